Context: an optimization exercise on an open-source flow, tuned for small area. The choices shown serve that exercise and are no tape-out recipe. RTL that was checked went through simulation tests only; none was proved equivalent to the original. Runs are listed by start time; runs that overlapped did not see each other's results, and the first one shown may already differ from the original design. Some runs may be left out. An edit can pass the tests and still lose a function that they never use. No functional check of the RTL was part of runs 2 and 7. No activity file was given, so power comes from the tool's default toggle rates.

--- config.mk ---
export PLATFORM = sky130hd
export DESIGN_NAME = RISCVunicycle
export DESIGN_NICKNAME = RISCVunicycle
export VERILOG_FILES = /design/flow/design.v
export SDC_FILE = /design/flow/constraint.sdc
export NUM_CORES = 4
export LEC_CHECK = 0
export CAP_MARGIN = 20
export CORE_MARGIN = 2
export CORE_UTILIZATION = 40
export SETUP_SLACK_MARGIN = 0.3
export SLEW_MARGIN = 20
--- constraint.sdc ---
create_clock -name core_clock -period 10.0 [get_ports {clk}]
set_input_delay 2.0000 -clock core_clock [delete_from_list [all_inputs] [get_ports {clk}]]
set_output_delay 2.0000 -clock core_clock [all_outputs]
set_load 0.01 [all_outputs]
--- design.v ---
module adder (
    input  wire signed [31:0] ina,
    input  wire signed [31:0] inb,
    output wire signed [31:0] out
);
    assign out = ina + inb;
endmodule
module mux21 (
    input  wire sel,
    input  wire [31:0] ina,
    input  wire [31:0] inb,
    output wire [31:0] out
);
    assign out = (sel) ? inb : ina;
endmodule
module mux4 (
    input  wire [31:0] d0,
    input  wire [31:0] d1,
    input  wire [31:0] d2,
    input  wire [31:0] d3,
    input  wire [1:0]  sel,
    output wire [31:0] out
);
    assign out = (sel[1]) ? ((sel[0]) ? d3 : d2) : ((sel[0]) ? d1 : d0);
endmodule
module pc_register (
    input  wire clk,
    input  wire rst,
    input  wire [31:0] pcnext,
    output reg  [31:0] pc
);
    always @(posedge clk, posedge rst) begin  
        if (rst) begin
            pc <= 32'b0;
        end 
        else begin
            pc <= pcnext;
        end
    end
endmodule
module register_file(
    input  wire        clk,
    input  wire        we3,
    input  wire [4:0]  a1,
    input  wire [4:0]  a2,
    input  wire [4:0]  a3,
    input  wire [31:0] wd3,
    output wire [31:0] rd1,
    output wire [31:0] rd2
    );
    reg [31:0] rf[31:0];
    always @(posedge clk) begin
        if (we3) rf[a3] <= wd3;
    end
    assign rd1 = (a1 != 0) ? rf[a1] : 0;
    assign rd2 = (a2 != 0) ? rf[a2] : 0;
endmodule
module imm_ext (
    input  wire [31:0] instr,
    input  wire [2:0]  ImmSrc,
    output reg  [31:0] ImmExt
);
    always @(*) begin
        case (ImmSrc)
            3'b000: ImmExt = {{20{instr[31]}}, instr[31:20]};  
            3'b001: ImmExt = {{20{instr[31]}}, instr[31:25], instr[11:7]};  
            3'b010: ImmExt = {{20{instr[31]}}, instr[7], instr[30:25], instr[11:8], 1'b0};  
            3'b011: ImmExt = {{12{instr[31]}}, instr[19:12], instr[20], instr[30:21], 1'b0};  
            3'b100: ImmExt = instr[31:12] << 12;  
            default: ImmExt = 32'bx;
        endcase
    end
endmodule
module alu (
    input  wire [3:0]  ALUControl,
    input  wire signed [31:0] SrcA,
    input  wire signed [31:0] SrcB,
    output reg  signed [31:0] ALUResult,
    output reg         zero,
    output reg         comparison
);
    always @(*) begin
        comparison = 0;  
        ALUResult = 32'bx;  
        case (ALUControl)
            4'b0000: ALUResult = SrcA + SrcB;  
            4'b0001: ALUResult = SrcA - SrcB;  
            4'b0010: ALUResult = SrcA & SrcB;  
            4'b0011: ALUResult = SrcA | SrcB;  
            4'b0100: ALUResult = SrcA ^ SrcB;  
            4'b0101: ALUResult = (SrcA) < (SrcB) ? 1 : 0;  
            4'b0110: ALUResult = ($unsigned(SrcA) < $unsigned(SrcB)) ? 1 : 0;  
            4'b0111: ALUResult = SrcA << SrcB[4:0];  
            4'b1000: ALUResult = SrcA >> SrcB[4:0];  
            4'b1001: ALUResult = SrcA >>> SrcB[4:0];  
            4'b1010: comparison = (SrcA) != (SrcB) ? 1 : 0;  
            4'b1011: comparison = (SrcA < SrcB) ? 1 : 0;  
            4'b1100: comparison = (SrcA >= SrcB) ? 1 : 0;  
            default: begin
                ALUResult = 32'bx;
                comparison = 0;
            end
        endcase
    end
    always @(*) begin
        case (ALUControl)
            4'b0001: zero = (SrcA == SrcB) ? 1 : 0;  
            default: zero = 0;  
        endcase
    end
endmodule
module aludeco (
    input  wire [6:0] opcode,
    input  wire [2:0] funct3,
    input  wire [6:0] funct7,
    input  wire [1:0] ALUOp,
    output reg  [3:0] ALUControl
);
    wire instr_sel;
    assign instr_sel = funct7[5] && opcode[5] ? 1'b1 : 1'b0;
    always @(*) begin
        case (ALUOp)
            2'b00: ALUControl = 4'b0000;  
            2'b01: case (funct3)
                3'b000:  ALUControl = 4'b0001;  
                3'b001:  ALUControl = 4'b1010;  
                3'b100:  ALUControl = 4'b1011;  
                3'b101:  ALUControl = 4'b1100;  
                default: ALUControl = 4'bx;
            endcase
            2'b10: case (funct3)
                3'b000: begin
                    if (instr_sel) ALUControl = 4'b0001;  
                    else ALUControl = 4'b0000;  
                end
                3'b001: ALUControl = 4'b0111;  
                3'b010: ALUControl = 4'b0101;  
                3'b011: ALUControl = 4'b0110;  
                3'b100: ALUControl = 4'b0100;  
                3'b101: begin
                    if (funct7[5]) ALUControl = 4'b1001;  
                    else ALUControl = 4'b1000;  
                end
                3'b110: ALUControl = 4'b0011;  
                3'b111: ALUControl = 4'b0010;  
                default: ALUControl = 4'bx;
            endcase
            2'b11: ALUControl = 4'b0000;   
            default: ALUControl = 4'bx;
        endcase
    end
endmodule
module maindeco (
    input  wire [6:0] opcode,
    output reg        Branch,
    output reg        Jump,
    output reg  [1:0] ResultSrc,
    output reg        MemWrite,
    output reg        MemRead,
    output reg        ALUSrc,
    output reg  [2:0] ImmSrc,
    output reg        RegWrite,
    output reg  [1:0] ALUOp,
    output reg        JumpSrc
);
    parameter R_type = 7'b0110011;
    parameter I_type = 7'b0010011;
    parameter B_type = 7'b1100011;
    parameter lw     = 7'b0000011;
    parameter sw     = 7'b0100011;
    parameter lui    = 7'b0110111;
    parameter jal    = 7'b1101111;
    parameter jalr   = 7'b1100111;
    always @(*) begin
        case (opcode)
            R_type: begin
                Branch    = 1'b0;
                Jump      = 1'b0;
                JumpSrc   = 1'bx;
                ResultSrc = 2'b00;
                MemWrite  = 1'b0;
                MemRead   = 1'b0;
                ALUSrc    = 1'b0;
                ImmSrc    = 3'bx;
                RegWrite  = 1'b1;
                ALUOp     = 2'b10;
            end 
            I_type: begin
                Branch    = 1'b0;
                Jump      = 1'b0;
                JumpSrc   = 1'bx;
                ResultSrc = 2'b00;
                MemWrite  = 1'b0;
                MemRead   = 1'b0;
                ALUSrc    = 1'b1;
                ImmSrc    = 3'b0;
                RegWrite  = 1'b1;
                ALUOp     = 2'b10;
            end
            B_type: begin
                Branch    = 1'b1;
                Jump      = 1'b0;
                JumpSrc   = 1'b0;
                ResultSrc = 2'bx;
                MemWrite  = 1'b0;
                MemRead   = 1'b0;
                ALUSrc    = 1'b0;
                ImmSrc    = 3'b010;
                RegWrite  = 1'b0;
                ALUOp     = 2'b01;
            end
            lw: begin
                Branch    = 1'b0;
                Jump      = 1'b0;
                JumpSrc   = 1'bx;
                ResultSrc = 2'b01;
                MemWrite  = 1'b0;
                MemRead   = 1'b1;
                ALUSrc    = 1'b1;
                ImmSrc    = 3'b000;
                RegWrite  = 1'b1;
                ALUOp     = 2'b00;
            end
            sw: begin
                Branch    = 1'b0;
                Jump      = 1'b0;
                JumpSrc   = 1'bx;
                ResultSrc = 2'bx;
                MemWrite  = 1'b1;
                MemRead   = 1'b0;
                ALUSrc    = 1'b1;
                ImmSrc    = 3'b001;
                RegWrite  = 1'b0;
                ALUOp     = 2'b00;
            end
            lui: begin
                Branch    = 1'b0;
                Jump      = 1'b0;
                JumpSrc   = 1'bx;
                ResultSrc = 2'b11;
                MemWrite  = 1'b0;
                MemRead   = 1'b0;
                ALUSrc    = 1'bx;
                ImmSrc    = 3'b100;
                RegWrite  = 1'b1;
                ALUOp     = 2'bx;
            end
            jal: begin
                Branch    = 1'b0;
                Jump      = 1'b1;
                JumpSrc   = 1'b0;
                ResultSrc = 2'b10;
                MemWrite  = 1'b0;
                MemRead   = 1'b0;
                ALUSrc    = 1'bx;
                ImmSrc    = 3'b011;
                RegWrite  = 1'b1;
                ALUOp     = 2'bx;
            end
            jalr: begin
                Branch    = 1'b0;
                Jump      = 1'b1;
                JumpSrc   = 1'b1;
                ResultSrc = 2'b10;
                MemWrite  = 1'b0;
                MemRead   = 1'b0;
                ALUSrc    = 1'b1;
                ImmSrc    = 3'b000;
                RegWrite  = 1'b1;
                ALUOp     = 2'b11;
            end
            default: begin
                Branch    = 1'bx;
                Jump      = 1'bx;
                JumpSrc   = 1'bx;
                ResultSrc = 2'bx;
                MemWrite  = 1'bx;
                MemRead   = 1'bx;
                ALUSrc    = 1'bx;
                ImmSrc    = 3'bx;
                RegWrite  = 1'bx;
                ALUOp     = 2'bx;
            end
        endcase
    end
endmodule
module control_unit (
    input wire [6:0] opcode,
    input wire [2:0] funct3,
    input wire [6:0] funct7,
    input wire       zero,
    input wire       comparison,
    output wire       PCSrc,
    output wire       Jump,
    output wire [1:0] ResultSrc,
    output wire       MemWrite,
    output wire       MemRead,
    output wire       ALUSrc,
    output wire [2:0] ImmSrc,
    output wire       RegWrite,
    output wire [3:0] ALUControl,
    output wire       JumpSrc
);
    wire [1:0] ALUOp;
    wire Branch;
    maindeco main_decoder(
        .opcode(opcode),
        .Branch(Branch),
        .Jump(Jump),
        .ResultSrc(ResultSrc),
        .MemWrite(MemWrite),
        .MemRead(MemRead),
        .ALUSrc(ALUSrc),
        .ImmSrc(ImmSrc),
        .RegWrite(RegWrite),
        .ALUOp(ALUOp),
        .JumpSrc(JumpSrc)
    );
    aludeco alu_decoder(
        .opcode(opcode),
        .funct3(funct3),
        .funct7(funct7),
        .ALUOp(ALUOp),
        .ALUControl(ALUControl)
        );
    assign PCSrc = (zero | comparison) & Branch | Jump;
endmodule
module datapath (
    input wire        clk,
    input wire        rst,
    input wire [31:0] instr,
    input wire        PCSrc,
    input wire [1:0]  ResultSrc,
    input wire        ALUSrc,
    input wire [2:0]  ImmSrc,
    input wire        RegWrite,
    input wire [3:0]  ALUControl,
    input wire [31:0] ReadData,
    input wire        JumpSrc,
    output wire [31:0] PC,
    output wire        zero,
    output wire        comparison,
    output wire signed [31:0] ALUResult,
    output wire [31:0] WriteData
);
    wire [31:0] PCNext;
    wire [31:0] PCPlus4;
    wire [31:0] PCTarget;
    wire [31:0] PCBranch;
    wire [31:0] PCJump;
    wire [31:0] SrcA;
    wire [31:0] SrcB;
    wire [31:0] ImmExt;
    wire [31:0] Result;
    wire [31:0] SrcAPlusImm;
    pc_register pc_reg(
        .clk(clk),
        .rst(rst),
        .pcnext(PCNext),
        .pc(PC)
    );
    adder pc_4(
        .ina(PC),
        .inb(32'd4),
        .out(PCPlus4)
    );
    adder pc_branch(
        .ina(PC),
        .inb(ImmExt),
        .out(PCBranch)
    );
    adder jalr_add(
        .ina(SrcA),
        .inb(ImmExt),
        .out(SrcAPlusImm)
    );
    mux21 target_mux(
        .sel(JumpSrc),
        .ina(PCBranch),      
        .inb(SrcAPlusImm),
        .out(PCTarget)
    );
    mux21 pc_mux(
        .sel(PCSrc),
        .ina(PCPlus4),
        .inb(PCTarget),
        .out(PCNext)
    );
    register_file regfile(
        .clk(clk),
        .we3(RegWrite),
        .a1(instr[19:15]),
        .a2(instr[24:20]),
        .a3(instr[11:7]),
        .wd3(Result),
        .rd1(SrcA),
        .rd2(WriteData)
    );
    imm_ext imm_extend(
        .instr(instr),
        .ImmSrc(ImmSrc),
        .ImmExt(ImmExt)
    );
    mux21 alu_mux(
        .sel(ALUSrc),
        .ina(WriteData),
        .inb(ImmExt),
        .out(SrcB)
    );
    alu alu(
        .ALUControl(ALUControl),
        .SrcA(SrcA),
        .SrcB(SrcB),
        .ALUResult(ALUResult),
        .zero(zero),
        .comparison(comparison)
    );
    mux4 result_mux(
        .d0(ALUResult),
        .d1(ReadData),
        .d2(PCPlus4),
        .d3(ImmExt),
        .sel(ResultSrc),
        .out(Result)
    );
endmodule
module RISCVunicycle (
    input  wire        clk,
    input  wire        rst,
    input  wire [31:0] instr,
    input  wire [31:0] ReadData,
    output wire [31:0] PC,
    output wire        MemWrite,
    output wire        MemRead,
    output wire signed [31:0] ALUResult,
    output wire [31:0] WriteData
);
    wire ALUSrc;
    wire RegWrite;
    wire Jump;
    wire PCSrc;
    wire zero;
    wire comparison;
    wire JumpSrc;
    wire [1:0] ResultSrc;
    wire [2:0] ImmSrc;
    wire [3:0] ALUControl;
    wire [6:0] opcode;
    wire [2:0] funct3;
    wire [6:0] funct7;
    assign opcode = instr[6:0];
    assign funct3 = instr[14:12];
    assign funct7 = instr[31:25];
    control_unit ctrl_unit(
        .opcode(opcode),
        .funct3(funct3),
        .funct7(funct7),
        .zero(zero),
        .comparison(comparison),
        .PCSrc(PCSrc),
        .Jump(Jump),
        .ResultSrc(ResultSrc),
        .MemWrite(MemWrite),
        .MemRead(MemRead),
        .ALUSrc(ALUSrc),
        .ImmSrc(ImmSrc),
        .RegWrite(RegWrite),
        .ALUControl(ALUControl),
        .JumpSrc(JumpSrc)
    );
    datapath datapath(
        .clk(clk),
        .rst(rst),
        .instr(instr),
        .PCSrc(PCSrc),
        .ResultSrc(ResultSrc),
        .ALUSrc(ALUSrc),
        .ImmSrc(ImmSrc),
        .RegWrite(RegWrite),
        .ALUControl(ALUControl),
        .ReadData(ReadData),
        .PC(PC),
        .zero(zero),
        .comparison(comparison),
        .ALUResult(ALUResult),
        .WriteData(WriteData),
        .JumpSrc(JumpSrc)
    );
endmodule
--- run.sh ---
#!/bin/bash
# synth_recipe.tcl (not shown) runs the flow's synth.tcl, then flattens the netlist and writes it again
# the make line also repeats each setting of config.mk as NAME=value (left out here)
make -C /OpenROAD-flow-scripts/flow DESIGN_CONFIG=/design/flow/config.mk WORK_HOME=/design/flow/orfs CLKGATE_MAP_FILE= SYNTH_SCRIPT=/design/flow/synth_recipe.tcl finish
==> results of run 1 <==
## worst max path at each step
stage	from	end	slack, ns	cells after the start
detailed placement	instr[20]	ALUResult[23]	-0.36	27
CTS	instr[20]	ALUResult[30]	0.27	24
global route	instr[20]	ALUResult[0]	0.21	22
global placement	instr[20]	ALUResult[23]	-0.42	27
finish	instr[17]	ALUResult[17]	0.38	16
floorplan	instr[20]	ALUResult[27]	0.30	24
## through the flow
stage | hold WS, ns | std cells | TNS [ns]
after floorplan | 0.592 | 4520 | 0
after global placement | 0.672 | 6976 | -1.56
after detailed placement | 0.681 | 6978 | -1.22
after CTS | 0.697 | 7180 | 0
after global routing | 0.721 | 7190 | 0
final | 0.705 | 7191 | 0
## metal layers
layer / part of all wire, % / track usage, %
met5: 0.028 / 0
met1: 38 / 43.7
met3: 11 / 6.40
met4: 6.1 / 16.9
met2: 45 / 51.5
## worst max-delay path, stage by stage
cell and delay [ns]:
buf_6 0.23, buf_12 0.25, or3b_1 0.53, buf_4 0.24
o22a_1 0.21, nand4_1 0.30, nand3_2 0.44, or3_1 0.54
nand3_1 0.10, o21ai_1 0.07, o21ai_0 0.69, o21ai_0 0.40
a32o_1 0.48, a21oi_1 0.34, buf_4 0.19, clkdlybuf4s50_1 0.53
## cells in the mapped netlist (20+ instances only)
| master | number | area (sq um) |
|---|---|---|
| a211oi_1 | 32 | 240 |
| a21o_1 | 64 | 480 |
| a21oi_1 | 253 | 1270 |
| a22o_1 | 28 | 245 |
| a22oi_1 | 46 | 345 |
| a31oi_1 | 27 | 169 |
| and2_1 | 23 | 144 |
| and3_1 | 20 | 125 |
| buf_1 | 40 | 150 |
| buf_12 | 22 | 440 |
| buf_2 | 77 | 385 |
| clkbuf_1 | 175 | 657 |
| dfrtp_1 | 32 | 801 |
| edfxtp_1 | 1024 | 30700 |
| ha_1 | 129 | 1610 |
| inv_1 | 132 | 495 |
| mux2_2 | 39 | 439 |
| mux2i_1 | 244 | 2440 |
| mux4_1 | 27 | 709 |
| mux4_2 | 460 | 10400 |
| nand2_1 | 252 | 946 |
| nand3_1 | 102 | 510 |
| nand4_1 | 26 | 163 |
| nor2_1 | 266 | 998 |
| nor2b_1 | 33 | 206 |
| nor3_1 | 51 | 255 |
| o211ai_1 | 51 | 383 |
| o21a_1 | 25 | 188 |
| o21ai_0 | 205 | 1030 |
| o21ai_1 | 39 | 195 |
| o221ai_1 | 44 | 385 |
| o22ai_1 | 59 | 369 |
| xnor2_1 | 41 | 359 |
| xor2_1 | 31 | 272 |
## where the power goes
part           internal (uW)  switching [uW]  total, uW
clock                   2310            1790       4100
sequential              5310             136       5450
combinational           1720            2830       4560
## cell usage in the layout, fill, tap and decap left out, types with 18 or more instances in the layout
cell / instances
nand3_1: 101
nor2_1: 224
clkdlybuf4s50_1: 145
a31oi_1: 20
mux2i_1: 238
mux2_2: 39
dfrtp_1: 32
o211ai_1: 51
xor2_1: 31
clkinv_2: 26
buf_12: 43
inv_1: 131
or3_1: 18
o22ai_1: 57
nand4_1: 26
and2_1: 22
clkbuf_16: 114
mux4_2: 460
buf_4: 555
o221ai_1: 42
ha_1: 124
nor2_4: 32
a21o_1: 63
mux4_1: 27
edfxtp_1: 1024
xnor2_1: 41
nor2b_1: 30
and3_1: 20
nand2_1: 250
nor3_1: 42
a22oi_1: 46
a21oi_1: 239
clkinv_1: 22
a22o_1: 27
a211oi_1: 29
o21ai_0: 198
o21ai_1: 44
o21a_1: 20
## layout make-up
type	count	area share, %
diodes	1	0.00337
clock buffers	122	3.80
clock inverters	77	1.01
inverters	139	0.703
multi-input cells	2977	39.0
flip-flops and latches	1056	42.5
well taps	2044	3.44
repair buffers	775	9.51
## what timing repair did
item                                    CTS  global route
endpoints found under the setup margin   23            24
hold buffers                              0             0
gates resized for setup                  42            81
pin swaps                                 1            11
cloned                                    2             3
buffers inserted                          1             7
## logic make-up (layout without fill, tap and decap cells)
group / after synthesis / in the layout / synth area share, %
buffers and inverters: 487 / 1113 / 4.02
adder cells (fa/ha/maj): 133 / 133 / 2.71
multiplexers: 776 / 776 / 22.6
AO/OA/AOI/OAI: 1104 / 1104 / 12.1
XOR/XNOR: 72 / 72 / 1.01
AND/OR/NAND/NOR: 892 / 892 / 6.84
flip-flops: 1056 / 1056 / 50.7
other: 0 / 1 / 0
==> qor.txt, run 1 <==
Synth Register Bits: 1056
Critical Path AT: 7.62 ns
PortBufs: 163
Cells on worst reg2reg path: 23
Root buffer cell: clkbuf_16
Kind of end point of the critical path: output pin
Post-route cell area: 74300 sq um
Top FF cell, synth: edfxtp_1
Initial DRT Pass Iterations: 6
CTS tree: built
Status: timing/DRC/antenna clean
DR iter-0 viols: 6896
Min Tclk post-route: 9.62 ns
Final hold violations: 0
Share of layout cells above drive strength 1: 29.4%
Gp weighted congestion: 1.05
Layout Utilization: 48.1%
GRT Total Usage: 32.9%
CTS Buf Count: 108
Worst Skew: 0.0647 ns
Average routed wire per standard cell: 37.1 um
DR vias: 47358
Final setup margin: 0.383 ns
Syn. warnings: 6
Die width: 398 um
Place WS: -0.365 ns
Post-synthesis sequential area ratio: 50.7%
# IOs: 164
Maximum VDD drop: 0.000147 V
Measured slew at the worst slew-check pin: 1.31 ns
Grt ovf: 0
Total chip power: 14100 uW
Final Cycle Share: 96.2%
Max reg flops: 1024
Via/cell ratio: 6.59
Area of the multi-input gates: 29000 sq um
DP HPWL: 183000 um
Flip-flop and latch area: 31600 sq um
Worst Hold Launch: datapath.pc_reg.pc[6]
Slew HR: 12.5%
Hold path depth: 2
Max Slew Vio Count: 0
Core area: 154000 sq um
Max Clk Rate: 104 MHz
Mapped Area: 62200 sq um
Critical R2R Capture: datapath.regfile.rf[10][28]
Reg2reg setup slack: 3.75 ns
Post-Synthesis Cells: 4520
Nets: 5255
Die area: 159000 sq um
Lkg Pwr: 0.0263 uW
Post-synth EDFFs: 1024
Yosys cell types: 118
First-pass GRT wire length: 364000 um
Critical path startpoint category: input port
Unrepaired setup endpoints after global routing: yes
Final WL: 267000 um
Initial Utilization: 40.3%
H-tree depth: 3
Min-Delay Endpoint: datapath.pc_reg.pc[6]
FFs w/ async S/R, synth: 3.03%
Clock Tree Buf Depth: 3
Setup Viol. Count Final: 0
Remaining DRCs: 0
Required @ worst endpoint: 8.00 ns
Crit path kind: in2out
Largest net degree at the start of global routing: 62
MaxCap Viol Count: 0
Syn avg cell area: 13.8 sq um
Hold Crit Class: reg2reg
Synth-to-layout area growth: 19.3%
Clock latency (worst-skew pair): 0.76 ns
Cell Area, Placed: 70000 sq um
Vert. Die Dim: 398 um
Vias in the first global route: 45665
Initial antenna violation count: 8
Critical path peak fanout: 19
Fillers: 13443
PwrDens: 190 nW/um^2
Clock Sinks: 1056
CTS clk-pin slew, worst paths: 0.07 ns
Routed Antenna Nets: 0
RR Startpoint: datapath.regfile.rf[28][0]
Row count: 144
==> run 2: changes to the inputs <==
==> design.v (replaced) <==
module pc_register (
    input  wire        clk,
    input  wire        rst,
    input  wire [31:0] pcnext,
    output reg  [31:0] pc
);
    always @(posedge clk, posedge rst)
        if (rst) pc <= 32'b0;
        else     pc <= pcnext;
endmodule
module register_file (
    input  wire        clk,
    input  wire        we,
    input  wire [4:0]  a1,
    input  wire [4:0]  a2,
    input  wire [4:0]  a3,
    input  wire [31:0] wd,
    output wire [31:0] rd1,
    output wire [31:0] rd2
);
    reg  [31:0] r [1:31];
    wire [31:1] s1, s2;
    genvar i, b;
    generate for (i = 1; i < 32; i = i + 1) begin : regs
        always @(posedge clk)
            if (we && a3 == i) r[i] <= wd;
        assign s1[i] = a1 == i;
        assign s2[i] = a2 == i;
    end endgenerate
    generate for (b = 0; b < 32; b = b + 1) begin : bits
        wire [31:1] col;
        for (i = 1; i < 32; i = i + 1) begin : c
            assign col[i] = r[i][b];
        end
        rmux m1 (.s(s1), .d(col), .y(rd1[b]));
        rmux m2 (.s(s2), .d(col), .y(rd2[b]));
    end endgenerate
endmodule
module rmux (
    input  wire [31:1] s,
    input  wire [31:1] d,
    output wire y
);
    assign y = |(s & d);
endmodule
module imm_ext (
    input  wire [31:0] instr,
    output wire [31:0] imm,
    output wire [31:0] pcimm
);
    wire [4:0] op = instr[6:2];
    wire is_s = ~op[4] & op[3] & ~op[2];
    wire is_u = op[2] & op[0];
    wire s31 = instr[31];
    assign imm[0]     = is_u ? 1'b0 : (is_s ? instr[7] : instr[20]);
    assign imm[4:1]   = is_u ? 4'b0 : (is_s ? instr[11:8] : instr[24:21]);
    assign imm[10:5]  = is_u ? 6'b0 : instr[30:25];
    assign imm[11]    = is_u ? 1'b0 : s31;
    assign imm[31:12] = is_u ? instr[31:12] : {20{s31}};
    wire is_j = op[1];
    assign pcimm[0]     = 1'b0;
    assign pcimm[4:1]   = is_j ? instr[24:21] : instr[11:8];
    assign pcimm[10:5]  = instr[30:25];
    assign pcimm[11]    = is_j ? instr[20] : instr[7];
    assign pcimm[19:12] = is_j ? instr[19:12] : {8{s31}};
    assign pcimm[31:20] = {12{s31}};
endmodule
module alu (
    input  wire [2:0]  f3,
    input  wire        alt,
    input  wire        is_alu,
    input  wire        is_lui,
    input  wire        is_jmp,
    input  wire        sub,
    input  wire [31:0] a,
    input  wire [31:0] b,
    input  wire [31:0] uimm,
    input  wire [31:0] pc4,
    output wire [31:0] y,
    output wire        eq,
    output wire        lt,
    output wire [31:0] sum
);
    wire [31:0] bx = b ^ {32{sub}};
    wire [32:0] s = {1'b0, a} + {1'b0, bx} + {32'b0, sub};
    assign sum = s[31:0];
    wire ltu = ~s[32];
    assign lt = (a[31] ^ b[31]) ? a[31] : s[31];
    wire [31:0] x = a ^ b;
    assign eq = ~|x;
    wire left = ~f3[2];
    wire [31:0] ar;
    genvar i;
    generate for (i = 0; i < 32; i = i + 1) begin : rev
        assign ar[i] = left ? a[31 - i] : a[i];
    end endgenerate
    wire fill = alt & a[31] & ~left;
    wire [31:0] sr = $signed({fill, ar}) >>> b[4:0];
    wire [31:0] srr;
    generate for (i = 0; i < 32; i = i + 1) begin : rev2
        assign srr[i] = sr[31 - i];
    end endgenerate
    wire o_add = is_alu & (f3 == 3'b000);
    wire o_sll = is_alu & (f3 == 3'b001);
    wire o_slt = is_alu & (f3 == 3'b010);
    wire o_slu = is_alu & (f3 == 3'b011);
    wire o_xor = is_alu & (f3 == 3'b100);
    wire o_sr  = is_alu & (f3 == 3'b101);
    wire o_or  = is_alu & (f3 == 3'b110);
    wire o_and = is_alu & (f3 == 3'b111);
    wire o_sum = o_add | ~(is_alu | is_lui | is_jmp);
    assign y = ({32{o_sum}} & sum) | ({32{o_sll}} & srr) | ({32{o_sr}} & sr) |
               ({32{o_xor}} & x) | ({32{o_or}} & (a | b)) | ({32{o_and}} & (a & b)) |
               {31'b0, (o_slt & lt) | (o_slu & ltu)} |
               ({32{is_lui}} & uimm) | ({32{is_jmp}} & pc4);
endmodule
module maindeco (
    input  wire [31:0] instr,
    output wire is_jal, is_jalr, is_br, is_lui, is_lw, is_alu, use_imm, reg_write,
    output wire MemWrite, MemRead, sub
);
    wire [4:0] op = instr[6:2];
    assign is_jal    = op[1];
    assign is_jalr   = op[0] & ~op[2] & ~op[1];
    assign is_br     = op[4] & ~op[0];
    assign is_lui    = op[2] & op[0];
    assign is_lw     = ~op[3] & ~op[2];
    assign MemRead   = is_lw;
    assign MemWrite  = ~op[4] & op[3] & ~op[2];
    assign is_alu    = op[2] & ~op[0];                        
    wire   is_r      = op[3] & op[2] & ~op[0];
    assign use_imm   = ~(is_r | is_br);
    assign reg_write = ~(op[3] & ~op[2] & ~op[0]);            
    wire [2:0] f3 = instr[14:12];
    assign sub = is_br | (is_alu & ~f3[2] & f3[1]) | (is_r & instr[30] & (f3 == 3'b000));
endmodule
module RISCVunicycle (
    input  wire        clk,
    input  wire        rst,
    input  wire [31:0] instr,
    input  wire [31:0] ReadData,
    output wire [31:0] PC,
    output wire        MemWrite,
    output wire        MemRead,
    output wire [31:0] ALUResult,
    output wire [31:0] WriteData
);
    wire        is_jal, is_jalr, is_br, is_lui, is_lw, is_alu, use_imm, reg_write, sub;
    wire [31:0] imm, pcimm;
    wire [31:0] SrcA, rs2;
    wire [31:0] SrcB;
    wire [31:0] alu_y;
    wire        eq, lt;
    wire [31:0] PCPlus4;
    wire [31:0] Result;
    maindeco dec (
        .instr(instr), .is_jal(is_jal), .is_jalr(is_jalr), .is_br(is_br),
        .is_lui(is_lui), .is_lw(is_lw), .is_alu(is_alu), .use_imm(use_imm),
        .reg_write(reg_write), .MemWrite(MemWrite), .MemRead(MemRead), .sub(sub)
    );
    imm_ext immx (.instr(instr), .imm(imm), .pcimm(pcimm));
    register_file rf (
        .clk(clk), .we(reg_write), .a1(instr[19:15]), .a2(instr[24:20]),
        .a3(instr[11:7]), .wd(Result), .rd1(SrcA), .rd2(rs2)
    );
    assign WriteData = rs2;
    assign SrcB = use_imm ? imm : rs2;
    alu alu (
        .f3(instr[14:12]), .alt(instr[30]), .is_alu(is_alu), .is_lui(is_lui),
        .is_jmp(is_jal | is_jalr), .sub(sub), .a(SrcA), .b(SrcB), .uimm(imm),
        .pc4(PCPlus4), .y(alu_y), .eq(eq), .lt(lt), .sum(ALUResult)
    );
    assign Result = is_lw ? ReadData : alu_y;
    wire taken = is_br & (instr[14] ? (lt ^ instr[12]) : (eq ^ instr[12]));
    wire [31:0] PCTarget = PC + pcimm;
    assign PCPlus4 = PC + 32'd4;
    wire [31:0] PCNext = is_jalr ? ALUResult : ((taken | is_jal) ? PCTarget : PCPlus4);
    pc_register pcr (.clk(clk), .rst(rst), .pcnext(PCNext), .pc(PC));
endmodule
--- a/config.mk
+++ b/config.mk
@@ -7,6 +7,8 @@
 export LEC_CHECK = 0
 export CAP_MARGIN = 20
 export CORE_MARGIN = 2
-export CORE_UTILIZATION = 40
-export SETUP_SLACK_MARGIN = 0.3
+export CORE_UTILIZATION = 70
+export SETUP_SLACK_MARGIN = 0
 export SLEW_MARGIN = 20
+export SYNTH_HIERARCHICAL = 1
+export SYNTH_MINIMUM_KEEP_SIZE = 0
==> run 2 against run 1 <==
Net effect:
- synthesized area shrank 15%
- the flow now stops in 5_1_grt
- synthesized cell count decreased by 11%
==> qor.txt, run 2 <==
Die width: 278 um (was 398 um)
Most common cell in the netlist: edfxtp_1 (unchanged)
Clock Sinks: 1024 (was 1056)
Synth area leaders: edfxtp_1 (57%), a22oi_1 (11%), ha_1 (3.0%) (was edfxtp_1 (49%), mux4_2 (17%), mux2i_1 (3.9%))
Root buffer cell: clkbuf_16 (unchanged)
Gp weighted congestion: 1.15 (was 1.05)
Status: stopped before the end (was timing/DRC/antenna clean)
Vert. Die Dim: 278 um (was 398 um)
Setup Buffers After CTS: 0 (was 1)
Error Message: [ERROR GRT-0232] Routing congestion too high. Check the congestion heatmap in the GUI.
Row count: 100 (was 144)
# IOs: 164 (unchanged)
PortBufs: 161 (was 163)
Largest net degree at the start of global routing: 42
Post-Synthesis Cells: 4026 (was 4520)
CTS Buf Count: 95 (was 108)
H-tree depth: 3 (unchanged)
Initial Utilization: 70.8% (was 40.3%)
Place WS: -0.0289 ns (was -0.365 ns)
Top-area cell type share of the netlist area: 56.5% (was 49.4%)
Top FF cell, synth: edfxtp_1 (unchanged)
FFs w/ async S/R, synth: 3.13% (was 3.03%)
Post-synthesis sequential area ratio: 58.0% (was 50.7%)
Failed at: 5_1_grt
Mapped Area: 52700 sq um (was 62200 sq um)
GRT Total Usage: 77.1%
Placed cells: 5448 (was 6978)
Syn avg cell area: 13.1 sq um (was 13.8 sq um)
Post-synth EDFFs: 992 (was 1024)
DP HPWL: 159000 um (was 183000 um)
Syn. warnings: 9 (was 6)
Clock Tree Buf Depth: 3 (unchanged)
Synth top cells by count: edfxtp_1 (992), a22oi_1 (778), nor2_1 (186) (was edfxtp_1 (1024), mux4_2 (460), nor2_1 (266))
Synth Register Bits: 1024 (was 1056)
Yosys cell types: 102 (was 118)
Post-synth top area cell: edfxtp_1 (unchanged)
Grt ovf: 46
-- run 2: cell count changes after synthesis, sizes merged, moves of 123 or more --
cell / before / now
a21oi: 256 / 106
a22oi: 46 / 778
mux2i: 248 / 61
mux4: 487 / 26
nand4: 26 / 149
o21ai: 249 / 93
-- run 2: timing repair --
item                       CTS
setup endpoints to repair    5
gates resized for setup     11
hold buffers                 0
-- run 2: power groups by stage --
stage	combinational, uW	clock [uW]	sequential, uW
after floorplan	2230	0	5550
after detailed placement	4540	0	5610
after CTS	4590	3520	5530
after global placement	4460	0	5600
-- run 2: worst min-delay path by stage --
stage / startpoint / endpoint
after global placement: pcr.pc[31] / pcr.pc[31]
after floorplan: pcr.pc[0] / pcr.pc[0]
after CTS: pcr.pc[31] / pcr.pc[31]
after detailed placement: pcr.pc[31] / pcr.pc[31]
-- run 2: per-layer routing --
layer	overflow	track usage [%]
met4	23	76.5
met5	1	30.2
met1	0	77.2
met3	0	63.8
met2	22	92.2
-- run 2: kinds of logic after synthesis --
group / count (synthesis) / synth area share, %
AOI/OAI and AO/OA: 1463 / 21.7
DFF: 1024 / 58.0
and+or+nand+nor: 879 / 8.79
buffers and inverters: 222 / 1.88
muxes: 192 / 4.56
adders and majority gates: 130 / 3.11
xor gates and xnor gates: 115 / 1.94
other: 1 / 0.00712
-- run 2: per-module statistics from Yosys, one instance, submodules excluded, a selection --
module / flip-flops and latches / cells inside / times used / cell area [sq um]
imm_ext: 0 / 94 / 1 / 657
register_file: 992 / 1130 / 1 / 30400
rmux: 0 / 20 / 64 / 154
alu: 0 / 969 / 1 / 7160
pc_register: 32 / 33 / 1 / 805
RISCVunicycle: 0 / 506 / 1 / 3700
-- run 2: stage by stage --
stage,cell area [sq um],TNS (ns)
floorplan,52700,0
global placement,58800,-0.00599
detailed placement,58900,-0.0289
CTS,61900,0
==> run 3: changes to the inputs <==
==> design.v (replaced) <==
module pcadd (
    input  wire [31:0] pc,
    input  wire [31:1] pi,
    output wire [31:0] t
);
    wire [31:2] c;
    wire [31:2] p, g;
    assign t[0] = pc[0];
    c_ha h1 (.a(pc[1]), .b(pi[1]), .co(c[2]), .s(t[1]));
    genvar b;
    generate for (b = 2; b < 32; b = b + 1) begin : g_
        if (b % 2 == 0) begin : ev
            c_ha    u (.a(pc[b]), .b(pi[b]), .co(g[b]), .s(p[b]));
            c_a21oi cc (.a1(p[b]), .a2(c[b]), .b1(g[b]), .y(c[b+1]));
        end else begin : od
            c_xnor2 u (.a(pc[b]), .b(pi[b]), .y(p[b]));
            if (b < 31) begin : cy
                c_nand2 v (.a(pc[b]), .b(pi[b]), .y(g[b]));
                c_o21ai cc (.a1(p[b]), .a2(c[b]), .b1(g[b]), .y(c[b+1]));
            end
        end
        c_xor2 sm (.a(p[b]), .b(c[b]), .y(t[b]));
    end endgenerate
endmodule
module pcinc (
    input  wire [31:0] pc,
    output wire [31:0] pc4
);
    wire [31:3] c;
    assign pc4[1:0] = pc[1:0];
    c_inv i2 (.a(pc[2]), .y(pc4[2]));
    assign c[3] = pc[2];
    genvar b;
    generate for (b = 3; b < 31; b = b + 1) begin : g
        c_ha h (.a(pc[b]), .b(c[b]), .co(c[b+1]), .s(pc4[b]));
    end endgenerate
    c_xor2 x31 (.a(pc[31]), .b(c[31]), .y(pc4[31]));
endmodule
module c_inv    (input a, output y);                 assign y = ~a;                          endmodule
module c_nand2  (input a, b, output y);              assign y = ~(a & b);                    endmodule
module c_nand3  (input a, b, c, output y);           assign y = ~(a & b & c);                endmodule
module c_nand4  (input a, b, c, d, output y);        assign y = ~(a & b & c & d);            endmodule
module c_nor2   (input a, b, output y);              assign y = ~(a | b);                    endmodule
module c_nor4   (input a, b, c, d, output y);        assign y = ~(a | b | c | d);            endmodule
module c_xor2   (input a, b, output y);              assign y = a ^ b;                       endmodule
module c_xnor2  (input a, b, output y);              assign y = ~(a ^ b);                    endmodule
module c_a21oi  (input a1, a2, b1, output y);        assign y = ~((a1 & a2) | b1);           endmodule
module c_o21ai  (input a1, a2, b1, output y);        assign y = ~((a1 | a2) & b1);           endmodule
module c_a22oi  (input a1, a2, b1, b2, output y);    assign y = ~((a1 & a2) | (b1 & b2));    endmodule
module c_a22o   (input a1, a2, b1, b2, output y);    assign y = (a1 & a2) | (b1 & b2);       endmodule
module c_o22ai  (input a1, a2, b1, b2, output y);    assign y = ~((a1 | a2) & (b1 | b2));    endmodule
module c_a222oi (input a1, a2, b1, b2, c1, c2, output y);
    assign y = ~((a1 & a2) | (b1 & b2) | (c1 & c2));
endmodule
module c_a2111o (input a1, a2, b1, c1, d1, output y); assign y = (a1 & a2) | b1 | c1 | d1;   endmodule
module c_mux2i  (input a0, a1, s, output y);         assign y = ~(s ? a1 : a0);              endmodule
module c_ha     (input a, b, output co, s);          assign co = a & b; assign s = a ^ b;    endmodule
module c_fa     (input a, b, ci, output co, s);      assign {co, s} = a + b + ci;            endmodule
module c_and2   (input a, b, output y);              assign y = a & b;                       endmodule
module c_or3    (input a, b, c, output y);           assign y = a | b | c;                   endmodule
module c_o22a   (input a1, a2, b1, b2, output y);    assign y = (a1 | a2) & (b1 | b2);       endmodule
module c_and3   (input a, b, c, output y);           assign y = a & b & c;                   endmodule
module c_and4   (input a, b, c, d, output y);        assign y = a & b & c & d;               endmodule
module pc_register (
    input  wire        clk,
    input  wire        rst,
    input  wire        s_jalr, s_tk, s_nt,
    input  wire [31:0] jalr_t,    
    input  wire [31:0] pc_t,      
    input  wire [31:0] pc4,
    output reg  [31:0] pc
);
    wire [31:0] npc, pcnext;
    genvar b;
    generate for (b = 0; b < 32; b = b + 1) begin : g
        c_a222oi m (.a1(s_jalr), .a2(jalr_t[b]), .b1(s_tk), .b2(pc_t[b]), .c1(s_nt), .c2(pc4[b]), .y(npc[b]));
        c_inv    i (.a(npc[b]), .y(pcnext[b]));
    end endgenerate
    always @(posedge clk, posedge rst)
        if (rst) pc <= 32'b0;
        else     pc <= pcnext;
endmodule
module register_file (
    input  wire        clk,
    input  wire        we,
    input  wire        re1,       
    input  wire [4:0]  a1,
    input  wire [4:0]  a2,
    input  wire [4:0]  a3,
    input  wire [31:0] wd,
    output wire [31:0] rd1,
    output wire [31:0] rd2
);
    wire [31:1] wsel, s1, s2;
    decode5 dw (.en(we),   .a(a3), .sel(wsel));
    decode5 d1 (.en(re1),  .a(a1), .sel(s1));
    decode5 d2 (.en(1'b1), .a(a2), .sel(s2));
    reg  [31:0] r [1:31];
    genvar i, b;
    generate for (i = 1; i < 32; i = i + 1) begin : regs
        always @(posedge clk)
            if (wsel[i]) r[i] <= wd;
    end endgenerate
    generate for (b = 0; b < 32; b = b + 1) begin : bits
        wire [31:1] col;
        for (i = 1; i < 32; i = i + 1) begin : c
            assign col[i] = r[i][b];
        end
        rmux31 m1 (.s(s1), .d(col), .y(rd1[b]));
        rmux31 m2 (.s(s2), .d(col), .y(rd2[b]));
    end endgenerate
endmodule
module decode5 (
    input  wire        en,
    input  wire [4:0]  a,
    output wire [31:1] sel
);
    wire [4:0] na;
    wire [3:0] nlo;
    wire [7:0] nhi;
    genvar k;
    generate for (k = 0; k < 5; k = k + 1) begin : iv
        c_inv u (.a(a[k]), .y(na[k]));
    end
    for (k = 0; k < 4; k = k + 1) begin : lo
        c_nand2 u (.a(k[0] ? a[0] : na[0]), .b(k[1] ? a[1] : na[1]), .y(nlo[k]));
    end
    for (k = 0; k < 8; k = k + 1) begin : hi
        c_nand4 u (.a(en), .b(k[0] ? a[2] : na[2]), .c(k[1] ? a[3] : na[3]),
                   .d(k[2] ? a[4] : na[4]), .y(nhi[k]));
    end
    for (k = 1; k < 32; k = k + 1) begin : o
        c_nor2 u (.a(nlo[k % 4]), .b(nhi[k / 4]), .y(sel[k]));
    end endgenerate
endmodule
module rmux31 (
    input  wire [31:1] s,
    input  wire [31:1] d,
    output wire        y
);
    wire [10:0] t;
    wire p1, p2, p3;
    genvar k;
    generate for (k = 0; k < 10; k = k + 1) begin : g
        c_a222oi u (.a1(s[3*k+1]), .a2(d[3*k+1]), .b1(s[3*k+2]), .b2(d[3*k+2]),
                    .c1(s[3*k+3]), .c2(d[3*k+3]), .y(t[k]));
    end endgenerate
    c_nand2 u10 (.a(s[31]), .b(d[31]), .y(t[10]));
    c_and4  n1 (.a(t[0]), .b(t[1]), .c(t[2]), .d(t[3]), .y(p1));
    c_and4  n2 (.a(t[4]), .b(t[5]), .c(t[6]), .d(t[7]), .y(p2));
    c_and3  n3 (.a(t[8]), .b(t[9]), .c(t[10]), .y(p3));
    c_nand3 o  (.a(p1), .b(p2), .c(p3), .y(y));
endmodule
module opb (
    input  wire [31:0] instr,
    input  wire [31:0] rs2,
    input  wire        sR, sI, sS, sIS, sU, nsub,
    output wire [31:0] bp
);
    wire [31:0] imm, nb;
    genvar b;
    generate for (b = 0; b < 32; b = b + 1) begin : g
        if (b < 5) begin : lo
            c_a22o  u (.a1(sI), .a2(instr[20+b]), .b1(sS), .b2(instr[7+b]), .y(imm[b]));
        end else if (b < 11) begin : md
            c_and2  u (.a(sIS), .b(instr[20+b]), .y(imm[b]));
        end else if (b == 11) begin : b11
            c_and2  u (.a(sIS), .b(instr[31]), .y(imm[b]));
        end else if (b < 31) begin : hi
            c_a22o  u (.a1(sIS), .a2(instr[31]), .b1(sU), .b2(instr[b]), .y(imm[b]));
        end else begin : b31
            assign imm[b] = instr[31];
        end
        c_mux2i m (.a0(imm[b]), .a1(rs2[b]), .s(sR), .y(nb[b]));
        c_xor2  x (.a(nb[b]), .b(nsub), .y(bp[b]));
    end endgenerate
endmodule
module pcimm (
    input  wire [31:0] instr,
    input  wire        j, nj,
    output wire [31:1] pi
);
    genvar b;
    generate for (b = 1; b < 32; b = b + 1) begin : g
        if (b < 5) begin : lo
            c_a22o u (.a1(j), .a2(instr[20+b]), .b1(nj), .b2(instr[7+b]), .y(pi[b]));
        end else if (b < 11) begin : md
            assign pi[b] = instr[20+b];
        end else if (b == 11) begin : b11
            c_a22o u (.a1(j), .a2(instr[20]), .b1(nj), .b2(instr[7]), .y(pi[b]));
        end else if (b < 20) begin : hi
            c_a22o u (.a1(j), .a2(instr[b]), .b1(nj), .b2(instr[31]), .y(pi[b]));
        end else begin : sg
            assign pi[b] = instr[31];
        end
    end endgenerate
endmodule
module alu (
    input  wire [31:0] a,
    input  wire [31:0] bp,       
    input  wire        sub,      
    input  wire        left, fillen,
    input  wire        o_sum, o_x, o_g, no_x, no_g, o_sr, o_sl, o_pc4, o_slt, o_sltu,
    input  wire        lt, ltu,
    input  wire [31:0] pc4,
    output wire [31:0] y,
    output wire [31:0] sum,
    output wire        nc32,     
    output wire        np31,     
    output wire        eq_n,     
    output wire        eq_m
);
    wire [31:0] p, g;
    genvar i;
    generate for (i = 0; i < 32; i = i + 1) begin : pg
        if (i % 2 == 0) begin : ev
            c_ha    u (.a(a[i]), .b(bp[i]), .co(g[i]), .s(p[i]));
        end else begin : od
            c_xnor2 u (.a(a[i]), .b(bp[i]), .y(p[i]));
            c_nand2 v (.a(a[i]), .b(bp[i]), .y(g[i]));
        end
    end endgenerate
    wire [8:0] c;
    assign c[0] = sub;
    generate for (i = 0; i < 8; i = i + 1) begin : b0
        if (i % 2 == 0) begin : ev
            c_a21oi cc (.a1(p[i]), .a2(c[i]), .b1(g[i]), .y(c[i+1]));
        end else begin : od
            c_o21ai cc (.a1(p[i]), .a2(c[i]), .b1(g[i]), .y(c[i+1]));
        end
        c_xor2 sm (.a(p[i]), .b(c[i]), .y(sum[i]));
    end endgenerate
    wire ncin2, ncin3;
    csblock #(.S(8),  .E(15), .INV(0)) k1 (.a(a), .bp(bp), .p(p), .g(g), .cin(c[8]),  .sum(sum[15:8]),  .cout(ncin2));
    csblock #(.S(16), .E(23), .INV(1)) k2 (.a(a), .bp(bp), .p(p), .g(g), .cin(ncin2), .sum(sum[23:16]), .cout(ncin3));
    csblock #(.S(24), .E(31), .INV(1)) k3 (.a(a), .bp(bp), .p(p), .g(g), .cin(ncin3), .sum(sum[31:24]), .cout(nc32));
    assign np31 = p[31];
    wire [3:0] en, om;
    wire enor;
    generate for (i = 0; i < 4; i = i + 1) begin : eqg
        c_nand4 ne (.a(p[8*i]),   .b(p[8*i+2]), .c(p[8*i+4]), .d(p[8*i+6]), .y(en[i]));
        c_nor4  no (.a(p[8*i+1]), .b(p[8*i+3]), .c(p[8*i+5]), .d(p[8*i+7]), .y(om[i]));
    end endgenerate
    c_nor4  eqa (.a(en[0]), .b(en[1]), .c(en[2]), .d(en[3]), .y(eq_n));
    c_nand4 eqb (.a(om[0]), .b(om[1]), .c(om[2]), .d(om[3]), .y(eq_m));
    wire [31:0] sr;
    shifter sh (.a(a), .left(left), .fillen(fillen), .sh(bp[4:0]), .y(sr));
    generate for (i = 0; i < 32; i = i + 1) begin : res
        wire y1, y2, y3;
        c_nand2  m1 (.a(o_sum), .b(sum[i]), .y(y1));
        c_a222oi m2 (.a1(o_sr), .a2(sr[i]), .b1(o_sl), .b2(sr[31-i]), .c1(o_pc4), .c2(pc4[i]), .y(y2));
        if (i % 2 == 0) begin : ev
            c_a22oi m3 (.a1(o_x), .a2(p[i]), .b1(o_g), .b2(g[i]), .y(y3));
        end else begin : od
            c_o22a  m3 (.a1(no_x), .a2(p[i]), .b1(no_g), .b2(g[i]), .y(y3));
        end
        if (i == 0) begin : b0
            wire y4;
            c_a22oi m4 (.a1(o_slt), .a2(lt), .b1(o_sltu), .b2(ltu), .y(y4));
            c_nand4 o  (.a(y1), .b(y2), .c(y3), .d(y4), .y(y[i]));
        end else begin : bn
            c_nand3 o  (.a(y1), .b(y2), .c(y3), .y(y[i]));
        end
    end endgenerate
endmodule
module shifter (
    input  wire [31:0] a,
    input  wire        left, fillen,
    input  wire [4:0]  sh,
    output wire [31:0] y
);
    wire fill, nfill;
    c_and2  fa (.a(fillen), .b(a[31]), .y(fill));
    c_nand2 fb (.a(fillen), .b(a[31]), .y(nfill));
    wire [31:0] s [0:5];    
    genvar i, k;
    generate for (i = 0; i < 32; i = i + 1) begin : rv
        c_mux2i u (.a0(a[i]), .a1(a[31-i]), .s(left), .y(s[0][i]));
    end
    for (k = 0; k < 5; k = k + 1) begin : st
        for (i = 0; i < 32; i = i + 1) begin : b
            if (i + (1 << k) < 32) begin : m
                c_mux2i u (.a0(s[k][i]), .a1(s[k][i + (1 << k)]), .s(sh[k]), .y(s[k+1][i]));
            end else begin : f
                c_mux2i u (.a0(s[k][i]), .a1(k % 2 == 0 ? nfill : fill), .s(sh[k]), .y(s[k+1][i]));
            end
        end
    end endgenerate
    assign y = s[5];
endmodule
module csblock #(parameter S = 12, parameter E = 21, parameter INV = 0) (
    input  wire [31:0]  a, bp, p, g,
    input  wire         cin,
    output wire [E:S]   sum,
    output wire         cout
);
    wire [E+1:S+1] k0, k1;    
    wire [E+1:S+1] cs;        
    c_nand2 f0 (.a(a[S]), .b(bp[S]), .y(k0[S+1]));
    c_nor2  f1 (.a(a[S]), .b(bp[S]), .y(k1[S+1]));
    genvar i;
    generate for (i = S + 1; i <= E; i = i + 1) begin : ch
        if (i % 2 == 0) begin : ev
            c_a21oi z (.a1(p[i]), .a2(k0[i]), .b1(g[i]), .y(k0[i+1]));
            c_a21oi o (.a1(p[i]), .a2(k1[i]), .b1(g[i]), .y(k1[i+1]));
        end else begin : od
            c_o21ai z (.a1(p[i]), .a2(k0[i]), .b1(g[i]), .y(k0[i+1]));
            c_o21ai o (.a1(p[i]), .a2(k1[i]), .b1(g[i]), .y(k1[i+1]));
        end
    end
    for (i = S + 1; i <= E + 1; i = i + 1) begin : sl
        if (INV) begin : n
            c_mux2i m (.a0(k1[i]), .a1(k0[i]), .s(cin), .y(cs[i]));
        end else begin : t
            c_mux2i m (.a0(k0[i]), .a1(k1[i]), .s(cin), .y(cs[i]));
        end
    end
    for (i = S + 1; i <= E; i = i + 1) begin : sm
        c_xnor2 x (.a(p[i]), .b(cs[i]), .y(sum[i]));
    end endgenerate
    generate if (INV) begin : s0n
        c_xnor2 x (.a(p[S]), .b(cin), .y(sum[S]));
    end else begin : s0t
        c_xor2  x (.a(p[S]), .b(cin), .y(sum[S]));
    end endgenerate
    assign cout = cs[E+1];
endmodule
module maindeco (
    input  wire [31:0] instr,
    output wire MemWrite, MemRead, nlw, reg_write, re1,
    output wire is_br, is_jal, is_jalr,
    output wire sR, sI, sS, sIS, sU, sub, nsub,
    output wire left, fillen,
    output wire o_sum, o_x, o_g, no_x, no_g, o_sr, o_sl, o_pc4, o_slt, o_sltu,
    output wire j, nj
);
    wire [4:0] op = instr[6:2];
    wire [2:0] f3 = instr[14:12];
    wire lw   = ~op[3] & ~op[2];
    wire sw   = ~op[4] & op[3] & ~op[2];
    wire jal  = op[1];
    wire jalr = op[0] & ~op[2] & ~op[1];
    wire br   = op[4] & ~op[0];
    wire lui  = op[2] & op[0];
    wire alu  = op[2] & ~op[0];
    wire r    = op[3] & op[2] & ~op[0];
    wire use_imm = ~(r | br);
    assign MemRead   = lw;
    assign nlw       = ~lw;
    assign MemWrite  = sw;
    assign reg_write = ~(op[3] & ~op[2] & ~op[0]);
    assign re1       = ~lui;
    assign is_br     = br;
    assign is_jal    = jal;
    assign is_jalr   = jalr;
    assign sR  = ~use_imm;
    assign sU  = lui;
    assign sS  = sw;
    assign sIS = use_imm & ~lui;
    assign sI  = use_imm & ~lui & ~sw;
    assign sub = br | (alu & ~f3[2] & f3[1]) | (r & instr[30] & (f3 == 3'b000));
    assign nsub = ~sub;
    assign left   = ~f3[2];
    assign fillen = instr[30] & f3[2];
    assign o_sum  = alu ? (f3 == 3'b000) : (lw | sw | lui);
    assign o_x    = alu & f3[2] & ~f3[0];
    assign o_g    = alu & f3[2] & f3[1];
    assign no_x   = ~o_x;
    assign no_g   = ~o_g;
    assign o_sr   = alu & (f3 == 3'b101);
    assign o_sl   = alu & (f3 == 3'b001);
    assign o_pc4  = jal | jalr;
    assign o_slt  = alu & (f3 == 3'b010);
    assign o_sltu = alu & (f3 == 3'b011);
    assign j  = jal;
    assign nj = ~jal;
endmodule
module control_unit (
    input  wire [2:0] f3,
    input  wire       is_br, is_jal, is_jalr,
    input  wire       nc32, np31, eq_n, eq_m,
    output wire       lt, ltu,
    output wire       s_jalr, s_tk, s_nt
);
    assign lt  = np31 ^ nc32;
    assign ltu = nc32;
    wire eq = eq_n & ~eq_m;
    wire taken = is_br & (f3[2] ? (lt ^ f3[0]) : (eq ^ f3[0]));
    assign s_jalr = is_jalr;
    assign s_tk   = is_jal | taken;
    assign s_nt   = ~(is_jalr | is_jal | taken);
endmodule
module RISCVunicycle (
    input  wire        clk,
    input  wire        rst,
    input  wire [31:0] instr,
    input  wire [31:0] ReadData,
    output wire [31:0] PC,
    output wire        MemWrite,
    output wire        MemRead,
    output wire [31:0] ALUResult,
    output wire [31:0] WriteData
);
    wire nlw, reg_write, re1, is_br, is_jal, is_jalr;
    wire sR, sI, sS, sIS, sU, sub, nsub, left, fillen;
    wire o_sum, o_x, o_g, no_x, no_g, o_sr, o_sl, o_pc4, o_slt, o_sltu, j, nj;
    wire lt, ltu, s_jalr, s_tk, s_nt, nc32, np31, eq_n, eq_m;
    wire [31:0] rs1, rs2, bp, sum, pc4, pc_t, Result;
    wire [31:1] pi;
    maindeco dec (
        .instr(instr), .MemWrite(MemWrite), .MemRead(MemRead), .nlw(nlw),
        .reg_write(reg_write), .re1(re1), .is_br(is_br), .is_jal(is_jal), .is_jalr(is_jalr),
        .sR(sR), .sI(sI), .sS(sS), .sIS(sIS), .sU(sU), .sub(sub), .nsub(nsub),
        .left(left), .fillen(fillen),
        .o_sum(o_sum), .o_x(o_x), .o_g(o_g), .no_x(no_x), .no_g(no_g), .o_sr(o_sr), .o_sl(o_sl),
        .o_pc4(o_pc4), .o_slt(o_slt), .o_sltu(o_sltu), .j(j), .nj(nj)
    );
    register_file rf (
        .clk(clk), .we(reg_write), .re1(re1), .a1(instr[19:15]), .a2(instr[24:20]),
        .a3(instr[11:7]), .wd(Result), .rd1(rs1), .rd2(rs2)
    );
    assign WriteData = rs2;
    opb ob (
        .instr(instr), .rs2(rs2), .sR(sR), .sI(sI), .sS(sS), .sIS(sIS), .sU(sU),
        .nsub(nsub), .bp(bp)
    );
    alu alu (
        .a(rs1), .bp(bp), .sub(sub), .left(left), .fillen(fillen),
        .o_sum(o_sum), .o_x(o_x), .o_g(o_g), .no_x(no_x), .no_g(no_g), .o_sr(o_sr), .o_sl(o_sl),
        .o_pc4(o_pc4), .o_slt(o_slt), .o_sltu(o_sltu), .lt(lt), .ltu(ltu), .pc4(pc4),
        .y(ALUResult), .sum(sum), .nc32(nc32), .np31(np31), .eq_n(eq_n), .eq_m(eq_m)
    );
    genvar b;
    generate for (b = 0; b < 32; b = b + 1) begin : wb
        c_a22o m (.a1(MemRead), .a2(ReadData[b]), .b1(nlw), .b2(ALUResult[b]), .y(Result[b]));
    end endgenerate
    control_unit cu (
        .f3(instr[14:12]), .is_br(is_br), .is_jal(is_jal), .is_jalr(is_jalr),
        .nc32(nc32), .np31(np31), .eq_n(eq_n), .eq_m(eq_m), .lt(lt), .ltu(ltu),
        .s_jalr(s_jalr), .s_tk(s_tk), .s_nt(s_nt)
    );
    pcimm pm (.instr(instr), .j(j), .nj(nj), .pi(pi));
    pcadd pa (.pc(PC), .pi(pi), .t(pc_t));
    pcinc pn (.pc(PC), .pc4(pc4));
    pc_register pcr (
        .clk(clk), .rst(rst), .s_jalr(s_jalr), .s_tk(s_tk), .s_nt(s_nt),
        .jalr_t(sum), .pc_t(pc_t), .pc4(pc4), .pc(PC)
    );
endmodule
--- a/config.mk
+++ b/config.mk
@@ -5,10 +5,10 @@
 export SDC_FILE = /design/flow/constraint.sdc
 export NUM_CORES = 4
 export LEC_CHECK = 0
-export CAP_MARGIN = 20
+export CAP_MARGIN = 0
 export CORE_MARGIN = 2
-export CORE_UTILIZATION = 70
+export CORE_UTILIZATION = 55
 export SETUP_SLACK_MARGIN = 0
-export SLEW_MARGIN = 20
+export SLEW_MARGIN = 0
 export SYNTH_HIERARCHICAL = 1
 export SYNTH_MINIMUM_KEEP_SIZE = 0
==> run 3 against run 2 <==
Net effect:
- now fails the layout checks on setup timing
- synthesized cell count shrank 25%
- synthesized area decreased by 10%
==> qor.txt, run 3 <==
Status: complete, but fails checks (was stopped before the end)
Layout check faults: setup timing
Kind of end point of the critical path: output pin
Critical R2R Capture: rf.r[9][31]
Synth top cells by count: edfxtp_1 (992), a222oi_1 (704), mux2i_1 (249) (was edfxtp_1 (992), a22oi_1 (778), nor2_1 (186))
Top reg by flops: rf.r
Initial DRT Pass Iterations: 13
Critical Path AT: 8.04 ns
Measured slew at the worst slew-check pin: 1.35 ns
Largest net degree at the start of global routing: 34
Reg2reg setup slack: 2.37 ns
Maximum VDD drop: 0.000232 V
Final WL: 199000 um
Via/cell ratio: 7.88
Crit-path max cell delay: 0.63 ns
Crit path kind: in2out
Final hold violations: 0
Post-synth top area cell: edfxtp_1 (unchanged)
Top FF cell, synth: edfxtp_1 (unchanged)
Vert. Die Dim: 297 um (was 278 um)
Unrepaired setup endpoints after global routing: yes
H-tree depth: 3 (unchanged)
Max reg flops: 992
Mapped Area: 47400 sq um (was 52700 sq um)
Grt ovf: 0
Vias in the first global route: 37575
MaxCap Viol Count: 0
Nets: 3908
Syn. warnings: 10 (was 9)
CP Launch Point: instr[17]
Average routed wire per standard cell: 39.7 um
Flip-flop and latch area: 30600 sq um
Slew HR: 10.2%
Clock Sinks: 1024 (unchanged)
# IOs: 164 (unchanged)
CTS tree: built
DP HPWL: 134000 um (was 159000 um)
Hold Crit Class: reg2reg
Place WS: -0.361 ns (was -0.0289 ns)
Lkg Pwr: 0.0196 uW
Hold-fix buffers, CTS: 0 (unchanged)
Initial antenna violation count: 25
Area of the multi-input gates: 17500 sq um
Die area: 88500 sq um
DR iter-0 viols: 10746
Synth Register Bits: 1024 (unchanged)
Cells on worst reg2reg path: 34
GRT Total Usage: 43.7%
Top-area cell type share of the netlist area: 62.9% (was 56.5%)
Die width: 297 um (was 278 um)
Max Clk Rate: 99.6 MHz
Core area: 85300 sq um
Initial Utilization: 55.5% (was 70.8%)
CTS Buf Count: 102 (was 95)
Largest registers: rf.r x992, pcr.pc x32
Fillers: 5799
Gp weighted congestion: 0.987 (was 1.15)
Worst Skew: 0.0412 ns
Yosys cell types: 43 (was 102)
Final Cycle Share: 100%
FFs w/ async S/R, synth: 3.13% (unchanged)
Setup Viol. Count Final: 1
Critical path peak fanout: 23
Max Slew Vio Count: 0
Clock latency (worst-skew pair): 0.72 ns
Critical path startpoint category: input port
Layout Utilization: 69.1%
Critical path's slowest cell: clkdlybuf4s50_1
Final setup margin: -0.0378 ns
First-pass GRT wire length: 276000 um
Most common cell after layout, fill and taps aside: edfxtp_1
Setup crit end: ALUResult[0]
Required @ worst endpoint: 8.00 ns
Most common cell in the netlist: edfxtp_1 (unchanged)
Min Tclk post-route: 10.04 ns
Synth-to-layout area growth: 24.4%
RR Startpoint: pcr.pc[3]
Post-Synthesis Cells: 3038 (was 4026)
DR vias: 39548
PwrDens: 223 nW/um^2
Most frequent cells in the layout: edfxtp_1 (992), a222oi_1 (704), buf_4 (449), mux2i_1 (238), clkdlybuf4s50_1 (149)
Post-synth EDFFs: 992 (unchanged)
Root buffer cell: clkbuf_16 (unchanged)
Syn avg cell area: 15.6 sq um (was 13.1 sq um)
Share of layout cells above drive strength 1: 23.0%
Post-synthesis sequential area ratio: 64.6% (was 58.0%)
Row count: 107 (was 100)
Routed Antenna Nets: 0
CTS clk-pin slew, worst paths: 0.07 ns
PortBufs: 161 (unchanged)
Synth area leaders: edfxtp_1 (63%), a222oi_1 (15%), mux2i_1 (5.3%) (was edfxtp_1 (57%), a22oi_1 (11%), ha_1 (3.0%))
Most used cell, CP: buf_4
Clock Tree Buf Depth: 3 (unchanged)
Remaining DRCs: 0
run 3: cell count changes after synthesis, sizes merged, moves of 68 or more:
cell / previous run / this run
and4: 5 / 129
a21oi: 106 / 38
clkbuf: 71 / 0
mux2i: 61 / 249
mux2: 105 / 0
nor2: 187 / 102
a22oi: 778 / 17
nand4: 149 / 30
nand3: 166 / 97
a221oi: 78 / 1
a222oi: 95 / 704
ha: 128 / 60
run 3: final cells by class:
class / count / area share [%]
sequential: 1024 / 51.9
tap: 1144 / 2.43
multi-input combinational: 1938 / 29.7
inverter: 55 / 0.389
clock inverter: 64 / 0.903
antenna: 8 / 0.0340
timing repair buffer: 661 / 10.1
clock buffer: 124 / 4.51
run 3: logic make-up after synthesis:
| family | count (synthesis) | share of synthesized area (%) |
|---|---|---|
| and+or+nand+nor | 601 | 7.16 |
| adders and majority gates | 60 | 1.58 |
| muxes | 249 | 5.26 |
| other | 1 | 0.00792 |
| xor gates and xnor gates | 128 | 2.38 |
| DFF | 1024 | 64.6 |
| buffers and inverters | 83 | 0.882 |
| AOI/OAI and AO/OA | 892 | 18.1 |
run 3: worst max-delay path: cells and delay by family:
family | cells | cell delay (ns)
simple gates | 6 | 1.09
buf+inv | 9 | 2.34
mux | 3 | 0.96
xor+xnor | 1 | 0.13
compound gates | 9 | 1.50
run 3: modules after synthesis (local to each module, per instance), a selection:
module / cells / flip-flops and latches / times used
c_a22oi: 1 / 0 / 17
pc_register: 33 / 32 / 1
c_nand3: 1 / 0 / 95
pcimm: 18 / 0 / 1
control_unit: 12 / 0 / 1
c_and3: 1 / 0 / 64
c_mux2i: 1 / 0 / 248
c_a222oi: 1 / 0 / 704
c_nand4: 1 / 0 / 30
c_ha: 1 / 0 / 60
pcinc: 2 / 0 / 1
c_and4: 1 / 0 / 128
c_xnor2: 1 / 0 / 54
c_o21ai: 1 / 0 / 42
run 3: how the worst min path moves through the flow:
stage	end	cells after the start	startpoint
2_1_floorplan	pcr.pc[0]	3	pcr.pc[0]
3_3_place_gp	pcr.pc[1]	2	pcr.pc[1]
3_5_place_dp	pcr.pc[1]	2	pcr.pc[1]
4_1_cts	pcr.pc[1]	2	pcr.pc[1]
5_1_grt	pcr.pc[1]	2	pcr.pc[1]
6_report	pcr.pc[1]	2	pcr.pc[1]
run 3: per-stage QoR:
stage	area (sq um)	setup TNS [ns]	std cells	total power [uW]	hold slack, ns
floorplan	47800	-13.60	3045	7410	0.632
global placement	55400	-2.51	4814	9240	0.609
detailed placement	55400	-2.74	4814	9330	0.603
CTS	58700	0	5005	13000	0.619
global route	58900	-0.117	5010	13500	0.662
finish	58900	-0.0378	5018	13100	0.634
run 3: metal layers:
metal / part of all wire [%] / vias to the layer above / global-route usage [%] / routed length, um
li1: - / 15622 / - / -
met3: 16 / 693 / 15.3 / 31900
met5: 0.093 / - / 0 / 185
met1: 34 / 19417 / 56.5 / 67400
met2: 44 / 3790 / 65.3 / 87000
met4: 6.2 / 26 / 22.4 / 12400
run 3: where the power goes:
group          internal (uW)  switching [uW]
Clock                   2030            1670
Combinational           1420            2450
Sequential              5430             138
run 3: what timing repair did:
item / in CTS / in global routing
buffers inserted: 3 / 5
endpoints found under the setup margin: 13 / 17
gates resized for setup: 33 / 46
pin swaps: 10 / 15
==> run 4: changes to the inputs <==
==> flow/run.sh (new file) <==
#!/bin/bash
# Own layout flow: the standard ORFS flow (standard.sh, unchanged synthesis)
# with two changes:
#  - plain buffers (buf_2) on the ports instead of the default port buffer,
#  - clock tree built from clkbuf_8 (clusters of up to 16 sinks, 80 um) without
#    dummy loads.
# The full make output goes to flow_make.log in the work folder; ORFS keeps its
# per-step logs under orfs/logs/.
set -euo pipefail
export BUFFER_PORTS_ARGS="-buffer_cell sky130_fd_sc_hd__buf_2"
export CTS_ARGS="-sink_clustering_enable -repair_clock_nets -dont_use_dummy_load -buf_list sky130_fd_sc_hd__clkbuf_8 -sink_clustering_size 16 -sink_clustering_max_diameter 80"
bash standard.sh > flow_make.log 2>&1
==> standard.sh (new file) <==
#!/bin/bash
# synth_recipe.tcl (not shown) runs the flow's synth.tcl, then flattens the netlist and writes it again
# the make line also repeats each setting of config.mk as NAME=value (left out here)
make -C /OpenROAD-flow-scripts/flow DESIGN_CONFIG=/design/flow/config.mk WORK_HOME=/design/flow/orfs CLKGATE_MAP_FILE= SYNTH_SCRIPT=/design/flow/synth_recipe.tcl "${@:-finish}"
--- a/config.mk
+++ b/config.mk
@@ -8,7 +8,7 @@
 export CAP_MARGIN = 0
 export CORE_MARGIN = 2
 export CORE_UTILIZATION = 55
-export SETUP_SLACK_MARGIN = 0
+export SETUP_SLACK_MARGIN = 0.1
 export SLEW_MARGIN = 0
 export SYNTH_HIERARCHICAL = 1
 export SYNTH_MINIMUM_KEEP_SIZE = 0
removed: run.sh
==> run 4 against run 3 <==
Net effect:
- register-to-register slack improved by 0.22 ns
- total power decreased by 16%
- the run now finishes clean
- synthesized area unchanged
- worst hold slack got worse by 0.043 ns
- sequential power about the same
- combinational power decreased by 8.5%
- clock power decreased by 47%
==> qor.txt, run 4 <==
Status: timing/DRC/antenna clean (was complete, but fails checks)
Max Clk Rate: 102 MHz (was 99.6 MHz)
DP HPWL: 135000 um (was 134000 um)
Die width: 297 um (unchanged)
Largest family of logic cells by synthesized area: compound AO/OA/AOI/OAI gates (unchanged)
Largest registers: rf.r x992, pcr.pc x32 (unchanged)
Most common cell after layout, fill and taps aside: edfxtp_1 (unchanged)
Final Cycle Share: 98.3% (was 100%)
Top FF cell, synth: edfxtp_1 (unchanged)
GRT Total Usage: 43.7% (about the same)
Vert. Die Dim: 297 um (unchanged)
Clock Tree Buf Depth: 3 (unchanged)
CTS tree: built (unchanged)
RR Startpoint: pcr.pc[3] (unchanged)
Grt ovf: 0 (unchanged)
Syn. warnings: 10 (unchanged)
Unrepaired setup endpoints after global routing: no (was yes)
Row count: 107 (unchanged)
Critical path's slowest cell: nand2_2 (was clkdlybuf4s50_1)
Mapped Area: 47400 sq um (unchanged)
Simple logic cell fraction of the synthesized area: 7.16% (unchanged)
Placed cells: 4605 (was 4814)
Max reg flops: 992 (unchanged)
Final hold violations: 0 (unchanged)
Syn avg cell area: 15.6 sq um (unchanged)
Final WL: 200000 um (was 199000 um)
Post-synth top area cell: edfxtp_1 (unchanged)
Vias in the first global route: 36095 (was 37575)
Synth-to-layout area growth: 14.2% (was 24.4%)
Most frequent cells in the layout: edfxtp_1 (992), a222oi_1 (704), buf_4 (293), mux2i_1 (242), buf_2 (160) (was edfxtp_1 (992), a222oi_1 (704), buf_4 (449), mux2i_1 (238), clkdlybuf4s50_1 (149))
FFs w/ async S/R, synth: 3.13% (unchanged)
Initial DRT Pass Iterations: 14 (was 13)
Stages on the worst setup path: 22 (was 28)
CTS clk-pin slew, worst paths: 0.09 ns (was 0.07 ns)
DR vias: 38201 (was 39548)
Top-area cell type share of the netlist area: 62.9% (unchanged)
# IOs: 164 (unchanged)
CTS Buf Count: 76 (was 102)
CP top delay family: simple AND/OR/NAND/NOR gates (was buffers and inverters)
Initial Utilization: 55.5% (unchanged)
Hold Crit Class: reg2reg (unchanged)
First-pass GRT wire length: 273000 um (was 276000 um)
Maximum VDD drop: 0.000170 V (was 0.000232 V)
Initial antenna violation count: 29 (was 25)
Critical path peak fanout: 9 (was 23)
Remaining DRCs: 0 (unchanged)
Measured slew at the worst slew-check pin: 1.34 ns (was 1.35 ns)
Xor and xnor area share after synthesis: 2.38% (unchanged)
Lkg Pwr: 0.0174 uW (was 0.0196 uW)
Largest net degree at the start of global routing: 33 (was 34)
Setup TNS: 0 ns (was -0.0378 ns)
Required @ worst endpoint: 8.00 ns (about the same)
Post-Synthesis Cells: 3038 (unchanged)
Cells on worst reg2reg path: 32 (was 34)
Top reg by flops: rf.r (unchanged)
Buffers and inverters on the worst path: 4 (was 9)
Clock Sinks: 1024 (unchanged)
PwrDens: 205 nW/um^2 (was 223 nW/um^2)
Max Slew Vio Count: 0 (unchanged)
Core area: 85300 sq um (unchanged)
MaxCap Viol Count: 0 (unchanged)
Adder-cell area share of the yosys netlist: 1.58% (unchanged)
PortBufs: 161 (unchanged)
Clock latency (worst-skew pair): 0.76 ns (was 0.72 ns)
Synth Register Bits: 1024 (unchanged)
DR iter-0 viols: 10004 (was 10746)
Hold-fix buffers, CTS: 0 (unchanged)
Most common cell in the netlist: edfxtp_1 (unchanged)
Compound-gate portion of the synthesized area: 18.1% (unchanged)
Routed Antenna Nets: 0 (unchanged)
Worst Skew: 0.146 ns (was 0.0412 ns)
CP Launch Point: instr[20] (was instr[17])
Yosys cell types: 43 (unchanged)
Via/cell ratio: 8.09 (was 7.88)
Slew HR: 10.6% (was 10.2%)
Die area: 88500 sq um (unchanged)
Crit-path max cell delay: 0.45 ns (was 0.63 ns)
Min Tclk post-route: 9.83 ns (was 10.04 ns)
Critical Path AT: 7.83 ns (was 8.04 ns)
Share of layout cells above drive strength 1: 21.6% (was 23.0%)
Mux cell area share after synthesis: 5.26% (unchanged)
Kind of end point of the critical path: output pin (unchanged)
Root buffer cell: clkbuf_8 (was clkbuf_16)
Layout Cells excl Fill: 4721 (was 5018)
Average routed wire per standard cell: 42.4 um (was 39.7 um)
Hold path depth: 2 (unchanged)
Critical path startpoint category: input port (unchanged)
Synth top cells by count: edfxtp_1 (992), a222oi_1 (704), mux2i_1 (249) (unchanged)
Post-synth EDFFs: 992 (unchanged)
CP cell instances: buf_2 -> nand2_2 -> nor2_4 -> buf_4 -> a222oi_1 -> and4_1 -> nand3_1 -> mux2i_2 -> xor2_4 -> ha_1 -> a21oi_2 -> o21ai_2 -> a21oi_2 -> o21ai_4 -> mux2i_4 -> mux2i_4 -> mux2i_2 -> xor2_2 -> a22oi_2 -> nand4_1 -> buf_4 -> buf_2
Crit path kind: in2out (unchanged)
Post-synthesis sequential area ratio: 64.6% (unchanged)
Gp weighted congestion: 1.00 (was 0.987)
Setup Viol. Count Final: 0 (was 1)
H-tree depth: 3 (unchanged)
Synth area leaders: edfxtp_1 (63%), a222oi_1 (15%), mux2i_1 (5.3%) (unchanged)
Worst Hold Launch: pcr.pc[0] (was pcr.pc[1])
Nets: 3692 (was 3908)
## run 4: layout make-up
class	count	area, sq um
fillers	6371	31200
repair buffers	467	3270
well taps	1144	1430
flip-flops and latches	1024	30600
clock buffers	76	1050
inverters	55	229
multi-input cells	1942	17500
diodes	13	32.5
## run 4: cell families (layout without fill, tap and decap cells)
logic type / count (synthesis) / count (layout)
AOI/OAI and AO/OA: 892 / 892
adders and majority gates: 60 / 60
buffers and inverters: 83 / 598
other: 1 / 21
DFF: 1024 / 1024
and+or+nand+nor: 601 / 605
xor gates and xnor gates: 128 / 128
muxes: 249 / 249
## run 4: worst paths after layout
path / to / slack (ns)
hold / removal: pcr.pc[0] / 0.59
min in group asynchronous: pcr.pc[22] / 1.39
setup / recovery: ALUResult[0] / 0.17
hold reg to reg: pcr.pc[0] / 0.59
max in group asynchronous: pcr.pc[9] / 8.21
setup reg to reg: rf.r[30][30] / 2.59
## run 4: timing repair
item / CTS / global route
endpoints found under the setup margin: 13 / 12
buffers inserted: 11 / 12
cloned: 4 / 0
gates resized for setup: 1 / 17
pin swaps: 8 / 5
## run 4: worst min-delay path, cell delays in order, from the launching register on
cell and delay [ns]:
dfrtp_1 0.41, a222oi_1 0.09, inv_1 0.06
## run 4: per-module statistics from Yosys (local to each module, per instance), a selection
| module | cells inside | flip-flops and latches |
|---|---|---|
| c_and2 | 1 | 0 |
| c_and3 | 1 | 0 |
| c_nand2 | 1 | 0 |
| c_and4 | 1 | 0 |
| pcadd | 1 | 0 |
| c_a21oi | 1 | 0 |
| c_o21ai | 1 | 0 |
| register_file | 993 | 992 |
| c_o22a | 1 | 0 |
| c_xnor2 | 1 | 0 |
| c_nor2 | 1 | 0 |
| pcimm | 18 | 0 |
| c_a22oi | 1 | 0 |
## run 4: stage by stage
step	cell area, sq um	hold WS [ns]	worst slack [ns]	util [%]	total power (uW)
finish	54100	0.591	0.174	63.4	11100
floorplan	47900	0.632	-1.14	-	7420
detailed placement	52700	0.584	-0.216	61.8	9030
CTS	53800	0.602	0.103	63.1	10900
global placement	52700	0.569	-0.104	61.8	8950
global route	54100	0.648	0.105	63.4	11300
## run 4: power breakdown
part / internal (uW) / total (uW) / switching [uW]
clock network: 682 / 1970 / 1290
registers: 5420 / 5550 / 132
logic: 1090 / 3540 / 2450
## run 4: routing by layer
layer  GRT usage [%]  wire, um  part of all wire [%]  vias up
li1                -         -                     -    15092
met5               0       290                  0.15        -
met3            14.4     31400                    16      640
met4            23.9     13100                   6.6       36
met1            55.6     67000                    34    18872
met2            66.4     88200                    44     3561
==> run 5: changes to the inputs <==
--- a/design.v
+++ b/design.v
@@ -83,7 +83,6 @@
 module register_file (
     input  wire        clk,
     input  wire        we,
-    input  wire        re1,       
     input  wire [4:0]  a1,
     input  wire [4:0]  a2,
     input  wire [4:0]  a3,
@@ -91,34 +90,40 @@
     output wire [31:0] rd1,
     output wire [31:0] rd2
 );
-    wire [31:1] wsel, s1, s2;
-    decode5 dw (.en(we),   .a(a3), .sel(wsel));
-    decode5 d1 (.en(re1),  .a(a1), .sel(s1));
-    decode5 d2 (.en(1'b1), .a(a2), .sel(s2));
-    reg  [31:0] r [1:31];
-    genvar i, b;
+    localparam NC = 4;
+    localparam GW = 32 / NC;
+    wire [NC*32-1:0] wsel, s1, s2;
+    decode5 #(.NC(NC)) dw (.en(we),   .a(a3), .sel(wsel));
+    decode5 #(.NC(NC)) d1 (.en(1'b1), .a(a1), .sel(s1));
+    decode5 #(.NC(NC)) d2 (.en(1'b1), .a(a2), .sel(s2));
+    wire [31:0] rq [1:31];
+    genvar i, b, c;
     generate for (i = 1; i < 32; i = i + 1) begin : regs
+        reg [31:0] q;
+        integer g;
         always @(posedge clk)
-            if (wsel[i]) r[i] <= wd;
+            for (g = 0; g < NC; g = g + 1)
+                if (wsel[g*32+i]) q[g*GW +: GW] <= wd[g*GW +: GW];
+        assign rq[i] = q;
     end endgenerate
     generate for (b = 0; b < 32; b = b + 1) begin : bits
         wire [31:1] col;
         for (i = 1; i < 32; i = i + 1) begin : c
-            assign col[i] = r[i][b];
+            assign col[i] = rq[i][b];
         end
-        rmux31 m1 (.s(s1), .d(col), .y(rd1[b]));
-        rmux31 m2 (.s(s2), .d(col), .y(rd2[b]));
+        rmux31 m1 (.s(s1[(b/GW)*32+1 +: 31]), .d(col), .y(rd1[b]));
+        rmux31 m2 (.s(s2[(b/GW)*32+1 +: 31]), .d(col), .y(rd2[b]));
     end endgenerate
 endmodule
-module decode5 (
-    input  wire        en,
-    input  wire [4:0]  a,
-    output wire [31:1] sel
+module decode5 #(parameter NC = 1) (
+    input  wire           en,
+    input  wire [4:0]     a,
+    output wire [NC*32-1:0] sel
 );
     wire [4:0] na;
     wire [3:0] nlo;
     wire [7:0] nhi;
-    genvar k;
+    genvar k, c;
     generate for (k = 0; k < 5; k = k + 1) begin : iv
         c_inv u (.a(a[k]), .y(na[k]));
     end
@@ -129,8 +134,11 @@
         c_nand4 u (.a(en), .b(k[0] ? a[2] : na[2]), .c(k[1] ? a[3] : na[3]),
                    .d(k[2] ? a[4] : na[4]), .y(nhi[k]));
     end
-    for (k = 1; k < 32; k = k + 1) begin : o
-        c_nor2 u (.a(nlo[k % 4]), .b(nhi[k / 4]), .y(sel[k]));
+    for (c = 0; c < NC; c = c + 1) begin : cp
+        assign sel[c*32] = 1'b0;
+        for (k = 1; k < 32; k = k + 1) begin : o
+            c_nor2 u (.a(nlo[k % 4]), .b(nhi[k / 4]), .y(sel[c*32+k]));
+        end
     end endgenerate
 endmodule
 module rmux31 (
@@ -154,7 +162,7 @@
 module opb (
     input  wire [31:0] instr,
     input  wire [31:0] rs2,
-    input  wire        sR, sI, sS, sIS, sU, nsub,
+    input  wire        sR, sI, sS, nsub,
     output wire [31:0] bp
 );
     wire [31:0] imm, nb;
@@ -163,12 +171,8 @@
         if (b < 5) begin : lo
             c_a22o  u (.a1(sI), .a2(instr[20+b]), .b1(sS), .b2(instr[7+b]), .y(imm[b]));
         end else if (b < 11) begin : md
-            c_and2  u (.a(sIS), .b(instr[20+b]), .y(imm[b]));
-        end else if (b == 11) begin : b11
-            c_and2  u (.a(sIS), .b(instr[31]), .y(imm[b]));
-        end else if (b < 31) begin : hi
-            c_a22o  u (.a1(sIS), .a2(instr[31]), .b1(sU), .b2(instr[b]), .y(imm[b]));
-        end else begin : b31
+            assign imm[b] = instr[20+b];
+        end else begin : hi
             assign imm[b] = instr[31];
         end
         c_mux2i m (.a0(imm[b]), .a1(rs2[b]), .s(sR), .y(nb[b]));
@@ -200,7 +204,8 @@
     input  wire [31:0] bp,       
     input  wire        sub,      
     input  wire        left, fillen,
-    input  wire        o_sum, o_x, o_g, no_x, no_g, o_sr, o_sl, o_pc4, o_slt, o_sltu,
+    input  wire        o_sum, o_x, o_g, no_x, no_g, o_sr, o_sl, o_pc4, o_slt, o_sltu, o_lui,
+    input  wire [31:12] uimm,     
     input  wire        lt, ltu,
     input  wire [31:0] pc4,
     output wire [31:0] y,
@@ -246,20 +251,18 @@
     wire [31:0] sr;
     shifter sh (.a(a), .left(left), .fillen(fillen), .sh(bp[4:0]), .y(sr));
     generate for (i = 0; i < 32; i = i + 1) begin : res
-        wire y1, y2, y3;
-        c_nand2  m1 (.a(o_sum), .b(sum[i]), .y(y1));
-        c_a222oi m2 (.a1(o_sr), .a2(sr[i]), .b1(o_sl), .b2(sr[31-i]), .c1(o_pc4), .c2(pc4[i]), .y(y2));
-        if (i % 2 == 0) begin : ev
-            c_a22oi m3 (.a1(o_x), .a2(p[i]), .b1(o_g), .b2(g[i]), .y(y3));
-        end else begin : od
-            c_o22a  m3 (.a1(no_x), .a2(p[i]), .b1(no_g), .b2(g[i]), .y(y3));
-        end
         if (i == 0) begin : b0
-            wire y4;
-            c_a22oi m4 (.a1(o_slt), .a2(lt), .b1(o_sltu), .b2(ltu), .y(y4));
-            c_nand4 o  (.a(y1), .b(y2), .c(y3), .d(y4), .y(y[i]));
-        end else begin : bn
-            c_nand3 o  (.a(y1), .b(y2), .c(y3), .y(y[i]));
+            resbit0 m (.o_sum(o_sum), .sum(sum[i]), .o_sr(o_sr), .sr(sr[i]), .o_sl(o_sl), .sl(sr[31-i]),
+                       .o_pc4(o_pc4), .pc4(pc4[i]), .o_x(o_x), .o_g(o_g), .p(p[i]), .g(g[i]),
+                       .o_slt(o_slt), .lt(lt), .o_sltu(o_sltu), .ltu(ltu), .y(y[i]));
+        end else if (i % 2 == 0) begin : ev
+            resbit #(.INV(0), .LUI(i >= 12)) m (.o_sum(o_sum), .sum(sum[i]), .o_lui(o_lui), .u(i >= 12 ? uimm[i] : 1'b0),
+                       .o_sr(o_sr), .sr(sr[i]), .o_sl(o_sl), .sl(sr[31-i]), .o_pc4(o_pc4), .pc4(pc4[i]),
+                       .o_x(o_x), .o_g(o_g), .no_x(no_x), .no_g(no_g), .p(p[i]), .g(g[i]), .y(y[i]));
+        end else begin : od
+            resbit #(.INV(1), .LUI(i >= 12)) m (.o_sum(o_sum), .sum(sum[i]), .o_lui(o_lui), .u(i >= 12 ? uimm[i] : 1'b0),
+                       .o_sr(o_sr), .sr(sr[i]), .o_sl(o_sl), .sl(sr[31-i]), .o_pc4(o_pc4), .pc4(pc4[i]),
+                       .o_x(o_x), .o_g(o_g), .no_x(no_x), .no_g(no_g), .p(p[i]), .g(g[i]), .y(y[i]));
         end
     end endgenerate
 endmodule
@@ -325,11 +328,28 @@
     end endgenerate
     assign cout = cs[E+1];
 endmodule
+module resbit #(parameter INV = 0, parameter LUI = 0) (
+    input  wire o_sum, sum, o_lui, u, o_sr, sr, o_sl, sl, o_pc4, pc4,
+    input  wire o_x, o_g, no_x, no_g, p, g,
+    output wire y
+);
+    wire lg = INV ? ~((no_x | p) & (no_g | g)) : ((o_x & p) | (o_g & g));
+    wire lu = LUI ? (o_lui & u) : 1'b0;
+    assign y = (o_sum & sum) | lu | (o_sr & sr) | (o_sl & sl) | (o_pc4 & pc4) | lg;
+endmodule
+module resbit0 (
+    input  wire o_sum, sum, o_sr, sr, o_sl, sl, o_pc4, pc4,
+    input  wire o_x, o_g, p, g, o_slt, lt, o_sltu, ltu,
+    output wire y
+);
+    assign y = (o_sum & sum) | (o_sr & sr) | (o_sl & sl) | (o_pc4 & pc4) |
+               (o_x & p) | (o_g & g) | (o_slt & lt) | (o_sltu & ltu);
+endmodule
 module maindeco (
     input  wire [31:0] instr,
-    output wire MemWrite, MemRead, nlw, reg_write, re1,
+    output wire MemWrite, MemRead, nlw, reg_write,
     output wire is_br, is_jal, is_jalr,
-    output wire sR, sI, sS, sIS, sU, sub, nsub,
+    output wire sR, sI, sS, o_lui, sub, nsub,
     output wire left, fillen,
     output wire o_sum, o_x, o_g, no_x, no_g, o_sr, o_sl, o_pc4, o_slt, o_sltu,
     output wire j, nj
@@ -349,20 +369,18 @@
     assign nlw       = ~lw;
     assign MemWrite  = sw;
     assign reg_write = ~(op[3] & ~op[2] & ~op[0]);
-    assign re1       = ~lui;
     assign is_br     = br;
     assign is_jal    = jal;
     assign is_jalr   = jalr;
     assign sR  = ~use_imm;
-    assign sU  = lui;
+    assign o_lui = lui;
     assign sS  = sw;
-    assign sIS = use_imm & ~lui;
-    assign sI  = use_imm & ~lui & ~sw;
+    assign sI  = use_imm & ~sw;
     assign sub = br | (alu & ~f3[2] & f3[1]) | (r & instr[30] & (f3 == 3'b000));
     assign nsub = ~sub;
     assign left   = ~f3[2];
     assign fillen = instr[30] & f3[2];
-    assign o_sum  = alu ? (f3 == 3'b000) : (lw | sw | lui);
+    assign o_sum  = alu ? (f3 == 3'b000) : (lw | sw);
     assign o_x    = alu & f3[2] & ~f3[0];
     assign o_g    = alu & f3[2] & f3[1];
     assign no_x   = ~o_x;
@@ -401,33 +419,33 @@
     output wire [31:0] ALUResult,
     output wire [31:0] WriteData
 );
-    wire nlw, reg_write, re1, is_br, is_jal, is_jalr;
-    wire sR, sI, sS, sIS, sU, sub, nsub, left, fillen;
+    wire nlw, reg_write, is_br, is_jal, is_jalr;
+    wire sR, sI, sS, o_lui, sub, nsub, left, fillen;
     wire o_sum, o_x, o_g, no_x, no_g, o_sr, o_sl, o_pc4, o_slt, o_sltu, j, nj;
     wire lt, ltu, s_jalr, s_tk, s_nt, nc32, np31, eq_n, eq_m;
     wire [31:0] rs1, rs2, bp, sum, pc4, pc_t, Result;
     wire [31:1] pi;
     maindeco dec (
         .instr(instr), .MemWrite(MemWrite), .MemRead(MemRead), .nlw(nlw),
-        .reg_write(reg_write), .re1(re1), .is_br(is_br), .is_jal(is_jal), .is_jalr(is_jalr),
-        .sR(sR), .sI(sI), .sS(sS), .sIS(sIS), .sU(sU), .sub(sub), .nsub(nsub),
+        .reg_write(reg_write), .is_br(is_br), .is_jal(is_jal), .is_jalr(is_jalr),
+        .sR(sR), .sI(sI), .sS(sS), .o_lui(o_lui), .sub(sub), .nsub(nsub),
         .left(left), .fillen(fillen),
         .o_sum(o_sum), .o_x(o_x), .o_g(o_g), .no_x(no_x), .no_g(no_g), .o_sr(o_sr), .o_sl(o_sl),
         .o_pc4(o_pc4), .o_slt(o_slt), .o_sltu(o_sltu), .j(j), .nj(nj)
     );
     register_file rf (
-        .clk(clk), .we(reg_write), .re1(re1), .a1(instr[19:15]), .a2(instr[24:20]),
+        .clk(clk), .we(reg_write), .a1(instr[19:15]), .a2(instr[24:20]),
         .a3(instr[11:7]), .wd(Result), .rd1(rs1), .rd2(rs2)
     );
     assign WriteData = rs2;
     opb ob (
-        .instr(instr), .rs2(rs2), .sR(sR), .sI(sI), .sS(sS), .sIS(sIS), .sU(sU),
+        .instr(instr), .rs2(rs2), .sR(sR), .sI(sI), .sS(sS),
         .nsub(nsub), .bp(bp)
     );
     alu alu (
         .a(rs1), .bp(bp), .sub(sub), .left(left), .fillen(fillen),
         .o_sum(o_sum), .o_x(o_x), .o_g(o_g), .no_x(no_x), .no_g(no_g), .o_sr(o_sr), .o_sl(o_sl),
-        .o_pc4(o_pc4), .o_slt(o_slt), .o_sltu(o_sltu), .lt(lt), .ltu(ltu), .pc4(pc4),
+        .o_pc4(o_pc4), .o_slt(o_slt), .o_sltu(o_sltu), .o_lui(o_lui), .uimm(instr[31:12]), .lt(lt), .ltu(ltu), .pc4(pc4),
         .y(ALUResult), .sum(sum), .nc32(nc32), .np31(np31), .eq_n(eq_n), .eq_m(eq_m)
     );
     genvar b;
==> flow/run.sh (replaced) <==
#!/bin/bash
# Own layout flow: the standard ORFS flow (standard.sh, unchanged synthesis)
# with two changes:
#  - plain buffers (buf_1) on the ports instead of the default port buffer,
#  - clock tree built from clkbuf_8 (clusters of up to 16 sinks, 80 um) without
#    dummy loads.
# The full make output goes to flow_make.log in the work folder; ORFS keeps its
# per-step logs under orfs/logs/.
set -euo pipefail
export BUFFER_PORTS_ARGS="-buffer_cell sky130_fd_sc_hd__buf_1"
export CTS_ARGS="-sink_clustering_enable -repair_clock_nets -dont_use_dummy_load -buf_list sky130_fd_sc_hd__clkbuf_8 -sink_clustering_size 16 -sink_clustering_max_diameter 80"
bash standard.sh > flow_make.log 2>&1
--- a/config.mk
+++ b/config.mk
@@ -7,7 +7,7 @@
 export LEC_CHECK = 0
 export CAP_MARGIN = 0
 export CORE_MARGIN = 2
-export CORE_UTILIZATION = 55
+export CORE_UTILIZATION = 50
 export SETUP_SLACK_MARGIN = 0.1
 export SLEW_MARGIN = 0
 export SYNTH_HIERARCHICAL = 1
==> run 5 against run 4 <==
Net effect:
- highest routed layer unchanged
- clock power about the same
- still clean on timing, DRC and antenna
- maximum frequency about the same
- wire length shrank 3.7%
==> qor.txt, run 5 <==
Remaining DRCs: 0 (unchanged)
Syn. warnings: 9 (was 10)
Max reg flops: 992 (unchanged)
Synth-to-layout area growth: 11.5% (was 14.2%)
Routed Antenna Nets: 0 (unchanged)
Max Clk Rate: 102 MHz (about the same)
Most common cell after layout, fill and taps aside: edfxtp_1 (unchanged)
Place WS: 0.00275 ns (was -0.216 ns)
CTS Buf Count: 76 (unchanged)
Fillers: 7794 (was 6371)
Total chip power: 10600 uW (was 11100 uW)
Measured slew at the worst slew-check pin: 1.33 ns (was 1.34 ns)
Die area: 99000 sq um (was 88500 sq um)
Placed cells: 4928 (was 4605)
Largest net degree at the start of global routing: 35 (was 33)
Status: timing/DRC/antenna clean (unchanged)
Clock latency (worst-skew pair): 0.82 ns (was 0.76 ns)
Top reg by flops: rf.regs.q (was rf.r)
Clock Tree Buf Depth: 3 (unchanged)
Initial Utilization: 50.7% (was 55.5%)
Layout Cells excl Fill: 5029 (was 4721)
Comb pwr share: 30.0% (was 32.0%)
Critical path startpoint category: input port (unchanged)
DP HPWL: 137000 um (was 135000 um)
DR vias: 39144 (was 38201)
Final Cycle Share: 98.3% (about the same)
Unrepaired setup endpoints after global routing: no (unchanged)
Critical path peak fanout: 12 (was 9)
Clock Sinks: 1024 (unchanged)
Min Tclk post-route: 9.83 ns (about the same)
Root buffer cell: clkbuf_8 (unchanged)
CTS clk-pin slew, worst paths: 0.09 ns (about the same)
Setup Viol. Count Final: 0 (unchanged)
Fin Hold WS: 0.601 ns (was 0.591 ns)
Largest registers: rf.regs.q x992, pcr.pc x32 (was rf.r x992, pcr.pc x32)
Final WL: 193000 um (was 200000 um)
PortBufs: 161 (unchanged)
Maximum VDD drop: 0.000178 V (was 0.000170 V)
Slew HR: 11.3% (was 10.6%)
Hold Crit Class: reg2reg (unchanged)
Syn avg cell area: 14.6 sq um (was 15.6 sq um)
Average routed wire per standard cell: 38.3 um (was 42.4 um)
Internal Power: 6950 uW (was 7190 uW)
Share of layout cells above drive strength 1: 11.9% (was 21.6%)
Lkg Pwr: 0.0168 uW (was 0.0174 uW)
Vias in the first global route: 36695 (was 36095)
Psw: 3620 uW (was 3870 uW)
Final hold violations: 0 (unchanged)
Most frequent cells in the layout: edfxtp_1 (992), a222oi_1 (682), nor2_1 (351), mux2i_1 (246), buf_4 (219) (was edfxtp_1 (992), a222oi_1 (704), buf_4 (293), mux2i_1 (242), buf_2 (160))
CTS tree: built (unchanged)
Vert. Die Dim: 315 um (was 297 um)
Sw Share: 34.2% (was 35.0%)
Initial DRT Pass Iterations: 12 (was 14)
Final setup margin: 0.169 ns (was 0.174 ns)
Gp weighted congestion: 1.02 (was 1.00)
Via/cell ratio: 7.78 (was 8.09)
PwrDens: 196 nW/um^2 (was 205 nW/um^2)
Post-Synthesis Cells: 3298 (was 3038)
First-pass GRT wire length: 267000 um (was 273000 um)
Row count: 113 (was 107)
Required @ worst endpoint: 8.00 ns (about the same)
Initial antenna violation count: 7 (was 29)
GRT Total Usage: 37.9% (was 43.7%)
Sequential Power Share: 51.2% (was 50.2%)
Critical Path AT: 7.83 ns (about the same)
MaxCap Viol Count: 0 (unchanged)
Die width: 315 um (was 297 um)
H-tree depth: 3 (unchanged)
Post-route cell area: 53800 sq um (was 54100 sq um)
Nets: 3888 (was 3692)
Hold-fix buffers, CTS: 0 (unchanged)
Kind of end point of the critical path: output pin (unchanged)
Cell Area, Placed: 52300 sq um (was 52700 sq um)
Max Slew Vio Count: 0 (unchanged)
DR iter-0 viols: 9863 (was 10004)
Clock power frac: 18.8% (was 17.8%)
Crit path kind: in2out (unchanged)
Mapped Area: 48300 sq um (was 47400 sq um)
# IOs: 164 (unchanged)
Grt ovf: 0 (unchanged)
Worst Skew: 0.124 ns (was 0.146 ns)
Core area: 95300 sq um (was 85300 sq um)
==> run 5: changes by cell type in the layout (fill, tap and decap cells not counted), sizes merged, moves of 8 or more <==
cell / change
a22oi: +48
diode: -9
nor2: +285
a2bb2oi: +16
nand4b: +10
a222oi: -22
conb: +8
buf: -72
a22o: -19
nand2: -27
nand3: -17
o22a: -17
==> run 5: timing repair <==
| action | 4_1_cts | 5_1_grt |
|---|---|---|
| pin swaps | 1 | 16 |
| gates resized for setup | 8 | 61 |
| cloned | 0 | 0 |
| setup endpoints to repair | 11 | 17 |
| buffers inserted | 3 | 18 |
==> run 5: stage by stage <==
step	setup TNS, ns	util, %
after floorplan	-15.64	-
after global placement	0	54.9
after detailed placement	0	54.9
after CTS	0	56.0
after global routing	0	56.5
final	0	56.5
==> run 5: layout make-up <==
| class | instances | area (sq um) | share of cell area [%] |
|---|---|---|---|
| clock buffer | 76 | 1050 | 1.94 |
| inverter | 55 | 225 | 0.419 |
| timing repair buffer | 399 | 2590 | 4.81 |
| sequential | 1024 | 30600 | 56.8 |
| multi-input combinational | 2206 | 17800 | 33.0 |
| antenna | 4 | 10.0 | 0.0186 |
| tap | 1265 | 1580 | 2.94 |
==> run 5: power groups by stage <==
stage	logic, uW	clock network (uW)	registers, uW
6_report	3170	1990	5420
5_1_grt	3300	2150	5430
4_1_cts	3060	2000	5410
3_5_place_dp	3040	0	5510
3_3_place_gp	2990	0	5500
2_1_floorplan	1580	0	5510
==> run 5: worst max-delay path, cell delays in order <==
cell and delay, ns:
buf_1 0.22, inv_1 0.15, nand4_1 0.42, buf_4 0.47, nor2_1 0.19, buf_4 0.20
a222oi_1 0.53, and4_1 0.39, nand3_1 0.31, ha_1 0.49, a21oi_2 0.19, o21ai_1 0.13
a21oi_2 0.17, o21ai_1 0.12, mux2i_4 0.24, mux2i_4 0.31, buf_12 0.17, mux2i_1 0.22
xnor2_1 0.13, a22oi_1 0.20, nand4b_1 0.31, buf_1 0.23
==> run 5: final timing paths <==
check	from	endpoint	slack, ns	depth (start not counted)
hold reg to reg	pcr.pc[0]	pcr.pc[0]	0.60	2
hold / removal	pcr.pc[0]	pcr.pc[0]	0.60	2
setup reg to reg	pcr.pc[2]	rf.regs[27].q[31]	2.51	34
min in group asynchronous	rst	pcr.pc[31]	1.31	3
setup / recovery	instr[19]	ALUResult[29]	0.17	22
max in group asynchronous	rst	pcr.pc[3]	8.32	3
==> run 5: routing by layer <==
metal | global-route usage, % | share of wire, % | vias up
met3 | 8.87 | 13 | 538
met5 | 0 | 0.0036 | -
met4 | 16.8 | 5.6 | 2
li1 | - | - | 15732
met2 | 57.6 | 44 | 3386
met1 | 52.0 | 38 | 19486
==> run 6: changes to the inputs <==
--- a/design.v
+++ b/design.v
@@ -93,9 +93,9 @@
     localparam NC = 4;
     localparam GW = 32 / NC;
     wire [NC*32-1:0] wsel, s1, s2;
-    decode5 #(.NC(NC)) dw (.en(we),   .a(a3), .sel(wsel));
-    decode5 #(.NC(NC)) d1 (.en(1'b1), .a(a1), .sel(s1));
-    decode5 #(.NC(NC)) d2 (.en(1'b1), .a(a2), .sel(s2));
+    decode5 #(.NC(NC), .EN(1)) dw (.en(we),   .a(a3), .sel(wsel));
+    decode5 #(.NC(NC), .EN(0)) d1 (.en(1'b1), .a(a1), .sel(s1));
+    decode5 #(.NC(NC), .EN(0)) d2 (.en(1'b1), .a(a2), .sel(s2));
     wire [31:0] rq [1:31];
     genvar i, b, c;
     generate for (i = 1; i < 32; i = i + 1) begin : regs
@@ -115,7 +115,7 @@
         rmux31 m2 (.s(s2[(b/GW)*32+1 +: 31]), .d(col), .y(rd2[b]));
     end endgenerate
 endmodule
-module decode5 #(parameter NC = 1) (
+module decode5 #(parameter NC = 1, parameter EN = 1) (
     input  wire           en,
     input  wire [4:0]     a,
     output wire [NC*32-1:0] sel
@@ -131,8 +131,13 @@
         c_nand2 u (.a(k[0] ? a[0] : na[0]), .b(k[1] ? a[1] : na[1]), .y(nlo[k]));
     end
     for (k = 0; k < 8; k = k + 1) begin : hi
-        c_nand4 u (.a(en), .b(k[0] ? a[2] : na[2]), .c(k[1] ? a[3] : na[3]),
-                   .d(k[2] ? a[4] : na[4]), .y(nhi[k]));
+        if (EN) begin : e
+            c_nand4 u (.a(en), .b(k[0] ? a[2] : na[2]), .c(k[1] ? a[3] : na[3]),
+                       .d(k[2] ? a[4] : na[4]), .y(nhi[k]));
+        end else begin : n
+            c_nand3 u (.a(k[0] ? a[2] : na[2]), .b(k[1] ? a[3] : na[3]),
+                       .c(k[2] ? a[4] : na[4]), .y(nhi[k]));
+        end
     end
     for (c = 0; c < NC; c = c + 1) begin : cp
         assign sel[c*32] = 1'b0;
--- a/config.mk
+++ b/config.mk
@@ -8,7 +8,7 @@
 export CAP_MARGIN = 0
 export CORE_MARGIN = 2
 export CORE_UTILIZATION = 50
-export SETUP_SLACK_MARGIN = 0.1
+export SETUP_SLACK_MARGIN = 0.2
 export SLEW_MARGIN = 0
 export SYNTH_HIERARCHICAL = 1
 export SYNTH_MINIMUM_KEEP_SIZE = 0
==> run 6 against run 5 <==
Net effect:
- maximum frequency rose by 1.5%
- sequential power rose by 2%
- sequential share of layout area rose by 0.069 points
- still clean
- final cell count fell by 1.2%
- worst setup slack improved by 0.15 ns
==> qor.txt, run 6 <==
Status: timing/DRC/antenna clean (unchanged)
Syn. warnings: 9 (unchanged)
Kind of end point of the critical path: output pin (unchanged)
Min-Delay Endpoint: pcr.pc[0] (unchanged)
Clock Sinks: 1024 (unchanged)
GRT Total Usage: 37.4% (was 37.9%)
PwrDens: 207 nW/um^2 (was 196 nW/um^2)
Most frequent cells in the layout: edfxtp_1 (992), a222oi_1 (682), nor2_1 (333), mux2i_1 (244), buf_4 (176) (was edfxtp_1 (992), a222oi_1 (682), nor2_1 (351), mux2i_1 (246), buf_4 (219))
Share of layout cells above drive strength 1: 12.6% (was 11.9%)
Critical path peak fanout: 10 (was 12)
Required @ worst endpoint: 8.00 ns (about the same)
Critical Path AT: 7.69 ns (was 7.83 ns)
Hold path depth: 2 (unchanged)
Slew HR: 13.3% (was 11.3%)
Most common cell after layout, fill and taps aside: edfxtp_1 (unchanged)
Placed cells: 4874 (was 4928)
Gp weighted congestion: 1.03 (was 1.02)
Max Slew Vio Count: 0 (unchanged)
Maximum VDD drop: 0.000195 V (was 0.000178 V)
Routed Antenna Nets: 0 (unchanged)
Vias in the first global route: 36222 (was 36695)
Post-Synthesis Cells: 3297 (was 3298)
Lkg Pwr: 0.0167 uW (was 0.0168 uW)
Max reg flops: 992 (unchanged)
Largest registers: rf.regs.q x992, pcr.pc x32 (unchanged)
Remaining DRCs: 0 (unchanged)
Cell Area, Placed: 52000 sq um (was 52300 sq um)
Vert. Die Dim: 315 um (about the same)
Largest net degree at the start of global routing: 33 (was 35)
H-tree depth: 3 (unchanged)
Initial DRT Pass Iterations: 14 (was 12)
Average routed wire per standard cell: 38.5 um (was 38.3 um)
Reg2reg setup slack: 2.49 ns (was 2.51 ns)
Final hold violations: 0 (unchanged)
Synth-to-layout area growth: 11.4% (was 11.5%)
Initial antenna violation count: 5 (was 7)
Final Cycle Share: 96.9% (was 98.3%)
Grt ovf: 0 (unchanged)
Via/cell ratio: 7.79 (was 7.78)
DR vias: 38701 (was 39144)
Crit path kind: in2out (unchanged)
PortBufs: 161 (unchanged)
Root buffer cell: clkbuf_8 (unchanged)
MaxCap Viol Count: 0 (unchanged)
Worst Skew: 0.106 ns (was 0.124 ns)
Max Clk Rate: 103 MHz (was 102 MHz)
Worst Hold Launch: pcr.pc[0] (unchanged)
Core area: 95300 sq um (unchanged)
Clock Tree Buf Depth: 3 (unchanged)
Measured slew at the worst slew-check pin: 1.30 ns (was 1.33 ns)
DR iter-0 viols: 10355 (was 9863)
Mapped Area: 48200 sq um (was 48300 sq um)
RR Startpoint: pcr.pc[2] (unchanged)
Total chip power: 11100 uW (was 10600 uW)
Cells on worst reg2reg path: 33 (was 34)
Post-route cell area: 53700 sq um (was 53800 sq um)
Unrepaired setup endpoints after global routing: no (unchanged)
Die area: 99000 sq um (about the same)
CTS tree: built (unchanged)
Syn avg cell area: 14.6 sq um (about the same)
Die width: 315 um (about the same)
Critical R2R Capture: rf.regs[7].q[30] (was rf.regs[27].q[31])
Clock latency (worst-skew pair): 0.79 ns (was 0.82 ns)
First-pass GRT wire length: 263000 um (was 267000 um)
Layout Cells excl Fill: 4971 (was 5029)
Final WL: 192000 um (was 193000 um)
Row count: 113 (unchanged)
Nets: 3831 (was 3888)
Hold Crit Class: reg2reg (unchanged)
# IOs: 164 (unchanged)
DP HPWL: 134000 um (was 137000 um)
Critical path startpoint category: input port (unchanged)
Top reg by flops: rf.regs.q (unchanged)
CTS clk-pin slew, worst paths: 0.07 ns (was 0.09 ns)
Setup Viol. Count Final: 0 (unchanged)
Initial Utilization: 50.6% (was 50.7%)
CTS Buf Count: 76 (unchanged)
Min Tclk post-route: 9.69 ns (was 9.83 ns)
## run 6: changes by cell type in the layout (fill, tap and decap cells not counted), moves of 11 or more
cell,previous run,this run
nand3_2,3,14
nor2_1,351,333
buf_4,219,176
nand4_1,31,15
conb_1,16,0
nor2_2,30,43
## run 6: report_power, final
part	leakage [uW]	internal, uW	total, uW	switching [uW]
combinational	0.00682	1110	3640	2520
clock	0.000546	682	1990	1310
sequential	0.00936	5370	5510	143
## run 6: final cells by class
type / instances / area [sq um]
multi-input cells: 2190 / 18000
clock buffers: 76 / 1050
repair buffers: 358 / 2280
fillers: 7725 / 41500
diodes: 3 / 7.51
well taps: 1265 / 1580
flip-flops and latches: 1024 / 30600
inverters: 55 / 206
## run 6: metal layers
| layer | track usage [%] | share of wire (%) |
|---|---|---|
| met1 | 52.3 | 37 |
| met2 | 55.4 | 43 |
| met3 | 10.1 | 14 |
| met4 | 15.6 | 5.0 |
| met5 | 0 | 0 |
## run 6: worst max-delay path, stage by stage
cell,delay [ns]
buf_1,0.11
buf_4,0.22
nand2_8,0.20
nor2_2,0.06
buf_4,0.16
a222oi_1,0.44
and4_1,0.35
nand3_1,0.25
mux2i_1,0.24
buf_4,0.16
xor2_4,0.17
xnor2_1,0.13
o21ai_2,0.20
a21oi_2,0.09
o21ai_2,0.17
a21oi_2,0.10
o21ai_2,0.20
a21oi_2,0.11
o21ai_4,0.23
mux2i_4,0.35
mux2i_4,0.29
buf_12,0.17
mux2i_1,0.22
xnor2_1,0.12
a22oi_1,0.19
nand4b_1,0.31
buf_4,0.26
buf_1,0.12
## run 6: stage by stage
step	setup TNS (ns)	hold WS [ns]	util, %	setup WS (ns)
2_1_floorplan	0	0.632	-	0.212
3_3_place_gp	-0.0311	0.585	54.5	-0.0311
4_1_cts	0	0.600	55.9	0.200
3_5_place_dp	-0.0712	0.581	54.5	-0.0712
6_report	0	0.613	56.4	0.315
5_1_grt	0	0.646	56.4	0.167
## run 6: worst max-delay path by stage
stage              start             to  slack, ns  depth (start not counted)
2_1_floorplan  instr[20]   ALUResult[0]       0.21                         23
3_3_place_gp   instr[21]  ALUResult[29]      -0.03                         27
3_5_place_dp   instr[20]  ALUResult[29]      -0.07                         27
4_1_cts        instr[22]  ALUResult[29]       0.20                         28
5_1_grt        instr[19]  ALUResult[29]       0.17                         26
6_report       instr[20]  ALUResult[29]       0.31                         28
## run 6: timing repair
item / 4_1_cts / 5_1_grt
hold buffers: 0 / 0
pin swaps: 14 / 28
buffers inserted: 3 / 15
endpoints found under the setup margin: 8 / 15
gates resized for setup: 54 / 86
==> run 7: changes to the inputs <==
--- a/design.v
+++ b/design.v
@@ -90,7 +90,7 @@
     output wire [31:0] rd1,
     output wire [31:0] rd2
 );
-    localparam NC = 4;
+    localparam NC = 2;
     localparam GW = 32 / NC;
     wire [NC*32-1:0] wsel, s1, s2;
     decode5 #(.NC(NC), .EN(1)) dw (.en(we),   .a(a3), .sel(wsel));
==> run 7 against run 6 <==
Net effect:
- worst setup slack improved by 0.057 ns
- synthesized area decreased by 1.4%
- flip-flop and latch count unchanged
- global-route usage decreased by 0.95 points
- register-to-register slack improved by 0.29 ns
- critical path type unchanged
- highest routed layer is now met5
==> qor.txt, run 7 <==
Nets: 3799 (was 3831)
CTS clk-pin slew, worst paths: 0.07 ns (about the same)
Unrepaired setup endpoints after global routing: no (unchanged)
Mapped Area: 47500 sq um (was 48200 sq um)
Maximum VDD drop: 0.000117 V (was 0.000195 V)
Synth-to-layout area growth: 13.6% (was 11.4%)
Internal Power: 7150 uW (was 7160 uW)
Initial antenna violation count: 6 (was 5)
Final hold violations: 0 (unchanged)
Setup crit end: ALUResult[0] (was ALUResult[29])
Post-Synthesis Cells: 3111 (was 3297)
CTS Buf Count: 75 (was 76)
GRT Total Usage: 36.5% (was 37.4%)
Via/cell ratio: 7.60 (was 7.79)
Clock Sinks: 1024 (unchanged)
Setup Viol. Count Final: 0 (unchanged)
Vias in the first global route: 35137 (was 36222)
# IOs: 164 (unchanged)
Clock Tree Buf Depth: 3 (unchanged)
Routed Antenna Nets: 0 (unchanged)
Comb pwr share: 32.2% (was 32.6%)
Largest net degree at the start of global routing: 34 (was 33)
Root buffer cell: clkbuf_8 (unchanged)
Critical path startpoint category: input port (unchanged)
GR Layer Usage met1: 51.3% (was 52.3%)
Cells on worst reg2reg path: 33 (unchanged)
Top reg by flops: rf.regs.q (unchanged)
Critical Path AT: 7.63 ns (was 7.69 ns)
Psw: 3850 uW (was 3980 uW)
Required @ worst endpoint: 8.00 ns (about the same)
CTS tree: built (unchanged)
Initial DRT Pass Iterations: 13 (was 14)
Reg2reg setup slack: 2.78 ns (was 2.49 ns)
Sw Share: 35.0% (was 35.7%)
Min Tclk post-route: 9.63 ns (was 9.69 ns)
Hold path depth: 2 (unchanged)
Syn avg cell area: 15.3 sq um (was 14.6 sq um)
Hold Crit Class: reg2reg (unchanged)
Row count: 113 (unchanged)
Most frequent cells in the layout: edfxtp_1 (992), a222oi_1 (682), buf_4 (346), mux2i_1 (241), buf_1 (160) (was edfxtp_1 (992), a222oi_1 (682), nor2_1 (333), mux2i_1 (244), buf_4 (176))
GR peak layer: met2 (unchanged)
Die area: 97600 sq um (was 99000 sq um)
Initial Utilization: 50.3% (was 50.6%)
Final WL: 185000 um (was 192000 um)
Crit path kind: in2out (unchanged)
First-pass GRT wire length: 255000 um (was 263000 um)
Clock power frac: 17.9% (about the same)
Syn. warnings: 9 (unchanged)
Kind of end point of the critical path: output pin (unchanged)
Max Clk Rate: 104 MHz (was 103 MHz)
Clock latency (worst-skew pair): 0.79 ns (about the same)
Setup TNS: 0 ns (unchanged)
Remaining DRCs: 0 (unchanged)
RR Startpoint: pcr.pc[3] (was pcr.pc[2])
DR vias: 37553 (was 38701)
Critical R2R Capture: rf.regs[21].q[31] (was rf.regs[7].q[30])
Gp weighted congestion: 1.01 (was 1.03)
Vert. Die Dim: 312 um (was 315 um)
CP Launch Point: instr[17] (was instr[20])
Die width: 312 um (was 315 um)
Lkg Pwr: 0.0172 uW (was 0.0167 uW)
MaxCap Viol Count: 0 (unchanged)
PortBufs: 161 (unchanged)
Slew HR: 14.2% (was 13.3%)
Worst Skew: 0.0915 ns (was 0.106 ns)
Met2 usage: 53.9% (was 55.4%)
Final Cycle Share: 96.3% (was 96.9%)
Sequential Power Share: 49.9% (was 49.5%)
Max Slew Vio Count: 0 (unchanged)
DP HPWL: 131000 um (was 134000 um)
PwrDens: 204 nW/um^2 (was 207 nW/um^2)
Measured slew at the worst slew-check pin: 1.29 ns (was 1.30 ns)
Hold-fix buffers, CTS: 0 (unchanged)
H-tree depth: 3 (unchanged)
Grt ovf: 0 (unchanged)
Status: timing/DRC/antenna clean (unchanged)
Largest registers: rf.regs.q x992, pcr.pc x32 (unchanged)
Most common cell after layout, fill and taps aside: edfxtp_1 (unchanged)
Share of layout cells above drive strength 1: 15.9% (was 12.6%)
Core area: 94600 sq um (was 95300 sq um)
Average routed wire per standard cell: 37.4 um (was 38.5 um)
Met3 usage: 8.97% (was 10.1%)
Layout Utilization: 57.1% (was 56.4%)
Max reg flops: 992 (unchanged)
Critical path peak fanout: 9 (was 10)
DR iter-0 viols: 9123 (was 10355)
run 7: what timing repair did:
| action | CTS | global route |
|---|---|---|
| endpoints found under the setup margin | 13 | 16 |
| setup buffers | 22 | 22 |
| gates resized for setup | 5 | 48 |
| pin swaps | 10 | 20 |
run 7: critical path, stage by stage:
cell      delay, ns
buf_1          0.24
inv_1          0.16
nand3_1        0.49
nor2_1         0.20
buf_4          0.24
a222oi_1       0.42
and4_1         0.36
nand3_1        0.36
ha_1           0.53
a21oi_2        0.19
o21ai_1        0.11
a21oi_2        0.16
o21ai_1        0.12
a21oi_2        0.16
o21ai_1        0.12
mux2i_4        0.28
mux2i_4        0.31
buf_12         0.17
mux2i_4        0.27
xor2_2         0.25
a22oi_1        0.10
nand4_1        0.17
buf_1          0.17
run 7: how the worst min path moves through the flow:
stage	from	to	slack [ns]
detailed placement	pcr.pc[0]	pcr.pc[0]	0.56
finish	pcr.pc[0]	pcr.pc[0]	0.60
global placement	pcr.pc[0]	pcr.pc[0]	0.56
CTS	pcr.pc[0]	pcr.pc[0]	0.58
global route	pcr.pc[0]	pcr.pc[0]	0.64
floorplan	pcr.pc[0]	pcr.pc[0]	0.63
run 7: metrics by stage:
step | hold slack (ns) | instance area, sq um | worst slack (ns) | power, uW | cells
floorplan | 0.632 | 48000 | 0.216 | 7470 | 3111
detailed placement | 0.564 | 52400 | 0.00928 | 8990 | 4817
global route | 0.639 | 54000 | 0.208 | 11400 | 4937
finish | 0.597 | 54000 | 0.371 | 11000 | 4939
CTS | 0.578 | 53600 | 0.208 | 10900 | 4914
global placement | 0.558 | 52400 | 0.0698 | 8910 | 4817
run 7: area by class of cell:
type                            instances  area [sq um]
Clock buffer                           75          1030
Timing Repair Buffer                  513          3310
Tap cell                             1265          1580
Sequential cell                      1024         30600
Fill cell                            7587         40600
Inverter                               55           210
Antenna cell                            3          7.51
Multi-Input combinational cell       2004         17300
run 7: per-layer routing:
metal  up-vias  wire length (um)
li1      15331                 -
met1     18769             70000
met2      3076             79300
met3       375             25900
met4         2              9560
met5         -                13
run 7: power groups by stage:
stage	logic, uW	clock network, uW	registers, uW
after global routing	3720	2130	5510
final	3540	1970	5490
after floorplan	1880	0	5590
after detailed placement	3400	0	5580
after global placement	3340	0	5570
after CTS	3420	1990	5490
==> run 8: changes to the inputs <==
--- a/design.v
+++ b/design.v
@@ -90,7 +90,7 @@
     output wire [31:0] rd1,
     output wire [31:0] rd2
 );
-    localparam NC = 2;
+    localparam NC = 4;
     localparam GW = 32 / NC;
     wire [NC*32-1:0] wsel, s1, s2;
     decode5 #(.NC(NC), .EN(1)) dw (.en(we),   .a(a3), .sel(wsel));
--- a/config.mk
+++ b/config.mk
@@ -7,7 +7,7 @@
 export LEC_CHECK = 0
 export CAP_MARGIN = 0
 export CORE_MARGIN = 2
-export CORE_UTILIZATION = 50
+export CORE_UTILIZATION = 45
 export SETUP_SLACK_MARGIN = 0.2
 export SLEW_MARGIN = 0
 export SYNTH_HIERARCHICAL = 1
==> run 8 against run 7 <==
Net effect:
- worst hold slack better by 0.074 ns
- via count is 0.49% lower
- combinational power is 3% lower
- first-iteration DRC count is 7.4% lower
- critical endpoint is now ALUResult[28]
- largest power group unchanged
- highest routed layer unchanged
==> qor.txt, run 8 <==
Unrepaired setup endpoints after global routing: yes (was no)
Most frequent cells in the layout: edfxtp_1 (992), a222oi_1 (682), nor2_1 (345), mux2i_1 (244), buf_4 (193) (was edfxtp_1 (992), a222oi_1 (682), buf_4 (346), mux2i_1 (241), buf_1 (160))
DR vias: 37370 (was 37553)
Clock Sinks: 1024 (unchanged)
RR Startpoint: pcr.pc[3] (unchanged)
Post-Synthesis Cells: 3297 (was 3111)
Met2 usage: 47.3% (was 53.9%)
PortBufs: 161 (unchanged)
Psw: 3860 uW (was 3850 uW)
Min Tclk post-route: 9.74 ns (was 9.63 ns)
Core area: 107000 sq um (was 94600 sq um)
Min-Delay Endpoint: pcr.pc[1] (was pcr.pc[0])
Slew HR: 21.4% (was 14.2%)
Synth-to-layout area growth: 11.4% (was 13.6%)
CTS clk-pin slew, worst paths: 0.08 ns (was 0.07 ns)
Max reg flops: 992 (unchanged)
Cells on worst reg2reg path: 33 (unchanged)
Largest registers: rf.regs.q x992, pcr.pc x32 (unchanged)
Critical path's slowest cell: xnor2_1 (was ha_1)
Gp weighted congestion: 1.00 (was 1.01)
Remaining DRCs: 0 (unchanged)
Met3 usage: 7.45% (was 8.97%)
Max Clk Rate: 103 MHz (was 104 MHz)
MaxCap Viol Count: 0 (unchanged)
Setup TNS: 0 ns (unchanged)
Hold-fix buffers, CTS: 0 (unchanged)
Routed Antenna Nets: 0 (unchanged)
Maximum VDD drop: 0.000207 V (was 0.000117 V)
CP top delay family: compound AO/OA/AOI/OAI gates (was simple AND/OR/NAND/NOR gates)
GRT Total Usage: 31.1% (was 36.5%)
Sw Share: 35.2% (was 35.0%)
Hold path depth: 2 (unchanged)
Nets: 3841 (was 3799)
DP HPWL: 129000 um (was 131000 um)
Vias in the first global route: 35380 (was 35137)
Average routed wire per standard cell: 34.5 um (was 37.4 um)
Kind of end point of the critical path: output pin (unchanged)
Crit-path max cell delay: 0.43 ns (was 0.53 ns)
Clock power frac: 18.3% (was 17.9%)
Clock latency (worst-skew pair): 0.79 ns (about the same)
Vert. Die Dim: 331 um (was 312 um)
First-pass GRT wire length: 249000 um (was 255000 um)
DR iter-0 viols: 8447 (was 9123)
Die width: 331 um (was 312 um)
Worst Hold Launch: pcr.pc[1] (was pcr.pc[0])
Status: timing/DRC/antenna clean (unchanged)
Share of layout cells above drive strength 1: 11.7% (was 15.9%)
Syn avg cell area: 14.6 sq um (was 15.3 sq um)
Initial DRT Pass Iterations: 11 (was 13)
Comb pwr share: 31.4% (was 32.2%)
Cell Area, Placed: 52300 sq um (was 52400 sq um)
Clock Tree Buf Depth: 3 (unchanged)
Reg2reg setup slack: 2.52 ns (was 2.78 ns)
Most used cell, CP: a21oi_2
Crit path kind: in2out (unchanged)
Stages on the worst setup path: 27 (was 23)
Die area: 110000 sq um (was 97600 sq um)
Required @ worst endpoint: 8.00 ns (about the same)
Post-route cell area: 53700 sq um (was 54000 sq um)
# IOs: 164 (unchanged)
Buffers and inverters on the worst path: 5 (unchanged)
Initial antenna violation count: 8 (was 6)
Final WL: 177000 um (was 185000 um)
GR Layer Usage met1: 43.1% (was 51.3%)
Most common cell after layout, fill and taps aside: edfxtp_1 (unchanged)
Hold Crit Class: reg2reg (unchanged)
Final hold violations: 0 (unchanged)
Lkg Pwr: 0.0167 uW (was 0.0172 uW)
Initial Utilization: 45.2% (was 50.3%)
PwrDens: 204 nW/um^2 (about the same)
Critical Path AT: 7.74 ns (was 7.63 ns)
Measured slew at the worst slew-check pin: 1.18 ns (was 1.29 ns)
Internal Power: 7110 uW (was 7150 uW)
CTS tree: built (unchanged)
Mapped Area: 48200 sq um (was 47500 sq um)
Critical R2R Capture: rf.regs[3].q[31] (was rf.regs[21].q[31])
Largest net degree at the start of global routing: 34 (unchanged)
Max Slew Vio Count: 0 (unchanged)
Row count: 120 (was 113)
Critical path peak fanout: 9 (unchanged)
Syn. warnings: 9 (unchanged)
Worst Skew: 0.105 ns (was 0.0915 ns)
Via/cell ratio: 7.30 (was 7.60)
Root buffer cell: clkbuf_8 (unchanged)
Top reg by flops: rf.regs.q (unchanged)
Setup Viol. Count Final: 0 (unchanged)
Sequential Power Share: 50.3% (was 49.9%)
GR peak layer: met2 (unchanged)
CTS Buf Count: 78 (was 75)
Fillers: 9197 (was 7587)
Grt ovf: 0 (unchanged)
Final Cycle Share: 97.4% (was 96.3%)
H-tree depth: 3 (unchanged)
Critical path startpoint category: input port (unchanged)
## run 8: cell count changes in the layout (fill, tap and decap cells not counted), moves of 5 or more
cell	delta
nand2_1	-8
nor2_4	-18
buf_8	+5
nor2_2	+11
buf_4	-153
nor2_1	+193
nand2_2	+6
## run 8: final cells by class
| class | instances | area, sq um | share of cell area [%] |
|---|---|---|---|
| diodes | 6 | 15.0 | 0.0279 |
| clock buffers | 78 | 1070 | 2.00 |
| inverters | 55 | 206 | 0.384 |
| multi-input cells | 2190 | 17800 | 33.2 |
| flip-flops and latches | 1024 | 30600 | 56.9 |
| well taps | 1403 | 1760 | 3.27 |
| repair buffers | 366 | 2250 | 4.18 |
## run 8: worst max-delay path by stage
stage,start,slack [ns],endpoint
after floorplan,instr[20],0.21,ALUResult[0]
after global placement,instr[23],0.16,ALUResult[28]
after detailed placement,instr[17],0.10,ALUResult[28]
after CTS,instr[24],0.21,ALUResult[25]
after global routing,instr[22],0.07,ALUResult[25]
final,instr[22],0.26,ALUResult[28]
## run 8: what timing repair did
action                                  in CTS  in global routing
endpoints found under the setup margin       5                 15
gates resized for setup                      9                 63
setup buffers                                0                  4
pin swaps                                    0                 10
## run 8: worst reg2reg max path, delay by kind of cell (launching register included)
family	cells	cell delay, ns
and+or+nand+nor	1	0.23
AOI/OAI and AO/OA	2	0.29
buffers and inverters	1	0.40
adders and majority gates	28	5.51
xor gates and xnor gates	1	0.31
DFF	1	0.43
## run 8: power by group through the flow
stage	Combinational (uW)	Clock, uW	Sequential (uW)
detailed placement	3320	0	5600
finish	3440	2010	5510
global route	3640	2190	5530
CTS	3330	2050	5510
floorplan	1890	0	5590
global placement	3300	0	5600
## run 8: routing by layer
metal / share of wire [%] / routed length [um]
met1: 39 / 68800
met2: 44 / 78000
met3: 13 / 22400
met4: 4.2 / 7460
met5: 0.033 / 59
## run 8: stage by stage
| stage | cells | setup slack [ns] | hold WS, ns | utilization, % | power, uW |
|---|---|---|---|---|---|
| after detailed placement | 5034 | 0.103 | 0.617 | 49.0 | 8920 |
| after global placement | 5034 | 0.164 | 0.614 | 49.0 | 8900 |
| after floorplan | 3297 | 0.212 | 0.632 | - | 7480 |
| after global routing | 5121 | 0.0750 | 0.703 | 50.3 | 11400 |
| after CTS | 5112 | 0.211 | 0.642 | 50.0 | 10900 |
| final | 5122 | 0.263 | 0.671 | 50.3 | 11000 |
==> run 9: changes to the inputs <==
--- a/config.mk
+++ b/config.mk
@@ -7,7 +7,7 @@
 export LEC_CHECK = 0
 export CAP_MARGIN = 0
 export CORE_MARGIN = 2
-export CORE_UTILIZATION = 45
+export CORE_UTILIZATION = 40
 export SETUP_SLACK_MARGIN = 0.2
 export SLEW_MARGIN = 0
 export SYNTH_HIERARCHICAL = 1
==> run 9 against run 8 <==
Net effect:
- synthesized cell count is the same
- final area up 0.86%
- final cell count up 5.0%
- sequential share of layout area is 0.48 points lower
- worst setup slack worse by 0.071 ns
- critical endpoint is now ALUResult[31]
- count of clock-buffer cells in the layout decreased by 2
- utilization is 5.1 points lower
- total power rose by 1.6%
- sequential power about the same
- first-iteration DRC count increased by 11%
- maximum frequency decreased by 0.73%
==> qor.txt, run 9 <==
Lkg Pwr: 0.0169 uW (was 0.0167 uW)
CTS tree: built (unchanged)
Final Cycle Share: 98.1% (was 97.4%)
Largest net degree at the start of global routing: 34 (unchanged)
Initial DRT Pass Iterations: 14 (was 11)
Share of layout cells above drive strength 1: 12.7% (was 11.7%)
Worst Skew: 0.0762 ns (was 0.105 ns)
H-tree depth: 3 (unchanged)
Layout Cells excl Fill: 5379 (was 5122)
Average routed wire per standard cell: 35.0 um (was 34.5 um)
Met2 usage: 45.7% (was 47.3%)
Hold-fix buffers, CTS: 0 (unchanged)
Slew HR: 16.3% (was 21.4%)
Clock Sinks: 1024 (unchanged)
DP HPWL: 135000 um (was 129000 um)
Syn. warnings: 9 (unchanged)
Top reg by flops: rf.regs.q (unchanged)
Buffers and inverters on the worst path: 6 (was 5)
Synth-to-layout area growth: 12.3% (was 11.4%)
Max Clk Rate: 102 MHz (was 103 MHz)
Gp weighted congestion: 0.988 (was 1.00)
Most frequent cells in the layout: edfxtp_1 (992), a222oi_1 (682), nor2_1 (359), buf_4 (244), mux2i_1 (242) (was edfxtp_1 (992), a222oi_1 (682), nor2_1 (345), mux2i_1 (244), buf_4 (193))
DR vias: 38276 (was 37370)
Min Tclk post-route: 9.81 ns (was 9.74 ns)
GRT Total Usage: 29.5% (was 31.1%)
Status: timing/DRC/antenna clean (unchanged)
Crit-path max cell delay: 0.57 ns (was 0.43 ns)
Remaining DRCs: 0 (unchanged)
Crit path kind: in2out (unchanged)
Sw Share: 35.6% (was 35.2%)
Syn avg cell area: 14.6 sq um (unchanged)
Final hold violations: 0 (unchanged)
Sequential Power Share: 49.6% (was 50.3%)
DR iter-0 viols: 9372 (was 8447)
Via/cell ratio: 7.12 (was 7.30)
Row count: 127 (was 120)
Critical Path AT: 7.81 ns (was 7.74 ns)
Most common cell after layout, fill and taps aside: edfxtp_1 (unchanged)
Max reg flops: 992 (unchanged)
CP top delay family: compound AO/OA/AOI/OAI gates (unchanged)
Grt ovf: 0 (unchanged)
Initial antenna violation count: 14 (was 8)
Max Slew Vio Count: 0 (unchanged)
MaxCap Viol Count: 0 (unchanged)
Clock power frac: 17.9% (was 18.3%)
Clock Tree Buf Depth: 3 (unchanged)
Unrepaired setup endpoints after global routing: yes (unchanged)
Setup Viol. Count Final: 0 (unchanged)
Critical path startpoint category: input port (unchanged)
GR Layer Usage met1: 39.6% (was 43.1%)
Vert. Die Dim: 351 um (was 331 um)
Vias in the first global route: 35827 (was 35380)
Root buffer cell: clkbuf_8 (unchanged)
Clock latency (worst-skew pair): 0.78 ns (was 0.79 ns)
Critical path peak fanout: 11 (was 9)
Met3 usage: 8.53% (was 7.45%)
CP cell instances: buf_1 -> buf_4 -> nand2_2 -> buf_4 -> nor2_1 -> a222oi_1 -> and4_1 -> nand3_1 -> ha_1 -> a21oi_2 -> o21ai_1 -> a21oi_2 -> o21ai_1 -> a21oi_2 -> o21ai_1 -> mux2i_4 -> mux2i_4 -> buf_12 -> mux2i_2 -> xnor2_1 -> a22oi_1 -> nand4b_1 -> buf_6 -> buf_1
CTS clk-pin slew, worst paths: 0.11 ns (was 0.08 ns)
Post-Synthesis Cells: 3297 (unchanged)
First-pass GRT wire length: 260000 um (was 249000 um)
Core area: 120000 sq um (was 107000 sq um)
Largest registers: rf.regs.q x992, pcr.pc x32 (unchanged)
Routed Antenna Nets: 0 (unchanged)
Kind of end point of the critical path: output pin (unchanged)
Comb pwr share: 32.5% (was 31.4%)
Initial Utilization: 40.3% (was 45.2%)
GR peak layer: met2 (unchanged)
Final WL: 188000 um (was 177000 um)
# IOs: 164 (unchanged)
PwrDens: 206 nW/um^2 (was 204 nW/um^2)
PortBufs: 161 (unchanged)
Critical path's slowest cell: a222oi_1 (was xnor2_1)
Mapped Area: 48200 sq um (unchanged)
Maximum VDD drop: 0.000162 V (was 0.000207 V)
Required @ worst endpoint: 8.00 ns (about the same)
CTS Buf Count: 76 (was 78)
Nets: 3887 (was 3841)
Setup TNS: 0 ns (unchanged)
Die area: 123000 sq um (was 110000 sq um)
Measured slew at the worst slew-check pin: 1.26 ns (was 1.18 ns)
Hold Crit Class: reg2reg (unchanged)
Internal Power: 7170 uW (was 7110 uW)
Die width: 351 um (was 331 um)
Placed cells: 5287 (was 5034)
Psw: 3970 uW (was 3860 uW)
run 9: changes by cell type in the layout (fill, tap and decap cells not counted), moves of 4 or more:
| cell | delta |
|---|---|
| buf_4 | +51 |
| nor2_2 | -5 |
| buf_2 | +4 |
| nand3_1 | +4 |
| buf_8 | -5 |
| nor2_1 | +14 |
| nor2_4 | -9 |
| nand3_4 | -4 |
run 9: per-stage QoR:
stage          instance area, sq um  setup WS, ns  util (%)  power, uW  hold slack [ns]
2_1_floorplan                 48500         0.212         -       7480            0.632
3_3_place_gp                  52900        0.0965      44.1       9090            0.666
3_5_place_dp                  52900       0.00217      44.1       9110            0.658
4_1_cts                       54000         0.208      45.1      11100            0.689
5_1_grt                       54200         0.103      45.2      11500            0.740
6_report                      54200         0.192      45.2      11100            0.711
run 9: final timing paths:
kind | to | cells past startpoint | start | slack [ns]
max in group asynchronous | pcr.pc[11] | 3 | rst | 8.21
worst min register to register | pcr.pc[1] | 2 | pcr.pc[1] | 0.71
worst max-delay path | ALUResult[31] | 24 | instr[16] | 0.19
worst max register to register | rf.regs[15].q[31] | 34 | pcr.pc[3] | 2.50
worst min-delay path | pcr.pc[1] | 2 | pcr.pc[1] | 0.71
min in group asynchronous | pcr.pc[3] | 3 | rst | 1.33
run 9: per-layer routing:
metal | part of all wire [%] | up-vias
li1 | - | 15724
met1 | 38 | 19230
met2 | 44 | 2907
met3 | 13 | 403
met4 | 4.1 | 12
met5 | 0.037 | -
run 9: power by group through the flow:
stage | Combinational, uW | Sequential [uW] | Clock, uW
after floorplan | 1890 | 5590 | 0
after global placement | 3470 | 5610 | 0
after detailed placement | 3480 | 5620 | 0
after CTS | 3520 | 5520 | 2030
after global routing | 3810 | 5540 | 2180
final | 3620 | 5530 | 2000
run 9: timing repair:
item,in CTS,in global routing
setup endpoints to repair,8,12
endpoints found under the hold margin,0,0
pin swaps,2,12
gates resized for setup,18,31
setup buffers,2,5
gates cloned,0,1
run 9: worst register-to-register path: cells and delay by family (launching register included):
kind	cells	cell delay (ns)
AOI/OAI and AO/OA	2	0.35
xor gates and xnor gates	1	0.21
adders and majority gates	28	5.41
buffers and inverters	2	0.49
DFF	1	0.43
and+or+nand+nor	1	0.27
run 9: final cells by class:
class	instances	area, sq um
timing repair buffer	413	2550
multi-input combinational	2191	17700
antenna	8	20.0
sequential	1024	30600
tap	1612	2020
inverter	55	210
clock buffer	76	1050
fill	10842	65600
==> run 10: changes to the inputs <==
--- a/config.mk
+++ b/config.mk
@@ -7,7 +7,7 @@
 export LEC_CHECK = 0
 export CAP_MARGIN = 0
 export CORE_MARGIN = 2
-export CORE_UTILIZATION = 40
+export CORE_UTILIZATION = 35
 export SETUP_SLACK_MARGIN = 0.2
 export SLEW_MARGIN = 0
 export SYNTH_HIERARCHICAL = 1
==> run 10 against run 9 <==
Net effect:
- wire length is 1.1% lower
- critical path depth rose by 1
- non-clock buffer count up 34
- worst setup slack better by 0.026 ns
- register-to-register slack better by 0.20 ns
- total power is 1.4% higher
- via count down 0.91%
- synthesized cell count stayed put
- largest cell class unchanged
- largest power group unchanged
- maximum frequency grew 0.26%
==> qor.txt, run 10 <==
Largest net degree at the start of global routing: 33 (was 34)
CTS Buf Count: 78 (was 76)
Measured slew at the worst slew-check pin: 1.20 ns (was 1.26 ns)
Most common cell after layout, fill and taps aside: edfxtp_1 (unchanged)
Status: timing/DRC/antenna clean (unchanged)
Initial DRT Pass Iterations: 14 (unchanged)
Layout Cells excl Fill: 5593 (was 5379)
Die area: 141000 sq um (was 123000 sq um)
Maximum VDD drop: 0.000208 V (was 0.000162 V)
Total chip power: 11300 uW (was 11100 uW)
Hold Crit Class: reg2reg (unchanged)
Syn. warnings: 9 (unchanged)
Placed cells: 5508 (was 5287)
Vert. Die Dim: 375 um (was 351 um)
Remaining DRCs: 0 (unchanged)
Top reg by flops: rf.regs.q (unchanged)
Syn avg cell area: 14.6 sq um (unchanged)
Root buffer cell: clkbuf_8 (unchanged)
Max Clk Rate: 102 MHz (about the same)
Hold-fix buffers, CTS: 0 (unchanged)
First-pass GRT wire length: 256000 um (was 260000 um)
H-tree depth: 3 (unchanged)
DP HPWL: 137000 um (was 135000 um)
Min Tclk post-route: 9.78 ns (was 9.81 ns)
Die width: 375 um (was 351 um)
PortBufs: 161 (unchanged)
Gp weighted congestion: 0.981 (was 0.988)
Row count: 136 (was 127)
Critical path startpoint category: input port (unchanged)
Max reg flops: 992 (unchanged)
PwrDens: 206 nW/um^2 (about the same)
DR vias: 37928 (was 38276)
Share of layout cells above drive strength 1: 13.9% (was 12.7%)
Grt ovf: 0 (unchanged)
Initial antenna violation count: 9 (was 14)
Clock Sinks: 1024 (unchanged)
Synth-to-layout area growth: 13.7% (was 12.3%)
RR Startpoint: pcr.pc[3] (unchanged)
Core area: 137000 sq um (was 120000 sq um)
Largest registers: rf.regs.q x992, pcr.pc x32 (unchanged)
Via/cell ratio: 6.78 (was 7.12)
Final Cycle Share: 97.8% (was 98.1%)
Most frequent cells in the layout: edfxtp_1 (992), a222oi_1 (682), nor2_1 (347), buf_4 (267), mux2i_1 (245) (was edfxtp_1 (992), a222oi_1 (682), nor2_1 (359), buf_4 (244), mux2i_1 (242))
Nets: 3922 (was 3887)
Initial Utilization: 35.2% (was 40.3%)
Post-Synthesis Cells: 3297 (unchanged)
# IOs: 164 (unchanged)
Worst Skew: 0.0942 ns (was 0.0762 ns)
Average routed wire per standard cell: 33.3 um (was 35.0 um)
Final WL: 186000 um (was 188000 um)
CTS clk-pin slew, worst paths: 0.07 ns (was 0.11 ns)
Critical path peak fanout: 24 (was 11)
Routed Antenna Nets: 0 (unchanged)
DR iter-0 viols: 8993 (was 9372)
Crit path kind: in2out (unchanged)
Final hold violations: 0 (unchanged)
Setup Viol. Count Final: 0 (unchanged)
Vias in the first global route: 35660 (was 35827)
Clock Tree Buf Depth: 3 (unchanged)
Slew HR: 20.2% (was 16.3%)
CP Launch Point: instr[15] (was instr[16])
Max Slew Vio Count: 0 (unchanged)
Kind of end point of the critical path: output pin (unchanged)
CTS tree: built (unchanged)
Unrepaired setup endpoints after global routing: no (was yes)
Critical Path AT: 7.78 ns (was 7.81 ns)
MaxCap Viol Count: 0 (unchanged)
Mapped Area: 48200 sq um (unchanged)
Lkg Pwr: 0.0171 uW (was 0.0169 uW)
GRT Total Usage: 25.2% (was 29.5%)
Clock latency (worst-skew pair): 0.81 ns (was 0.78 ns)
Worst Hold Launch: pcr.pc[0] (was pcr.pc[1])
Reg2reg setup slack: 2.70 ns (was 2.50 ns)
Required @ worst endpoint: 8.00 ns (about the same)
[run 10: changes by cell type in the layout (fill, tap and decap cells not counted), sizes merged]
cell,delta
inv,+1
buf,+33
clkbuf,+3
clkinvlp,-1
diode,-3
nand2,-1
[run 10: repair_timing]
item,4_1_cts,5_1_grt
setup endpoints to repair,15,17
resized for setup,21,55
pin swaps,1,12
buffers inserted,0,2
[run 10: cell type report]
type,count,area [sq um]
multi-input combinational,2190,17800
inverter,55,206
tap,1794,2240
sequential,1024,30600
antenna,5,12.5
timing repair buffer,447,2910
fill,12784,82300
clock buffer,78,1070
[run 10: final timing paths]
path,cells after the start,end
min reg2reg,2,pcr.pc[0]
max in group asynchronous,3,pcr.pc[20]
min in group asynchronous,3,pcr.pc[5]
min,2,pcr.pc[0]
max,25,ALUResult[0]
max reg2reg,34,rf.regs[28].q[31]
[run 10: worst max-delay path: stages]
cell	delay (ns)
buf_1	0.16
buf_4	0.20
nand2_2	0.41
buf_8	0.35
nor2_1	0.24
a222oi_1	0.66
and4_1	0.40
nand3_2	0.25
nor2_1	0.22
o21ai_1	0.14
a21oi_2	0.17
o21ai_1	0.11
a21oi_2	0.15
o21ai_1	0.12
a21oi_2	0.16
o21ai_1	0.13
mux2i_4	0.25
mux2i_4	0.29
buf_12	0.17
mux2i_4	0.28
xor2_2	0.11
a22oi_1	0.19
nand4_1	0.23
buf_4	0.22
buf_1	0.13
[run 10: per-stage QoR]
step	utilization [%]	setup TNS, ns	cell area [sq um]	hold WS, ns	setup WS, ns
2_1_floorplan	-	0	48500	0.632	0.212
3_3_place_gp	39.0	-0.0524	53500	0.667	-0.0524
3_5_place_dp	39.0	-0.478	53500	0.668	-0.172
4_1_cts	39.8	0	54600	0.689	0.213
5_1_grt	40.0	0	54800	0.727	0.0874
6_report	40.0	0	54900	0.704	0.218
[run 10: metal layers]
layer  track usage, %  share of wire, %  wire, um
met1             34.0                39     72300
met2             38.6                44     81400
met3             6.10                12     22700
met4             11.1               5.2      9640
met5                0             0.018        34
[run 10: power breakdown]
group | total [uW] | internal [uW] | switching [uW]
Sequential | 5520 | 5370 | 148
Combinational | 3790 | 1210 | 2580
Clock | 1990 | 700 | 1300

-- what the ideal ports hide --
No port has a modelled driver above. Below, the same layouts with a new extraction and two added sets of constraints. Step 1 sets driving cells, clkbuf_16 on the clock port and buf_2 on the other inputs (assumed; they add their load-dependent delay and slew). Step 2 also shifts input and output timing later by t, the mid clock arrival at the registers, as if the neighbouring blocks saw the same clock. Slacks: ideal / step 1 / step 2; pairs: ideal / step 1.
run	t (ns)	setup slack, ns	hold slack, ns	worst register clock-pin slew, ns	worst slew at a driven data input, ns
run 1	0.807	0.383 / 0.167 / 0.167	0.705 / 0.705 / 0.705	0.08 / 0.08	0.24
run 3	0.774	-0.038 / -0.067 / -0.067	0.634 / 0.634 / 0.634	0.07 / 0.07	0.12
run 4	0.752	0.174 / 0.090 / 0.090	0.591 / 0.591 / 0.591	0.12 / 0.12	0.10
run 5	0.826	0.169 / 0.030 / 0.030	0.601 / 0.601 / 0.601	0.11 / 0.11	0.14
run 6	0.801	0.315 / 0.227 / 0.227	0.613 / 0.613 / 0.613	0.11 / 0.11	0.11
run 7	0.807	0.371 / 0.336 / 0.336	0.597 / 0.597 / 0.597	0.11 / 0.11	0.04
run 8	0.805	0.263 / 0.220 / 0.220	0.671 / 0.671 / 0.671	0.11 / 0.11	0.19
run 9	0.819	0.192 / 0.172 / 0.172	0.711 / 0.711 / 0.711	0.11 / 0.11	0.21
run 10	0.836	0.218 / 0.183 / 0.183	0.704 / 0.704 / 0.704	0.11 / 0.11	0.27
The setup slack of run 1, which loses most, moves by -0.216 ns with the drivers and by -0.216 ns with both steps.
